Context: an optimization exercise on an open-source flow, tuned for small area, a short achievable clock period and few clock cycles. The choices shown serve that exercise and are no tape-out recipe.
Only simulation tests tie the RTL to the original design; equivalence was not proved.
Order is by start time. A run may have started before the one above it ended, and the first run may already hold edits.
Some runs may be left out. An edit can pass the tests and still lose a function that they never use.
Power is estimated from default activity; no workload was simulated.

## flow/run.sh

```bash
#!/bin/bash
# synth_recipe.tcl (not shown) runs the flow's synth.tcl, then flattens the netlist and writes it again
# the make line also repeats each setting of config.mk as NAME=value (left out here)
make -C /OpenROAD-flow-scripts/flow DESIGN_CONFIG=/design/flow/config.mk WORK_HOME=/design/flow/orfs CLKGATE_MAP_FILE= SYNTH_SCRIPT=/design/flow/synth_recipe.tcl finish
```

## flow/config.mk

```make
export PLATFORM = sky130hd
export DESIGN_NAME = cache
export DESIGN_NICKNAME = cache
export VERILOG_FILES = /design/flow/design.v
export SDC_FILE = /design/flow/constraint.sdc
export NUM_CORES = 8
export LEC_CHECK = 0
export CAP_MARGIN = 40
export CORE_MARGIN = 2
export CORE_UTILIZATION = 30
export PLACE_DENSITY = 0.5
export SLEW_MARGIN = 40
```

## flow/constraint.sdc

```tcl
create_clock -name core_clock -period 12.0 [get_ports {clk}]
set_input_delay 2.4000 -clock core_clock [delete_from_list [all_inputs] [get_ports {clk}]]
set_output_delay 2.4000 -clock core_clock [all_outputs]
set_load 0.01 [all_outputs]
```

## flow/design.v

```verilog
module cache(
    clk,
    proc_reset,
    proc_read,
    proc_write,
    proc_addr,
    proc_rdata,
    proc_wdata,
    proc_stall,
    mem_read,
    mem_write,
    mem_addr,
    mem_rdata,
    mem_wdata,
    mem_ready
);
    input          clk;
    input          proc_reset;
    input          proc_read, proc_write;
    input   [29:0] proc_addr;
    input   [31:0] proc_wdata;
    output         proc_stall;
    output  [31:0] proc_rdata;
    input  [127:0] mem_rdata;
    input          mem_ready;
    output         mem_read, mem_write;
    output  [27:0] mem_addr;
    output [127:0] mem_wdata;
    localparam IDLE = 2'd0;
    localparam READ_STALL = 2'd1;
    localparam WRITE_STALL_READ = 2'd2;
    localparam WRITE_STALL_WRITE = 2'd3;
    reg [1:0] state_r, state_w;
    reg [311:0] cache_r[0:3] ,cache_w[0:3];  
    reg proc_stall_r, proc_stall_w;
    reg [31:0] proc_rdata; 
    reg mem_read_r, mem_read_w;
    reg mem_write_r, mem_write_w;
    reg [27:0] mem_addr_r, mem_addr_w;
    reg [127:0] mem_wdata_r, mem_wdata_w;
    wire [1:0] index;  
    wire [25:0] tag, tag_in_cache_1, tag_in_cache_2;  
    wire valid_in_cache_1, valid_in_cache_2;
    wire LRU_1, LRU_2;  
    wire hit_1, hit_2;  
    assign index            = proc_addr[3:2];
    assign tag              = proc_addr[29:4];
    assign tag_in_cache_1   = cache_r[index][309:284];
    assign tag_in_cache_2   = cache_r[index][153:128];
    assign valid_in_cache_1 = cache_r[index][311];
    assign valid_in_cache_2 = cache_r[index][155];
    assign LRU_1            = cache_r[index][310];
    assign LRU_2            = cache_r[index][154];
    assign hit_1            = (tag == tag_in_cache_1) && valid_in_cache_1;
    assign hit_2            = (tag == tag_in_cache_2) && valid_in_cache_2;
    assign proc_stall   = proc_stall_w;
    assign mem_read     = mem_read_r;
    assign mem_write    = mem_write_r;
    assign mem_addr     = mem_addr_r;
    assign mem_wdata    = mem_wdata_r;
    integer idx;  
    always@(*) begin 
        state_w         = state_r;
        proc_stall_w    = proc_stall_r;
        mem_read_w      = mem_read_r;
        mem_write_w     = mem_write_r;
        mem_addr_w      = mem_addr_r;
        mem_wdata_w     = mem_wdata_r;
        proc_rdata      = 32'd0;
        for(idx = 0; idx <= 3; idx = idx+1) begin
             cache_w[idx] = cache_r[idx];
        end
        case(state_r)
        IDLE:
        begin
            if(proc_read) begin  
                if(hit_1) begin  
                    case(proc_addr[1:0])
                        2'd3: proc_rdata = cache_r[index][283:252];  
                        2'd2: proc_rdata = cache_r[index][251:220];   
                        2'd1: proc_rdata = cache_r[index][219:188];   
                        2'd0: proc_rdata = cache_r[index][187:156];    
                        default: proc_rdata = 32'd0;
                    endcase
                end
                else if(hit_2) begin  
                    case(proc_addr[1:0])
                        2'd3: proc_rdata = cache_r[index][127:96];  
                        2'd2: proc_rdata = cache_r[index][95:64];   
                        2'd1: proc_rdata = cache_r[index][63:32];   
                        2'd0: proc_rdata = cache_r[index][31:0];    
                        default: proc_rdata = 32'd0;
                    endcase
                end
                else begin  
                    state_w         = READ_STALL;
                    proc_stall_w    = 1'd1;
                    mem_read_w      = 1'd1;
                    mem_addr_w      = proc_addr[29:2];
                end
            end
            if(proc_write) begin  
                if(hit_1) begin  
                    state_w = WRITE_STALL_WRITE;
                    case(proc_addr[1:0])
                        2'd3: cache_w[index][283:252]= proc_wdata;
                        2'd2: cache_w[index][251:220] = proc_wdata; 
                        2'd1: cache_w[index][219:188] = proc_wdata;
                        2'd0: cache_w[index][187:156]  = proc_wdata;
                        default: cache_w[index]     = cache_r[index];
                    endcase
                    proc_stall_w        = 1'd1;
                    mem_write_w         = 1'd1;
                    mem_addr_w          = proc_addr[29:2];
                    mem_wdata_w         = cache_w[index][283:156];
                    cache_w[index][310] = 1'd1;
                    cache_w[index][154] = 1'd0;
                end
                else if (hit_2) begin  
                    state_w = WRITE_STALL_WRITE;
                    case(proc_addr[1:0])
                        2'd3: cache_w[index][127:96]= proc_wdata;
                        2'd2: cache_w[index][95:64] = proc_wdata; 
                        2'd1: cache_w[index][63:32] = proc_wdata;
                        2'd0: cache_w[index][31:0]  = proc_wdata;
                        default: cache_w[index]     = cache_r[index];
                    endcase
                    proc_stall_w    = 1'd1;
                    mem_write_w     = 1'd1;
                    mem_addr_w      = proc_addr[29:2];
                    mem_wdata_w     = cache_w[index][127:0];
                    cache_w[index][310] = 1'd0;
                    cache_w[index][154] = 1'd1;
                end
                else begin  
                    state_w = WRITE_STALL_READ;
                    proc_stall_w    = 1'd1;
                    mem_read_w      = 1'd1;
                    mem_addr_w      = proc_addr[29:2];
                end 
            end
        end
        READ_STALL:
        begin
            if(mem_ready) begin
                state_w                 = IDLE;
                proc_stall_w            = 1'd0;
                mem_read_w              = 1'd0;
                mem_addr_w              = 28'd0;
                if(valid_in_cache_1) begin 
                    if(~(valid_in_cache_2)) begin                
                        cache_w[index][155]     = 1'd1;          
                        cache_w[index][153:128] = tag;           
                        cache_w[index][127:0]   = mem_rdata;     
                        cache_w[index][154]     = 1'd1;          
                        cache_w[index][310]     = 1'd0;          
                    end
                    else begin  
                        if(cache_r[index][310]) begin  
                            cache_w[index][153:128] = tag;
                            cache_w[index][127:0]   = mem_rdata;
                            cache_w[index][154]     = 1'd1;
                            cache_w[index][310]     = 1'd0;
                        end
                        else begin  
                            cache_w[index][309:284] = tag;
                            cache_w[index][283:156] = mem_rdata;
                            cache_w[index][310]     = 1'd1;
                            cache_w[index][154]     = 1'd0;
                        end
                    end
                end
                else begin  
                    cache_w[index][311]     = 1'd1;      
                    cache_w[index][309:284] = tag;
                    cache_w[index][283:156] = mem_rdata;
                    cache_w[index][310]     = 1'd1;      
                    cache_w[index][154]     = 1'd0;      
                end
                case(proc_addr[1:0])
                    2'd3: proc_rdata = mem_rdata[127:96];  
                    2'd2: proc_rdata = mem_rdata[95:64];   
                    2'd1: proc_rdata = mem_rdata[63:32];   
                    2'd0: proc_rdata = mem_rdata[31:0];    
                    default: proc_rdata = 32'd0;
                endcase
            end
        end
        WRITE_STALL_READ:  
        begin
            if(mem_ready) begin
                state_w = WRITE_STALL_WRITE;
                if(valid_in_cache_1) begin
                    if(~(valid_in_cache_2)) begin  
                        cache_w[index][155]     = 1'd1;
                        cache_w[index][153:128] = tag;
                        cache_w[index][127:0]   = mem_rdata;
                        cache_w[index][154]     = 1'd1;
                        cache_w[index][310]     = 1'd0;
                    end
                    else begin  
                        if(cache_r[index][310]) begin  
                            cache_w[index][153:128] = tag;
                            cache_w[index][127:0]   = mem_rdata;
                            cache_w[index][154]     = 1'd1;
                            cache_w[index][310]     = 1'd0;
                        end
                        else begin  
                            cache_w[index][309:284] = tag;
                            cache_w[index][283:156] = mem_rdata;
                            cache_w[index][154]     = 1'd0;
                            cache_w[index][310]     = 1'd1;
                        end 
                    end
                end
                else begin  
                    cache_w[index][311]     = 1'd1;
                    cache_w[index][309:284] = tag;
                    cache_w[index][283:156] = mem_rdata;
                    cache_w[index][154]     = 1'd0;
                    cache_w[index][310]     = 1'd1;
                end
                case(proc_addr[1:0])
                    2'd3: 
                    begin
                        if(valid_in_cache_1) begin
                            if(~(valid_in_cache_2)) begin  
                                cache_w[index][127:96]= proc_wdata;
                                mem_wdata_w = cache_w[index][127:0];     
                            end
                            else begin  
                                if(cache_r[index][310]) begin
                                    cache_w[index][127:96] = proc_wdata;
                                    mem_wdata_w = cache_w[index][127:0];
                                end
                                else begin  
                                    cache_w[index][283:252] = proc_wdata;
                                    mem_wdata_w = cache_w[index][283:156];
                                end               
                            end
                        end 
                        else begin   
                            cache_w[index][283:252] = proc_wdata; 
                            mem_wdata_w = cache_w[index][283:156];  
                        end                      
                    end
                    2'd2: 
                    begin
                        if(valid_in_cache_1) begin
                            if(~(valid_in_cache_2)) begin  
                                cache_w[index][95:64]= proc_wdata;
                                mem_wdata_w = cache_w[index][127:0];          
                            end
                            else begin
                                if(cache_r[index][310]) begin  
                                    cache_w[index][95:64] = proc_wdata;
                                    mem_wdata_w = cache_w[index][127:0];     
                                end
                                else begin  
                                    cache_w[index][251:220] = proc_wdata; 
                                    mem_wdata_w = cache_w[index][283:156];                 
                                end
                            end
                        end 
                        else begin   
                            cache_w[index][251:220] = proc_wdata;
                            mem_wdata_w = cache_w[index][283:156];    
                        end                     
                    end 
                    2'd1: 
                    begin
                        if(valid_in_cache_1) begin  
                            if(~(valid_in_cache_2)) begin 
                                cache_w[index][63:32]= proc_wdata;
                                mem_wdata_w = cache_w[index][127:0];     
                            end
                            else begin
                                if(cache_r[index][310]) begin  
                                    cache_w[index][63:32] = proc_wdata;
                                    mem_wdata_w = cache_w[index][127:0];
                                end
                                else begin  
                                    cache_w[index][219:188] = proc_wdata;
                                    mem_wdata_w = cache_w[index][283:156];                 
                                end
                            end
                        end
                        else begin  
                            cache_w[index][219:188] = proc_wdata;
                            mem_wdata_w = cache_w[index][283:156];
                        end                         
                    end
                    2'd0:
                    begin
                        if(valid_in_cache_1) begin
                            if(~(valid_in_cache_2)) begin  
                                cache_w[index][31:0]= proc_wdata; 
                                mem_wdata_w = cache_w[index][127:0];    
                            end
                            else begin
                                if(cache_r[index][310]) begin  
                                    cache_w[index][31:0] = proc_wdata;
                                    mem_wdata_w = cache_w[index][127:0];
                                end
                                else begin  
                                    cache_w[index][187:156] = proc_wdata; 
                                    mem_wdata_w = cache_w[index][283:156];                 
                                end
                            end
                        end
                        else begin  
                            cache_w[index][187:156] = proc_wdata;
                            mem_wdata_w = cache_w[index][283:156]; 
                        end                         
                    end
                    default: cache_w[index] = cache_r[index];
                endcase
                proc_stall_w = 1'd1;
                mem_read_w = 1'd0;
                mem_write_w = 1'd1;
                mem_addr_w = proc_addr[29:2];
            end
        end
        WRITE_STALL_WRITE: 
        begin
            if(mem_ready) begin
                state_w         = IDLE;
                proc_stall_w    = 1'd0;
                mem_write_w     = 1'd0;
                mem_addr_w      = 28'd0;
            end
        end
        default:
        begin
            state_w         = state_r;
            proc_stall_w    = proc_stall_r;
            mem_read_w      = mem_read_r;
            mem_write_w     = mem_write_r;
            mem_addr_w      = mem_addr_r;
            mem_wdata_w     = mem_wdata_r;
            for(idx = 0; idx <= 3; idx = idx+1) begin
                 cache_w[idx] = cache_r[idx];
            end
        end
        endcase
    end
integer i;
always@( posedge clk ) begin
    if( proc_reset ) begin
        for(i = 0; i<=3; i = i+1) begin
            cache_r[i]  <= 154'd0;
        end
        state_r         <= 2'd0;
        proc_stall_r    <= 1'd0;
        mem_read_r      <= 1'd0;
        mem_write_r     <= 1'd0;
        mem_addr_r      <= 28'd0;
        mem_wdata_r     <= 128'd0;
    end
    else begin
        for(i = 0; i<=3; i = i+1) begin
            cache_r[i]  <= cache_w[i];
        end
        state_r         <= state_w;
        proc_stall_r    <= proc_stall_w;
        mem_read_r      <= mem_read_w;
        mem_write_r     <= mem_write_w;
        mem_addr_r      <= mem_addr_w;
        mem_wdata_r     <= mem_wdata_w;
    end
end
endmodule
```

==> results of run 1 <==
-- per-stage QoR --
step | utilization, % | worst slack (ns)
after floorplan | - | 4.11
after global placement | 32.3 | 2.11
after detailed placement | 32.6 | 2.28
after CTS | 34.2 | 2.28
after global routing | 34.3 | 2.20
final | 34.4 | 1.96
-- where the power goes --
group / internal (uW) / switching, uW / total, uW
clock: 3220 / 2670 / 5890
sequential: 6040 / 2460 / 8510
combinational: 5740 / 14200 / 19900
-- metal layers --
metal  wire length [um]  global-route usage, %
met3             159000                   27.4
met2             312000                   54.9
met1             297000                   50.5
met4              96100                   38.9
met5               3020                   5.48
-- layout make-up --
class                           instances  area (sq um)  share of cell area [%]
Multi-Input combinational cell      11600         75600                    59.6
Sequential cell                      1405         28100                    22.2
Timing Repair Buffer                 1003          9390                    7.40
Tap cell                             4950          6190                    4.88
Clock buffer                          276          5350                    4.21
Inverter                              283          1090                   0.862
Antenna cell                          256           641                   0.505
Clock inverter                         42           517                   0.407
-- cell usage in the layout (no fill, tap or decap), types with 123 or more instances in the layout --
cell,instances
a211oi_1,354
a21oi_1,1709
a221oi_1,229
a31oi_1,334
a32o_1,205
and2_1,210
and3_1,136
buf_4,528
clkbuf_16,182
clkdlybuf4s50_1,337
dfxtp_1,1399
diode_2,256
inv_1,277
mux2i_1,271
mux4_2,361
nand2_1,2012
nand3_1,134
nor2_1,1233
nor3_1,169
o211ai_1,267
o21ai_0,1315
o221a_2,150
o221ai_1,137
o22ai_1,380
o2bb2ai_1,187
o311ai_0,123
o41ai_1,127
-- synth_stat cells (all sizes together) (124+ instances only) --
| master | number | area [sq um] |
|---|---|---|
| o221ai | 137 | 1200 |
| mux4 | 362 | 8150 |
| nand2 | 2040 | 7660 |
| buf | 416 | 2010 |
| o22ai | 382 | 2400 |
| o311ai | 124 | 1090 |
| nand3 | 146 | 741 |
| o221a | 150 | 1690 |
| a211oi | 356 | 2680 |
| and3 | 138 | 863 |
| o2bb2ai | 187 | 1640 |
| dfxtp | 1405 | 28100 |
| a221oi | 325 | 3450 |
| nor2 | 1301 | 4910 |
| clkbuf | 1507 | 5660 |
| inv | 283 | 1060 |
| a32o | 205 | 2050 |
| a31oi | 343 | 2170 |
| o211ai | 267 | 2000 |
| o21ai | 1347 | 6740 |
| mux2i | 280 | 2800 |
| nor3 | 195 | 1040 |
| o41ai | 128 | 1120 |
| a21oi | 1723 | 8630 |
| and2 | 213 | 1330 |
-- worst max-delay path, delay by kind of cell --
family / cells / cell delay, ns
muxes: 1 / 0.46
AOI/OAI and AO/OA: 2 / 1.23
buffers and inverters: 4 / 1.84
and+or+nand+nor: 3 / 1.34
-- state kept, by name, indices dropped and copies added, names as in the netlist --
register,flops
cache_r,1244
mem_wdata_r,128
mem_addr_r,28
state_r,2
mem_read_r,1
mem_write_r,1
proc_stall_r,1
-- worst max-delay path by stage --
stage / startpoint / end / slack (ns) / cells after the start
after CTS: proc_addr[3] / proc_rdata[31] / 2.28 / 11
after detailed placement: proc_addr[3] / proc_rdata[31] / 2.28 / 11
final: proc_addr[3] / proc_rdata[5] / 1.96 / 10
after floorplan: proc_addr[2] / proc_rdata[14] / 4.11 / 13
after global placement: proc_addr[2] / proc_rdata[5] / 2.11 / 11
after global routing: proc_addr[29] / proc_rdata[5] / 2.20 / 11
-- cell families after synthesis --
| group | count (synthesis) |
|---|---|
| and+or+nand+nor | 4318 |
| buffers and inverters | 2206 |
| AOI/OAI and AO/OA | 6538 |
| muxes | 655 |
| adders and majority gates | 4 |
| DFF | 1405 |
| xor gates and xnor gates | 40 |
==> flow_metrics.py, run 1 <==
metrics = {
    "run_status": {
        "status": "complete, no violations",
    },
    "global_routing": {
        "antenna_found_initial": 210,
        "grt_start_max_net_pins": 137,
        "grt_pass1_vias": 126000,
        "grt_pass1_wl_um": 1150000,
        "grt_usage_pct": 44.0,
        "overflow": 0,
    },
    "sta": {
        "drv_slew": 0,
        "skew_ns": 0.0722,
        "tightest_slew_ns": 1.16,
        "fin_hold_ws_ns": 0.451,
        "fmax_mhz": 99.6,
        "min_period_ns": 10.04,
        "setup_violations": 0,
        "totalNegativeSetupSlack_ns": 0,
        "hold_violations": 0,
        "rsz0062_at_grt": "false",
        "period_share_pct": 83.6,
        "timing.slew.headroom_pct": 22.9,
    },
    "power": {
        "total_power_uw": 34300,
        "ir_drop_uv": 248,
        "p_leak_uw": 0.0395,
        "powerDensity_mw_per_mm2": 270,
    },
    "synthesis": {
        "netlist_area_sq_mm": 0.111,
        "synth_compound_area_share_pct": 39.8,
        "yosysUniqueCellTypes": 100,
        "async_flop_share_pct": 0,
        "seq_area_frac_synth_pct": 25.3,
        "yosys.area_share.simple_pct": 16.6,
        "synthCells": 15200,
        "ys.flop_type": "dfxtp_1",
        "ys_warn_count": 3,
        "synth_edf_count": 0,
        "syn_avg_cell_area_sq_um": 7.32,
        "synthXorXnorAreaFrac_pct": 0.315,
        "yosys-mux-area-fraction_pct": 10.0,
        "ys_ff_latch": 1405,
        "syn_nets": 15400,
        "synth_top_family_by_area": "compound AO/OA/AOI/OAI gates",
        "synth-adder-area-share_pct": 0.0451,
    },
    "worst_setup_path": {
        "crit_type": "input pin to output pin",
        "crit_top_cell": "buf_12",
        "arrival_ns": 7.64,
        "path_cells": "buf_8, buf_12, mux2_2, or4_4, or4_1, nor2_4, buf_12, a21oi_1, o21ai_1, clkdlybuf4s50_1",
        "crit_path_top_delay_cell": "o21ai_1",
        "rr_startpoint": "state_r[0]",
        "max_stage_delay_ns": 0.93,
        "reg2reg_slack_ns": 5.52,
        "worstReg2RegEnd": "cache_r[0][207]",
        "endpoint_kind": "output pin",
        "crit_required_ns": 9.60,
        "r2r_cells": 13,
        "start_kind": "input pin",
        "crit_fanout": 82,
    },
    "floorplanning": {
        "core_area_sq_mm": 0.369,
        "row_count": 223,
        "io_pins": 386,
        "die_x_um": 612,
        "die_area_sq_mm": 0.375,
        "start_util_pct": 30.1,
        "die_y_um": 612,
    },
    "cts": {
        "htree_levels": 4,
        "root_buffer": "clkbuf_16",
        "cts.sinks": 1405,
        "cts_setup_buffers": 0,
        "clk_pin_slew_ns": 0.06,
        "hold_buffers": 0,
        "cts_resized": 0,
        "max-clock-path-buffers": 4,
        "clock_latency_ns": 1.00,
        "numCtsBuffers": 181,
        "cts_tree": "built",
    },
    "placed_design": {
        "place.port_buffers": 385,
        "dp_cells": 19200,
        "dp_hpwl_um": 558000,
        "dpl-instance-area_sq_mm": 0.120,
        "gp_congestion": 1.09,
    },
    "min_path": {
        "min_path_type": "flip-flop to flip-flop",
        "whs_endpoint": "mem_addr_r[3]",
        "min_from": "mem_addr_r[3]",
        "hold_depth": 2,
    },
    "routing": {
        "ant_nets": 0,
        "routed_wirelength_um": 868000,
        "wl_per_cell_um": 43.9,
        "drc": 0,
        "vias": 148000,
        "drtPass1Iterations": 13,
        "via_per_inst": 7.48,
        "first_iter_violations": 30100,
    },
    "final_layout": {
        "fillers": 39200,
        "final_design_area_no_fill_sq_mm": 0.127,
        "layout.nets": 14600,
        "syn2layout_area_growth_pct": 14.3,
        "drive_gt1_share_pct": 12.8,
        "fin_cells": 19800,
    },
    "job": {
        "maxCapViolCount": 0,
    },
}
Testbench counts, summed over its fixed seeds: cycles 118,196.
==> inputs of run 2 (changes only) <==
==> flow/design.v (replaced) <==
module cache(
    clk,
    proc_reset,
    proc_read,
    proc_write,
    proc_addr,
    proc_rdata,
    proc_wdata,
    proc_stall,
    mem_read,
    mem_write,
    mem_addr,
    mem_rdata,
    mem_wdata,
    mem_ready
);
    input          clk;
    input          proc_reset;
    input          proc_read, proc_write;
    input   [29:0] proc_addr;
    input   [31:0] proc_wdata;
    output         proc_stall;
    output  [31:0] proc_rdata;
    input  [127:0] mem_rdata;
    input          mem_ready;
    output         mem_read, mem_write;
    output  [27:0] mem_addr;
    output [127:0] mem_wdata;
    localparam IDLE  = 2'd0;    
    localparam RWAIT = 2'd1;    
    localparam WWAIT = 2'd2;    
    localparam DONE  = 2'd3;    
    reg [127:0] data0 [0:3];
    reg [127:0] data1 [0:3];
    reg  [25:0] tag0  [0:3];
    reg  [25:0] tag1  [0:3];
    reg   [3:0] v0, v1;
    reg   [3:0] mru0;           
    reg   [1:0] state;
    reg         done_r;
    reg         mem_read_r, mem_write_r;
    reg  [29:0] addr_r;         
    reg         wr_r;
    reg         way_r;          
    reg  [31:0] rdata_r;
    reg [127:0] wdata_r;
    assign proc_stall = ~done_r;
    assign proc_rdata = rdata_r;
    assign mem_read   = mem_read_r;
    assign mem_write  = mem_write_r;
    assign mem_addr   = addr_r[29:2];
    assign mem_wdata  = wdata_r;
    wire  [1:0] idx = proc_addr[3:2];
    wire  [1:0] off = proc_addr[1:0];
    wire [25:0] tg  = proc_addr[29:4];
    wire [3:0] eq0, eq1;
    genvar s;
    generate
        for (s = 0; s < 4; s = s + 1) begin : g_cmp
            assign eq0[s] = v0[s] & (tag0[s] == tg);
            assign eq1[s] = v1[s] & (tag1[s] == tg);
        end
    endgenerate
    wire h0 = eq0[idx];
    wire h1 = eq1[idx];
    wire hit = h0 | h1;
    wire [127:0] blk0 = data0[idx];
    wire [127:0] blk1 = data1[idx];
    wire  [31:0] w0 = blk0[32*off +: 32];
    wire  [31:0] w1 = blk1[32*off +: 32];
    wire [127:0] hblk = ({128{h0}} & blk0) | ({128{h1}} & blk1);
    wire  [1:0] idx_r = addr_r[3:2];
    wire  [1:0] off_r = addr_r[1:0];
    wire vic = ~v0[idx_r] ? 1'b0 : (~v1[idx_r] ? 1'b1 : mru0[idx_r]);
    reg [127:0] refill;         
    reg [127:0] hmerge;         
    integer k;
    always @(*) begin
        refill = mem_rdata;
        hmerge = hblk;
        for (k = 0; k < 4; k = k + 1) begin
            if (wr_r && off_r == k) refill[32*k +: 32] = proc_wdata;
            if (off == k)           hmerge[32*k +: 32] = proc_wdata;
        end
    end
    wire req = proc_read | proc_write;
    wire refill_en = (state == RWAIT) & mem_ready;
    always @(posedge clk) begin
        addr_r  <= proc_addr;
        wr_r    <= proc_write;
        rdata_r <= (state == IDLE) ? (({32{h0}} & w0) | ({32{h1}} & w1))
                                   : mem_rdata[32*off_r +: 32];
        wdata_r <= (state == RWAIT) ? refill : hmerge;
    end
    always @(posedge clk) begin
        if (proc_reset) begin
            state       <= IDLE;
            done_r      <= 1'b0;
            mem_read_r  <= 1'b0;
            mem_write_r <= 1'b0;
        end else begin
            case (state)
            IDLE: if (req) begin
                if (hit & proc_read) begin
                    state  <= DONE;
                    done_r <= 1'b1;
                end else if (hit) begin
                    state       <= WWAIT;
                    mem_write_r <= 1'b1;
                end else begin
                    state      <= RWAIT;
                    mem_read_r <= 1'b1;
                end
            end
            RWAIT: if (mem_ready) begin
                mem_read_r <= 1'b0;
                if (wr_r) begin
                    state       <= WWAIT;
                    mem_write_r <= 1'b1;
                end else begin
                    state  <= DONE;
                    done_r <= 1'b1;
                end
            end
            WWAIT: if (mem_ready) begin
                mem_write_r <= 1'b0;
                state       <= DONE;
                done_r      <= 1'b1;
            end
            default: begin
                state  <= IDLE;
                done_r <= 1'b0;
            end
            endcase
        end
    end
    always @(posedge clk) begin
        if (state == IDLE) way_r <= h1;
        else if (refill_en) way_r <= vic;
    end
    integer i;
    always @(posedge clk) begin
        if (proc_reset) begin
            v0 <= 4'd0;
            v1 <= 4'd0;
        end else begin
            for (i = 0; i < 4; i = i + 1) begin
                if (refill_en && idx_r == i) begin
                    if (vic) v1[i] <= 1'b1;
                    else     v0[i] <= 1'b1;
                end
            end
        end
    end
    always @(posedge clk) begin
        for (i = 0; i < 4; i = i + 1) begin
            if (refill_en && idx_r == i) begin
                mru0[i] <= ~vic;
                if (vic) begin
                    tag1[i]  <= addr_r[29:4];
                    data1[i] <= refill;
                end else begin
                    tag0[i]  <= addr_r[29:4];
                    data0[i] <= refill;
                end
            end
            if (state == WWAIT && idx_r == i) begin
                mru0[i] <= ~way_r;
                if (way_r) data1[i][32*off_r +: 32] <= proc_wdata;
                else       data0[i][32*off_r +: 32] <= proc_wdata;
            end
        end
    end
endmodule
==> run 2 against run 1 <==
- largest power group is now registers
- non-clock buffer count is 444 lower
- via count shrank 56%
- synthesized area decreased by 40%
==> flow_metrics.py, run 2 <==
metrics = {
    "run_status": {
        "status": "complete, no violations",
    },
    "worst_setup_path": {
        "start_kind": "input pin",
        "rr_startpoint": "addr_r[1]",
        "crit_fanout": 57,
        "arrival_ns": 6.81,
        "startpoint": "proc_addr[24]",
        "crit_type": "input pin to flip-flop",
        "endpoint_kind": "flip-flop",
        "crit_required_ns": 12.77,
    },
    "final_layout": {
        "syn2layout_area_growth_pct": 17.6,
        "layout_common_cells": "1226 x dfxtp_1, 1112 x o22ai_1, 1065 x o21ai_0",
        "layout.nets": 7167,
        "utilization_pct": 35.4,
        "final_common_cell": "dfxtp_1",
        "largestRegisters": "data0: 512 flops, data1: 512 flops, wdata_r: 128 flops",
        "drive_gt1_share_pct": 12.9,
    },
    "power": {
        "ir_drop_uv": 179,
        "total_power_uw": 18500,
        "p_leak_uw": 0.0255,
        "powerDensity_mw_per_mm2": 236,
    },
    "synthesis": {
        "syn_nets": 7250,
        "post-synth-top-area-cell": "dfxtp_1",
        "ys_warn_count": 5,
        "synth-adder-area-share_pct": 0.187,
        "synth_edf_count": 213,
        "ys_ff_latch": 1441,
        "seq_area_frac_synth_pct": 46.4,
        "yosys-mux-area-fraction_pct": 13.9,
        "synthXorXnorAreaFrac_pct": 2.73,
        "async_flop_share_pct": 0,
        "ys_top_cells_by_count": "1228 x dfxtp_1, 1112 x o22ai_1, 1065 x o21ai_0",
        "synth_top_family_by_area": "compound AO/OA/AOI/OAI gates",
        "ys.flop_type": "dfxtp_1",
        "yosysMostFrequentCell": "dfxtp_1",
        "syn_avg_cell_area_sq_um": 9.49,
        "synth_compound_area_share_pct": 21.7,
        "yosys.area_share.simple_pct": 9.82,
        "yosysUniqueCellTypes": 48,
        "synthCells": 7045,
        "netlist_top_cells_area": "dfxtp_1 37%, mux4_2 12%, o22ai_1 10%",
        "yosysTopAreaCellShare_pct": 36.8,
        "netlist_area_sq_mm": 0.0668,
    },
    "cts": {
        "cts_setup_buffers": 0,
        "clock_latency_ns": 0.88,
        "max-clock-path-buffers": 3,
        "clk_pin_slew_ns": 0.06,
        "cts.sinks": 1441,
        "root_buffer": "clkbuf_16",
        "cts_resized": 0,
        "hold_buffers": 0,
        "numCtsBuffers": 164,
        "htree_levels": 4,
        "cts_tree": "built",
    },
    "global_routing": {
        "grt_start_max_net_pins": 161,
        "grt_pass1_vias": 59700,
        "antenna_found_initial": 40,
        "grt_usage_pct": 32.0,
        "grt_pass1_wl_um": 507000,
        "overflow": 0,
    },
    "routing": {
        "via_per_inst": 6.46,
        "routed_wirelength_um": 376000,
        "drtPass1Iterations": 9,
        "drc": 0,
        "vias": 65100,
        "ant_nets": 0,
        "first_iter_violations": 11000,
        "wl_per_cell_um": 37.3,
    },
    "sta": {
        "timing.slew.headroom_pct": 31.6,
        "period_share_pct": 50.3,
        "hold_violations": 0,
        "final.setup.worst_slack_ns": 5.96,
        "totalNegativeSetupSlack_ns": 0,
        "skew_ns": 0.0471,
        "tightest_slew_ns": 1.03,
        "fin_hold_ws_ns": 0.494,
        "setup_violations": 0,
        "min_period_ns": 6.04,
        "drv_slew": 0,
        "rsz0062_at_grt": "false",
        "fmax_mhz": 166,
    },
    "placed_design": {
        "dp_hpwl_um": 231000,
        "gp_congestion": 0.954,
        "place_ws_ns": 5.02,
        "place.port_buffers": 385,
    },
    "floorplanning": {
        "die_x_um": 476,
        "io_pins": 386,
        "start_util_pct": 30.1,
        "row_count": 173,
        "die_y_um": 476,
        "die_area_sq_mm": 0.227,
        "core_area_sq_mm": 0.222,
    },
    "min_path": {
        "min_path_type": "flip-flop to flip-flop",
        "min_from": "v1[1]",
    },
    "job": {
        "maxCapViolCount": 0,
    },
}
[run 2: kinds of logic after synthesis]
kind of cell	Yosys count
AOI/OAI and AO/OA	2488
xor gates and xnor gates	208
adders and majority gates	10
buffers and inverters	822
DFF	1441
muxes	488
and+or+nand+nor	1588
[run 2: cell type report]
| cell class | instances | area (sq um) |
|---|---|---|
| well taps | 2975 | 3720 |
| clock inverters | 52 | 454 |
| diodes | 12 | 30.0 |
| fillers | 22000 | 143000 |
| clock buffers | 245 | 4770 |
| repair buffers | 559 | 5730 |
| flip-flops and latches | 1441 | 31000 |
| multi-input cells | 4782 | 32800 |
| inverters | 14 | 61.3 |
[run 2: metrics by stage]
stage,std cells,cell area (sq um)
after detailed placement,9764,73100
after global routing,10100,78600
after floorplan,7045,66800
final,10100,78600
after CTS,10100,78300
after global placement,9744,72500
[run 2: power by group]
part | leakage, uW | switching [uW] | internal, uW
registers | 0.0121 | 1410 | 6750
clock network | 0.00257 | 2230 | 2780
logic | 0.0108 | 3000 | 2380
[run 2: final timing paths]
path / endpoint / slack [ns] / depth (start not counted)
hold / removal: v1[1] / 0.49 / 2
hold reg to reg: v1[1] / 0.49 / 2
setup / recovery: wdata_r[36] / 5.96 / 10
setup reg to reg: data0[1][0] / 7.37 / 9
[run 2: worst max-delay path, stage by stage]
cell and delay [ns]:
clkdlybuf4s50_1 0.78, xor2_1 0.31, nor4_1 0.65, nand3_1 0.15
o22ai_1 0.21, a311o_2 0.45, buf_6 0.59, buf_4 0.69
a221oi_1 0.22, o22ai_1 0.19
[run 2: per-layer routing]
layer / vias to the layer above / global-route usage, % / share of wire [%]
met5: - / 0 / 0.041
met4: 24 / 27.3 / 10
met3: 1354 / 9.62 / 13
met2: 5610 / 45.7 / 41
met1: 31800 / 39.3 / 36
li1: 26300 / - / -
Testbench counts for the RTL of run 2, summed over its fixed seeds: cycles 142,196.
==> inputs of run 3 (changes only) <==
--- a/flow/design.v
+++ b/flow/design.v
@@ -45,4 +45,5 @@
     reg  [31:0] rdata_r;
     reg [127:0] wdata_r;
+    reg         fill_r;         
     assign proc_stall = ~done_r;
     assign proc_rdata = rdata_r;
@@ -91,5 +92,6 @@
         rdata_r <= (state == IDLE) ? (({32{h0}} & w0) | ({32{h1}} & w1))
                                    : mem_rdata[32*off_r +: 32];
-        wdata_r <= (state == RWAIT) ? refill : hmerge;
+        if (state != WWAIT) wdata_r <= (state == RWAIT) ? refill : hmerge;
+        fill_r  <= refill_en;
     end
     always @(posedge clk) begin
@@ -153,20 +155,16 @@
         end
     end
+    wire store = fill_r | (state == WWAIT);
     always @(posedge clk) begin
         for (i = 0; i < 4; i = i + 1) begin
             if (refill_en && idx_r == i) begin
                 mru0[i] <= ~vic;
-                if (vic) begin
-                    tag1[i]  <= addr_r[29:4];
-                    data1[i] <= refill;
-                end else begin
-                    tag0[i]  <= addr_r[29:4];
-                    data0[i] <= refill;
-                end
+                if (vic) tag1[i] <= addr_r[29:4];
+                else     tag0[i] <= addr_r[29:4];
             end
-            if (state == WWAIT && idx_r == i) begin
-                mru0[i] <= ~way_r;
-                if (way_r) data1[i][32*off_r +: 32] <= proc_wdata;
-                else       data0[i][32*off_r +: 32] <= proc_wdata;
+            if (state == WWAIT && idx_r == i) mru0[i] <= ~way_r;
+            if (store && idx_r == i) begin
+                if (way_r) data1[i] <= wdata_r;
+                else       data0[i] <= wdata_r;
             end
         end
==> flow/flow/run.sh (new file) <==
#!/bin/bash
set -euo pipefail
SETUP_MARGIN=8.2
bash standard.sh synth > synth.log 2>&1
bash standard.sh SETUP_SLACK_MARGIN=$SETUP_MARGIN finish > layout.log 2>&1
==> flow/standard.sh (new file) <==
#!/bin/bash
# synth_recipe.tcl (not shown) runs the flow's synth.tcl, then flattens the netlist and writes it again
# the make line also repeats each setting of config.mk as NAME=value (left out here)
make -C /OpenROAD-flow-scripts/flow DESIGN_CONFIG=/design/flow/config.mk WORK_HOME=/design/flow/orfs CLKGATE_MAP_FILE= SYNTH_SCRIPT=/design/flow/synth_recipe.tcl "${@:-finish}"
removed: flow/run.sh
==> run 3 against run 2 <==
- fmax grew 47%
- clock power shrank 2%
- still clean
- flip-flop and latch count up 1
- design area up 1.3%
- hold slack improved by 0.0035 ns
- via count is 46% lower
- total power is 18% lower
- highest routed layer unchanged
==> flow_metrics.py, run 3 <==
metrics = {
    "run_status": {
        "status": "complete, no violations",
    },
    "cts": {
        "max-clock-path-buffers": 3,
        "hold_buffers": 0,
        "htree_levels": 4,
        "cts_tree": "built",
        "root_buffer": "clkbuf_16",
        "cts.sinks": 1442,
        "numCtsBuffers": 163,
        "clk_pin_slew_ns": 0.06,
        "clock_latency_ns": 0.83,
    },
    "global_routing": {
        "antenna_found_initial": 10,
        "grt_pass1_vias": 35300,
        "grt_pass1_wl_um": 295000,
        "grt_usage_pct": 21.2,
        "grt_start_max_net_pins": 116,
        "overflow": 0,
    },
    "sta": {
        "hold_violations": 0,
        "skew_ns": 0.0451,
        "min_period_ns": 4.10,
        "fmax_mhz": 244,
        "totalNegativeSetupSlack_ns": 0,
        "setup_violations": 0,
        "drv_slew": 0,
        "tightest_slew_ns": 0.888,
        "rsz0062_at_grt": "true",
        "timing.slew.headroom_pct": 40.8,
        "period_share_pct": 34.2,
    },
    "routing": {
        "via_per_inst": 5.31,
        "wl_per_cell_um": 32.5,
        "drtPass1Iterations": 5,
        "first_iter_violations": 3388,
        "routed_wirelength_um": 216000,
        "drc": 0,
        "vias": 35300,
        "ant_nets": 0,
    },
    "floorplanning": {
        "die_area_sq_mm": 0.201,
        "die_y_um": 448,
        "core_area_sq_mm": 0.195,
        "die_x_um": 448,
        "io_pins": 386,
        "row_count": 162,
        "start_util_pct": 30.3,
    },
    "synthesis": {
        "synthCells": 3072,
        "synth_edf_count": 1365,
        "ys.flop_type": "edfxtp_1",
        "yosysMostFrequentCell": "edfxtp_1",
        "ys_top_cells_by_count": "1365 x edfxtp_1, 352 x mux4_2, 160 x a221oi_1",
        "yosysTopAreaCellShare_pct": 69.3,
        "ys_warn_count": 5,
        "syn_nets": 3272,
        "yosysUniqueCellTypes": 44,
        "netlist_top_cells_area": "edfxtp_1 69%, mux4_2 13%, dfxtp_1 2.6%",
        "syn_avg_cell_area_sq_um": 19.3,
        "post-synth-top-area-cell": "edfxtp_1",
        "seq_area_frac_synth_pct": 71.9,
        "async_flop_share_pct": 0,
        "ys_ff_latch": 1442,
        "netlist_area_sq_mm": 0.0591,
    },
    "final_layout": {
        "layout.nets": 4077,
        "layout_common_cells": "1365 x edfxtp_1, 352 x mux4_2, 308 x buf_4",
        "largestRegisters": "data0: 512 flops, data1: 512 flops, wdata_r: 128 flops",
        "syn2layout_area_growth_pct": 34.6,
        "drive_gt1_share_pct": 41.3,
        "final_common_cell": "edfxtp_1",
    },
    "worst_setup_path": {
        "start_kind": "input pin",
        "crit_required_ns": 12.53,
        "crit_fanout": 6,
        "worstReg2RegEnd": "wdata_r[47]",
        "r2r_cells": 7,
        "max_stage_delay_ns": 0.43,
        "path_buf_inv": 7,
        "startpoint": "proc_addr[19]",
        "rr_startpoint": "state[1]",
        "crit_family": "buffers and inverters",
        "crit_path_top_delay_cell": "a311o_2",
        "crit_top_cell": "buf_12",
        "endpoint_kind": "flip-flop",
        "path_depth": 14,
        "reg2reg_slack_ns": 8.50,
        "crit_end": "wdata_r[34]",
        "crit_type": "input pin to flip-flop",
        "arrival_ns": 4.64,
        "path_cells": "buf_8, buf_12, xor2_4, nor4_4, nand4_1, nor4_2, a311o_2, buf_4, buf_6, buf_12, buf_12, buf_16, a221oi_4, o22ai_1",
    },
    "power": {
        "powerDensity_mw_per_mm2": 190,
        "total_power_uw": 15100,
        "p_leak_uw": 0.0270,
        "ir_drop_uv": 164,
    },
    "placed_design": {
        "place.port_buffers": 385,
        "dp_hpwl_um": 116000,
        "gp_congestion": 0.797,
    },
    "min_path": {
        "min_path_type": "flip-flop to flip-flop",
    },
    "job": {
        "maxCapViolCount": 0,
    },
}
## run 3: changes by cell type after synthesis, moves of 138 or more
| cell | previous run | this run |
|---|---|---|
| edfxtp_1 | 213 | 1365 |
| o21ai_0 | 1065 | 139 |
| nor2_1 | 243 | 105 |
| nand2_1 | 1028 | 9 |
| o22ai_1 | 1112 | 129 |
| clkbuf_1 | 508 | 124 |
| dfxtp_1 | 1228 | 77 |
| nand3_1 | 193 | 12 |
## run 3: timing repair
item,4_1_cts,5_1_grt
endpoints found under the setup margin,375,417
resized for setup,1519,79
setup buffers,276,74
pin swaps,80,61
gates cloned,64,9
## run 3: cells by family (layout without fill, tap and decap cells)
logic type	count (synthesis)	in the layout	share of synthesized area [%]
AOI/OAI and AO/OA	452	452	5.21
xor gates and xnor gates	208	208	3.08
adders and majority gates	5	5	0.106
buffers and inverters	261	1204	2.23
DFF	1442	1442	71.9
muxes	486	486	15.7
other	0	3	0
and+or+nand+nor	218	218	1.79
## run 3: layer usage
layer	up-vias	GRT usage (%)	wire length, um
met5	-	0	13
met4	2	7.07	6890
met3	331	3.92	13900
met2	1393	35.8	108000
met1	19100	27.3	87200
li1	14500	-	-
## run 3: final cells by class
type | instances | area, sq um
diodes | 3 | 7.51
clock buffers | 206 | 4350
clock inverters | 97 | 887
fillers | 17600 | 116000
inverters | 11 | 57.6
multi-input cells | 1369 | 18300
flip-flops and latches | 1442 | 42700
well taps | 2624 | 3280
repair buffers | 890 | 10100
## run 3: worst min path at each step
stage	from	end	slack (ns)	cells after the start
5_1_grt	v1[0]	v1[0]	0.52	1
4_1_cts	v1[0]	v1[0]	0.50	1
6_report	v1[0]	v1[0]	0.50	1
3_5_place_dp	v1[0]	v1[0]	0.48	1
3_3_place_gp	v1[0]	v1[0]	0.47	1
2_1_floorplan	v0[0]	v0[0]	0.45	2
## run 3: where the power goes
part / internal [uW] / switching (uW)
sequential: 6630 / 313
clock: 2800 / 2100
combinational: 1310 / 1980
total: 10700 / 4400
## run 3: worst register-to-register path, delay by kind of cell, from the launching register on
family	cells	cell delay, ns
compound gates	2	0.62
fa+ha+maj	1	0.31
buf+inv	4	2.07
flops	1	0.38
## run 3: stage by stage
stage	instances	hold slack [ns]	cell area, sq um	utilization (%)	worst slack [ns]
floorplan	3072	0.448	61200	-	7.14
global route	6642	0.523	79600	40.7	7.89
detailed placement	5912	0.484	67200	34.4	5.03
global placement	5899	0.467	66900	34.2	4.82
CTS	6555	0.498	78200	40.0	7.96
finish	6642	0.497	79600	40.7	7.90
Testbench counts for the RTL of run 3, summed over its fixed seeds: cycles 142,196.
==> inputs of run 4 (changes only) <==
==> flow/flow/run.sh (replaced) <==
#!/bin/bash
# The standard layout with a few knobs changed:
# - ports get buf_2 buffers instead of the delay buffer the resizer picks;
# - the clock tree uses clkbuf_8 with larger sink clusters.
# Clock, constraints and all other steps are the standard ones; synthesis is
# the standard synthesis, unchanged.
set -euo pipefail
KNOBS=(
  SETUP_SLACK_MARGIN=8.0
  "BUFFER_PORTS_ARGS=-buffer_cell sky130_fd_sc_hd__buf_2"
  CTS_BUF_LIST=sky130_fd_sc_hd__clkbuf_8
  CTS_CLUSTER_SIZE=20
  CTS_CLUSTER_DIAMETER=50
)
bash standard.sh synth > synth.log 2>&1
bash standard.sh "${KNOBS[@]}" finish > layout.log 2>&1
==> run 4 against run 3 <==
- still clean on timing, DRC and antenna
- total power shrank 8.3%
- critical endpoint is now wdata_r[31]
- non-clock buffer count shrank 200
- clock power shrank 21%
- worst setup slack gained 0.010 ns
==> flow_metrics.py, run 4 <==
metrics = {
    "cts": {
        "htree_levels": 4,
        "numCtsBuffers": 162,
        "max-clock-path-buffers": 3,
        "cts.sinks": 1442,
        "clk_pin_slew_ns": 0.10,
        "cts_tree": "built",
        "root_buffer": "clkbuf_8",
        "clock_latency_ns": 0.97,
        "hold_buffers": 0,
    },
    "sta": {
        "skew_ns": 0.0758,
        "min_period_ns": 4.09,
        "drv_slew": 0,
        "period_share_pct": 34.1,
        "hold_violations": 0,
        "timing.slew.headroom_pct": 41.2,
        "totalNegativeSetupSlack_ns": 0,
        "fmax_mhz": 244,
        "setup_violations": 0,
        "rsz0062_at_grt": "true",
        "tightest_slew_ns": 0.881,
    },
    "synthesis": {
        "syn_avg_cell_area_sq_um": 19.3,
        "ys_ff_latch": 1442,
        "post-synth-top-area-cell": "edfxtp_1",
        "seq_area_frac_synth_pct": 71.9,
        "yosysUniqueCellTypes": 44,
        "synthCells": 3072,
        "ys.flop_type": "edfxtp_1",
        "ys_top_cells_by_count": "1365 x edfxtp_1, 352 x mux4_2, 160 x a221oi_1",
        "synth_edf_count": 1365,
        "netlist_top_cells_area": "edfxtp_1 69%, mux4_2 13%, dfxtp_1 2.6%",
        "ys_warn_count": 5,
        "syn_nets": 3272,
        "async_flop_share_pct": 0,
        "yosysMostFrequentCell": "edfxtp_1",
        "netlist_area_sq_mm": 0.0591,
        "yosysTopAreaCellShare_pct": 69.3,
    },
    "placed_design": {
        "dp_hpwl_um": 114000,
        "dp_cells": 5908,
        "dpl-instance-area_sq_mm": 0.0653,
        "gp_congestion": 0.773,
        "place.port_buffers": 385,
    },
    "floorplanning": {
        "start_util_pct": 30.3,
        "die_y_um": 448,
        "io_pins": 386,
        "row_count": 162,
        "die_area_sq_mm": 0.201,
        "core_area_sq_mm": 0.195,
        "die_x_um": 448,
    },
    "routing": {
        "via_per_inst": 5.28,
        "drc": 0,
        "drtPass1Iterations": 5,
        "routed_wirelength_um": 205000,
        "ant_nets": 0,
        "wl_per_cell_um": 31.8,
        "first_iter_violations": 3156,
        "vias": 34100,
    },
    "global_routing": {
        "antenna_found_initial": 38,
        "top_usage_layer": "met2",
        "grt_pass1_vias": 34200,
        "grt_usage_pct": 19.9,
        "globalRouteMet3Util_pct": 3.85,
        "grt_start_max_net_pins": 167,
        "grt_util_met1_pct": 25.9,
        "gr-usage-met2_pct": 33.2,
        "overflow": 0,
        "grt_pass1_wl_um": 280000,
    },
    "power": {
        "total_power_uw": 13900,
        "p_switching_uw": 4320,
        "pwr-share-clk_pct": 27.9,
        "p_comb_share_pct": 22.1,
        "p_seq_share_pct": 50.0,
        "internal-power_uw": 9550,
        "p_leak_uw": 0.0246,
        "ir_drop_uv": 107,
        "swShare_pct": 31.2,
        "powerDensity_mw_per_mm2": 191,
    },
    "worst_setup_path": {
        "endpoint_kind": "flip-flop",
        "crit_type": "input pin to flip-flop",
        "crit_required_ns": 12.76,
        "start_kind": "input pin",
        "crit_fanout": 38,
        "arrival_ns": 4.85,
    },
    "final_layout": {
        "drive_gt1_share_pct": 42.3,
        "final_common_cell": "edfxtp_1",
        "utilization_pct": 37.2,
        "largestRegisters": "data0: 512 flops, data1: 512 flops, wdata_r: 128 flops",
        "final_design_area_no_fill_sq_mm": 0.0727,
        "syn2layout_area_growth_pct": 22.9,
        "fillers": 18300,
        "fin_cells": 6458,
        "layout_common_cells": "1365 x edfxtp_1, 352 x mux4_2, 266 x buf_2",
        "layout.nets": 3876,
    },
    "job": {
        "maxCapViolCount": 0,
    },
    "run_status": {
        "status": "complete, no violations",
    },
    "min_path": {
        "min_path_type": "flip-flop to flip-flop",
    },
}
run 4: through the flow:
| stage | setup WS [ns] | hold slack (ns) |
|---|---|---|
| floorplan | 7.14 | 0.448 |
| global placement | 5.62 | 0.469 |
| detailed placement | 5.66 | 0.469 |
| CTS | 7.81 | 0.487 |
| global route | 7.85 | 0.518 |
| finish | 7.91 | 0.485 |
run 4: per-layer routing:
metal	up-vias	part of all wire (%)
li1	14100	-
met4	22	3.6
met2	1318	49
met5	-	0.062
met3	345	6.2
met1	18300	41
run 4: repair_timing:
item / in CTS / in global routing
gates resized for setup: 335 / 31
gates cloned: 16 / 6
pin swaps: 5 / 6
endpoints found under the setup margin: 333 / 216
buffers inserted: 173 / 32
run 4: worst max-delay path, stage by stage:
cell	delay, ns
buf_6	0.46
buf_8	0.51
or2_4	0.48
buf_4	0.51
o21ai_0	0.17
o22ai_1	0.22
run 4: path summary, 6_finish.rpt:
| path | from | to | slack, ns | depth (start not counted) |
|---|---|---|---|---|
| max reg2reg | addr_r[3] | data0[3][56] | 8.67 | 6 |
| min reg2reg | v1[0] | v1[0] | 0.48 | 1 |
| max | proc_addr[1] | wdata_r[31] | 7.91 | 6 |
| min | v1[0] | v1[0] | 0.48 | 1 |
run 4: cell type report:
type                       instances  area, sq um  share of cell area [%]
sequential                      1442        42700                    58.7
inverter                          11         63.8                  0.0878
timing repair buffer             690         5940                    8.18
clock buffer                     169         2330                    3.20
multi-input combinational       1369        16800                    23.2
tap                             2624         3280                    4.52
antenna                           17         42.5                  0.0585
clock inverter                   136         1510                    2.07
run 4: cell families (layout without fill, tap and decap cells):
kind of cell               count (synthesis)  count (layout)  synth area share, %
DFF                                     1442            1442                 71.9
muxes                                    486             486                 15.7
and+or+nand+nor                          218             218                 1.79
xor gates and xnor gates                 208             208                 3.08
AOI/OAI and AO/OA                        452             452                 5.21
adders and majority gates                  5               5                0.106
buffers and inverters                    261            1006                 2.23
other                                      0              17                    0
run 4: power groups by stage:
stage,logic (uW),clock network (uW),registers (uW)
floorplan,1040,0,7230
global placement,2170,0,7320
detailed placement,2200,0,7350
CTS,3030,3970,6940
global route,3260,4160,6980
finish,3070,3870,6930
==> inputs of run 5 (changes only) <==
--- a/flow/flow/run.sh
+++ b/flow/flow/run.sh
@@ -2,5 +2,6 @@
 # The standard layout with a few knobs changed:
 # - ports get buf_2 buffers instead of the delay buffer the resizer picks;
-# - the clock tree uses clkbuf_8 with larger sink clusters.
+# - the clock tree uses clkbuf_8;
+# - the core is smaller (65% utilisation), for shorter wires.
 # Clock, constraints and all other steps are the standard ones; synthesis is
 # the standard synthesis, unchanged.
@@ -12,4 +13,6 @@
   CTS_CLUSTER_SIZE=20
   CTS_CLUSTER_DIAMETER=50
+  CORE_UTILIZATION=65
+  PLACE_DENSITY=0.75
 )
 bash standard.sh synth > synth.log 2>&1
==> run 5 against run 4 <==
- via count up 3.0%
- first-iteration DRC count up 63%
- clock power down 14%
- largest power group unchanged
- highest routed layer unchanged
==> flow_metrics.py, run 5 <==
metrics = {
    "global_routing": {
        "antenna_found_initial": 9,
        "grt_start_max_net_pins": 120,
        "overflow": 0,
        "grt_pass1_wl_um": 245000,
        "grt_pass1_vias": 35100,
        "grt_usage_pct": 37.1,
    },
    "sta": {
        "drv_slew": 0,
        "totalNegativeSetupSlack_ns": 0,
        "timing.slew.headroom_pct": 39.0,
        "tightest_slew_ns": 0.914,
        "fmax_mhz": 250,
        "final.setup.worst_slack_ns": 7.99,
        "rsz0062_at_grt": "true",
        "setup_violations": 0,
        "skew_ns": 0.0482,
        "period_share_pct": 33.4,
        "hold_violations": 0,
        "min_period_ns": 4.01,
    },
    "synthesis": {
        "ys_top_cells_by_count": "1365 x edfxtp_1, 352 x mux4_2, 160 x a221oi_1",
        "synth_edf_count": 1365,
        "ys_ff_latch": 1442,
        "ys.flop_type": "edfxtp_1",
        "syn_avg_cell_area_sq_um": 19.3,
        "seq_area_frac_synth_pct": 71.9,
        "post-synth-top-area-cell": "edfxtp_1",
        "syn_nets": 3272,
        "yosysUniqueCellTypes": 44,
        "yosysMostFrequentCell": "edfxtp_1",
        "netlist_top_cells_area": "edfxtp_1 69%, mux4_2 13%, dfxtp_1 2.6%",
        "synthCells": 3072,
        "netlist_area_sq_mm": 0.0591,
        "ys_warn_count": 5,
        "yosysTopAreaCellShare_pct": 69.3,
        "async_flop_share_pct": 0,
    },
    "final_layout": {
        "syn2layout_area_growth_pct": 17.3,
        "fin_cells": 4888,
        "layout_common_cells": "1365 x edfxtp_1, 354 x buf_2, 352 x mux4_2",
        "final_common_cell": "edfxtp_1",
        "drive_gt1_share_pct": 40.4,
        "utilization_pct": 77.0,
        "layout.nets": 3803,
        "fillers": 4861,
        "largestRegisters": "data0: 512 flops, data1: 512 flops, wdata_r: 128 flops",
    },
    "routing": {
        "wl_per_cell_um": 35.7,
        "drc": 0,
        "vias": 35100,
        "first_iter_violations": 5154,
        "drtPass1Iterations": 7,
        "ant_nets": 0,
        "via_per_inst": 7.19,
        "routed_wirelength_um": 175000,
    },
    "worst_setup_path": {
        "arrival_ns": 4.68,
        "start_kind": "input pin",
        "endpoint_kind": "flip-flop",
        "crit_fanout": 43,
        "crit_required_ns": 12.67,
        "crit_type": "input pin to flip-flop",
    },
    "placed_design": {
        "dp_cells": 4451,
        "gp_congestion": 0.879,
        "dp_hpwl_um": 92400,
        "place.port_buffers": 385,
        "place_ws_ns": 5.86,
    },
    "power": {
        "total_power_uw": 13000,
        "ir_drop_uv": 144,
        "p_leak_uw": 0.0240,
        "powerDensity_mw_per_mm2": 187,
    },
    "cts": {
        "cts_tree": "built",
        "numCtsBuffers": 133,
        "max-clock-path-buffers": 3,
        "htree_levels": 4,
        "root_buffer": "clkbuf_8",
        "clock_latency_ns": 0.87,
        "clk_pin_slew_ns": 0.11,
        "cts.sinks": 1442,
    },
    "floorplanning": {
        "start_util_pct": 65.6,
        "die_y_um": 306,
        "core_area_sq_mm": 0.0901,
        "row_count": 110,
        "io_pins": 386,
        "die_area_sq_mm": 0.0934,
        "die_x_um": 306,
    },
    "min_path": {
        "min_path_type": "flip-flop to flip-flop",
    },
    "job": {
        "maxCapViolCount": 0,
    },
    "run_status": {
        "status": "complete, no violations",
    },
}
run 5: cell types whose count changed in the layout (fill, tap and decap cells not counted), sizes merged:
cell / previous run / this run
buf: 663 / 623
clkinv: 54 / 29
inv: 67 / 51
clkbuf: 187 / 155
diode: 17 / 5
bufbuf: 9 / 10
clkinvlp: 12 / 14
run 5: where the power goes:
| part | total, uW | switching, uW | internal (uW) |
|---|---|---|---|
| registers | 6920 | 309 | 6610 |
| logic | 2730 | 1770 | 961 |
| clock network | 3310 | 1830 | 1480 |
| total | 13000 | 3910 | 9060 |
run 5: worst max-delay path: stages:
cell and delay [ns]:
buf_4 0.30, buf_8 0.37, nor2b_4 0.60, buf_6 0.60
a221oi_2 0.08, o22ai_1 0.24
run 5: final timing paths:
| kind | end | startpoint | slack [ns] | cells past startpoint |
|---|---|---|---|---|
| worst max-delay path | wdata_r[61] | proc_addr[1] | 7.99 | 6 |
| worst min-delay path | v0[0] | v0[0] | 0.51 | 2 |
| worst max register to register | data1[2][108] | addr_r[2] | 8.87 | 6 |
| worst min register to register | v0[0] | v0[0] | 0.51 | 2 |
run 5: logic make-up after synthesis:
logic type | share of synthesized area [%]
AO/OA/AOI/OAI | 5.21
XOR/XNOR | 3.08
adder cells (fa/ha/maj) | 0.106
buffers and inverters | 2.23
flip-flops | 71.9
multiplexers | 15.7
AND/OR/NAND/NOR | 1.79
run 5: layout make-up:
type | count | area [sq um] | share of cell area (%)
Antenna cell | 5 | 12.5 | 0.0180
Clock buffer | 142 | 1950 | 2.82
Clock inverter | 97 | 1090 | 1.58
Inverter | 11 | 58.8 | 0.0848
Multi-Input combinational cell | 1369 | 16900 | 24.4
Sequential cell | 1442 | 42600 | 61.4
Tap cell | 1176 | 1470 | 2.12
Timing Repair Buffer | 646 | 5280 | 7.61
run 5: timing repair:
| item | in CTS | in global routing |
|---|---|---|
| gates resized for setup | 119 | 65 |
| hold buffers | 0 | 0 |
| pin swaps | 3 | 14 |
| buffers inserted | 127 | 37 |
| endpoints found under the setup margin | 308 | 162 |
| gates cloned | 19 | 7 |
run 5: metrics by stage:
| stage | instance area (sq um) | hold WS, ns |
|---|---|---|
| floorplan | 61100 | 0.448 |
| global placement | 63000 | 0.463 |
| detailed placement | 63400 | 0.492 |
| CTS | 68500 | 0.512 |
| global route | 69400 | 0.543 |
| finish | 69400 | 0.512 |
run 5: routing by layer:
| layer | wire length (um) | part of all wire (%) | vias up | GRT usage (%) |
|---|---|---|---|---|
| li1 | - | - | 13900 | - |
| met1 | 60000 | 34 | 17900 | 50.0 |
| met2 | 82400 | 47 | 2873 | 57.6 |
| met3 | 23700 | 14 | 494 | 10.4 |
| met4 | 8270 | 4.7 | 10 | 16.2 |
| met5 | 62 | 0.036 | - | 0 |
==> inputs of run 6 (changes only) <==
--- a/flow/design.v
+++ b/flow/design.v
@@ -27,8 +27,10 @@
     output  [27:0] mem_addr;
     output [127:0] mem_wdata;
-    localparam IDLE  = 2'd0;    
-    localparam RWAIT = 2'd1;    
-    localparam WWAIT = 2'd2;    
-    localparam DONE  = 2'd3;    
+    localparam IDLE  = 3'd0;    
+    localparam RWAIT = 3'd1;    
+    localparam WWAIT = 3'd2;    
+    localparam DONE  = 3'd3;    
+    localparam FIX   = 3'd4;    
+    localparam PK    = 4;       
     reg [127:0] data0 [0:3];
     reg [127:0] data1 [0:3];
@@ -37,5 +39,5 @@
     reg   [3:0] v0, v1;
     reg   [3:0] mru0;           
-    reg   [1:0] state;
+    reg   [2:0] state;
     reg         done_r;
     reg         mem_read_r, mem_write_r;
@@ -44,6 +46,5 @@
     reg         way_r;          
     reg  [31:0] rdata_r;
-    reg [127:0] wdata_r;
-    reg         fill_r;         
+    reg [127:0] wdata_r;        
     assign proc_stall = ~done_r;
     assign proc_rdata = rdata_r;
@@ -66,9 +67,18 @@
     wire h1 = eq1[idx];
     wire hit = h0 | h1;
+    wire [3:0] pm0, pm1;
+    generate
+        for (s = 0; s < 4; s = s + 1) begin : g_pred
+            assign pm0[s] = v0[s] & (tag0[s][PK-1:0] == tg[PK-1:0]);
+            assign pm1[s] = v1[s] & (tag1[s][PK-1:0] == tg[PK-1:0]);
+        end
+    endgenerate
+    wire p1 = pm1[idx] & ~pm0[idx];
+    wire sel = (state == IDLE) ? p1 : way_r;
+    wire right = sel ? h1 : h0;        
     wire [127:0] blk0 = data0[idx];
     wire [127:0] blk1 = data1[idx];
-    wire  [31:0] w0 = blk0[32*off +: 32];
-    wire  [31:0] w1 = blk1[32*off +: 32];
-    wire [127:0] hblk = ({128{h0}} & blk0) | ({128{h1}} & blk1);
+    wire [127:0] hblk = sel ? blk1 : blk0;
+    wire  [31:0] w    = hblk[32*off +: 32];
     wire  [1:0] idx_r = addr_r[3:2];
     wire  [1:0] off_r = addr_r[1:0];
@@ -90,8 +100,6 @@
         addr_r  <= proc_addr;
         wr_r    <= proc_write;
-        rdata_r <= (state == IDLE) ? (({32{h0}} & w0) | ({32{h1}} & w1))
-                                   : mem_rdata[32*off_r +: 32];
-        if (state != WWAIT) wdata_r <= (state == RWAIT) ? refill : hmerge;
-        fill_r  <= refill_en;
+        rdata_r <= (state == RWAIT) ? mem_rdata[32*off_r +: 32] : w;
+        wdata_r <= (state == RWAIT) ? refill : hmerge;
     end
     always @(posedge clk) begin
@@ -104,5 +112,7 @@
             case (state)
             IDLE: if (req) begin
-                if (hit & proc_read) begin
+                if (hit & ~right) begin
+                    state <= FIX;
+                end else if (hit & proc_read) begin
                     state  <= DONE;
                     done_r <= 1'b1;
@@ -129,4 +139,11 @@
                 state       <= DONE;
                 done_r      <= 1'b1;
+            end
+            FIX: if (proc_read) begin
+                state  <= DONE;
+                done_r <= 1'b1;
+            end else begin
+                state       <= WWAIT;
+                mem_write_r <= 1'b1;
             end
             default: begin
@@ -155,16 +172,21 @@
         end
     end
-    wire store = fill_r | (state == WWAIT);
+    wire [127:0] col = (state == RWAIT) ? refill : wdata_r;
     always @(posedge clk) begin
         for (i = 0; i < 4; i = i + 1) begin
             if (refill_en && idx_r == i) begin
                 mru0[i] <= ~vic;
-                if (vic) tag1[i] <= addr_r[29:4];
-                else     tag0[i] <= addr_r[29:4];
+                if (vic) begin
+                    tag1[i]  <= tg;
+                    data1[i] <= col;
+                end else begin
+                    tag0[i]  <= tg;
+                    data0[i] <= col;
+                end
             end
-            if (state == WWAIT && idx_r == i) mru0[i] <= ~way_r;
-            if (store && idx_r == i) begin
-                if (way_r) data1[i] <= wdata_r;
-                else       data0[i] <= wdata_r;
+            if (state == WWAIT && idx_r == i) begin
+                mru0[i] <= ~way_r;
+                if (way_r) data1[i] <= col;
+                else       data0[i] <= col;
             end
         end
==> run 6 against run 5 <==
- count of clock-buffer cells in the layout up 11
- utilization decreased by 3.8 points
- highest routed layer unchanged
- fmax shrank 2.5%
- first-iteration DRC count is 38% higher
- global-route usage increased by 6.5 points
- flip-flop and latch count unchanged
- clock power hardly changed
- sequential power grew 13%
- critical endpoint is now wdata_r[127]
- largest cell class unchanged
- non-clock buffer count down 149
==> flow_metrics.py, run 6 <==
metrics = {
    "run_status": {
        "status": "complete, no violations",
    },
    "sta": {
        "period_share_pct": 34.2,
        "totalNegativeSetupSlack_ns": 0,
        "hold_violations": 0,
        "drv_slew": 0,
        "fmax_mhz": 243,
        "min_period_ns": 4.11,
        "skew_ns": 0.0543,
        "rsz0062_at_grt": "true",
        "setup_violations": 0,
        "timing.slew.headroom_pct": 37.3,
        "tightest_slew_ns": 0.941,
        "final.setup.worst_slack_ns": 7.89,
    },
    "final_layout": {
        "fin_cells": 7226,
        "layout.nets": 6102,
        "syn2layout_area_growth_pct": 11.9,
        "drive_gt1_share_pct": 20.3,
        "final_design_area_no_fill_sq_mm": 0.0658,
        "layout_common_cells": "1187 x dfxtp_1, 1051 x nand2_1, 909 x o21ai_0",
        "largestRegisters": "data0: 512 flops, data1: 512 flops, wdata_r: 128 flops",
        "final_common_cell": "dfxtp_1",
    },
    "worst_setup_path": {
        "path_buf_inv": 3,
        "crit_top_cell": "buf_16",
        "crit_required_ns": 12.78,
        "crit_path_top_delay_cell": "mux2_2",
        "path_cells": "buf_16, buf_16, nand2_1, nor2_1, nand3_2, o2111ai_4, o21a_4, buf_12, mux2_2, nor2b_1, a221o_1",
        "endpoint_kind": "flip-flop",
        "crit_type": "input pin to flip-flop",
        "crit_family": "compound AO/OA/AOI/OAI gates",
        "arrival_ns": 4.89,
        "max_stage_delay_ns": 0.40,
        "crit_fanout": 32,
        "start_kind": "input pin",
    },
    "synthesis": {
        "async_flop_share_pct": 0,
        "yosysUniqueCellTypes": 65,
        "yosysTopAreaCellShare_pct": 41.9,
        "yosys-mux-area-fraction_pct": 15.0,
        "synth_compound_area_share_pct": 14.2,
        "synth-adder-area-share_pct": 0.0170,
        "yosysMostFrequentCell": "dfxtp_1",
        "synth_top_family_by_area": "multiplexers",
        "syn_nets": 5964,
        "post-synth-top-area-cell": "dfxtp_1",
        "netlist_area_sq_mm": 0.0588,
        "netlist_top_cells_area": "dfxtp_1 42%, mux4_2 11%, edfxtp_1 11%",
        "synthCells": 5769,
        "ys_ff_latch": 1442,
        "ys.flop_type": "dfxtp_1",
        "synthXorXnorAreaFrac_pct": 3.10,
        "seq_area_frac_synth_pct": 52.7,
        "syn_avg_cell_area_sq_um": 10.2,
        "yosys.area_share.simple_pct": 11.0,
        "ys_top_cells_by_count": "1229 x dfxtp_1, 1137 x o21ai_0, 1055 x nand2_1",
        "synth_edf_count": 213,
        "ys_warn_count": 5,
    },
    "cts": {
        "root_buffer": "clkbuf_8",
        "htree_levels": 4,
        "hold_buffers": 0,
        "clock_latency_ns": 0.90,
        "clk_pin_slew_ns": 0.10,
        "cts_tree": "built",
        "max-clock-path-buffers": 3,
        "cts.sinks": 1442,
        "numCtsBuffers": 136,
    },
    "routing": {
        "vias": 47500,
        "drtPass1Iterations": 7,
        "ant_nets": 0,
        "routed_wirelength_um": 206000,
        "first_iter_violations": 7111,
        "drc": 0,
        "via_per_inst": 6.57,
        "wl_per_cell_um": 28.6,
    },
    "power": {
        "pwr-share-clk_pct": 19.6,
        "p_leak_uw": 0.0255,
        "powerDensity_mw_per_mm2": 256,
        "swShare_pct": 38.8,
        "total_power_uw": 16900,
        "internal-power_uw": 10300,
        "p_comb_share_pct": 34.1,
        "ir_drop_uv": 154,
        "p_seq_share_pct": 46.3,
        "p_switching_uw": 6540,
    },
    "min_path": {
        "min_path_type": "flip-flop to flip-flop",
    },
    "floorplanning": {
        "io_pins": 386,
        "die_x_um": 305,
        "die_area_sq_mm": 0.0929,
        "start_util_pct": 65.4,
        "die_y_um": 305,
        "row_count": 110,
        "core_area_sq_mm": 0.0899,
    },
    "placed_design": {
        "dp_cells": 6902,
        "gp_congestion": 0.949,
        "dp_hpwl_um": 127000,
        "dpl-instance-area_sq_mm": 0.0612,
        "place_ws_ns": 5.68,
        "place.port_buffers": 385,
    },
    "global_routing": {
        "grt_usage_pct": 43.5,
        "antenna_found_initial": 53,
        "grt_start_max_net_pins": 134,
        "grt_pass1_wl_um": 297000,
        "overflow": 0,
        "grt_pass1_vias": 43800,
    },
    "job": {
        "maxCapViolCount": 0,
    },
}
-- run 6: cell count changes in the layout (fill, tap and decap cells not counted), moves of 159 or more --
cell and delta:
nand2_1 +1043, a221oi_2 -159, dfxtp_1 +1142, o21ai_1 +245, edfxtp_1 -1152, o21ai_0 +773
-- run 6: cell type report --
class | instances | area (sq um)
tap | 1176 | 1470
sequential | 1442 | 31100
multi-input combinational | 3791 | 26200
clock inverter | 97 | 920
clock buffer | 153 | 2110
inverter | 39 | 146
fill | 6542 | 24100
timing repair buffer | 497 | 3820
antenna | 31 | 77.6
-- run 6: power by group through the flow --
stage	Sequential [uW]	Combinational, uW	Clock (uW)
6_report	7800	5750	3310
3_3_place_gp	7740	5010	0
2_1_floorplan	7500	3520	0
5_1_grt	7950	6150	3490
3_5_place_dp	7810	5180	0
4_1_cts	7720	5480	3300
-- run 6: through the flow --
| stage | hold WS [ns] | utilization (%) |
|---|---|---|
| 2_1_floorplan | 0.419 | - |
| 3_3_place_gp | 0.428 | 67.9 |
| 3_5_place_dp | 0.436 | 68.1 |
| 4_1_cts | 0.453 | 72.5 |
| 5_1_grt | 0.475 | 73.2 |
| 6_report | 0.452 | 73.2 |
-- run 6: what timing repair did --
item,in CTS,in global routing
pin swaps,9,14
hold endpoints to repair,0,0
endpoints found under the setup margin,791,509
gates cloned,15,7
buffers inserted,9,11
resized for setup,132,79
-- run 6: metal layers --
layer / track usage, % / share of wire (%)
met1: 56.7 / 36
met2: 60.6 / 41
met3: 17.8 / 16
met4: 26.4 / 7.4
met5: 0.517 / 0.17
-- run 6: cells by family after synthesis --
kind of cell / count (synthesis)
AO/OA/AOI/OAI: 1522
XOR/XNOR: 208
adder cells (fa/ha/maj): 1
buffers and inverters: 539
AND/OR/NAND/NOR: 1544
flip-flops: 1442
multiplexers: 513
-- run 6: worst min-delay path: cells and delay by family, from the launching register on --
kind            cells  cell delay [ns]
flops               1             0.32
compound gates      1             0.05
simple gates        1             0.04
-- run 6: worst paths after layout --
check,slack (ns),end,start,cells after the start
min reg2reg,0.45,data1[3][120],data1[3][120],2
max,7.89,wdata_r[127],proc_addr[2],11
max reg2reg,8.19,data0[1][15],state[1],8
min,0.45,data1[3][120],data1[3][120],2
Testbench counts for the RTL of run 6, summed over its fixed seeds: cycles 143,066.
==> inputs of run 7 (changes only) <==
--- a/flow/design.v
+++ b/flow/design.v
@@ -32,5 +32,6 @@
     localparam DONE  = 3'd3;    
     localparam FIX   = 3'd4;    
-    localparam PK    = 4;       
+    localparam WPREP = 3'd5;    
+    localparam PK    = 6;       
     reg [127:0] data0 [0:3];
     reg [127:0] data1 [0:3];
@@ -79,9 +80,10 @@
     wire [127:0] blk0 = data0[idx];
     wire [127:0] blk1 = data1[idx];
-    wire [127:0] hblk = sel ? blk1 : blk0;
-    wire  [31:0] w    = hblk[32*off +: 32];
-    wire  [1:0] idx_r = addr_r[3:2];
+    wire  [31:0] w0 = blk0[32*off +: 32];
+    wire  [31:0] w1 = blk1[32*off +: 32];
+    wire [127:0] hblk = way_r ? blk1 : blk0;
+    wire wright = way_r ? h1 : h0;
     wire  [1:0] off_r = addr_r[1:0];
-    wire vic = ~v0[idx_r] ? 1'b0 : (~v1[idx_r] ? 1'b1 : mru0[idx_r]);
+    wire vic = ~v0[idx] ? 1'b0 : (~v1[idx] ? 1'b1 : mru0[idx]);
     reg [127:0] refill;         
     reg [127:0] hmerge;         
@@ -100,5 +102,5 @@
         addr_r  <= proc_addr;
         wr_r    <= proc_write;
-        rdata_r <= (state == RWAIT) ? mem_rdata[32*off_r +: 32] : w;
+        rdata_r <= (state == RWAIT) ? mem_rdata[32*off_r +: 32] : (sel ? w1 : w0);
         wdata_r <= (state == RWAIT) ? refill : hmerge;
     end
@@ -112,12 +114,14 @@
             case (state)
             IDLE: if (req) begin
-                if (hit & ~right) begin
+                if (hit & proc_write & wright) begin
+                    state       <= WWAIT;
+                    mem_write_r <= 1'b1;
+                end else if (hit & proc_write) begin
+                    state <= WPREP;
+                end else if (hit & ~right) begin
                     state <= FIX;
-                end else if (hit & proc_read) begin
+                end else if (hit) begin
                     state  <= DONE;
                     done_r <= 1'b1;
-                end else if (hit) begin
-                    state       <= WWAIT;
-                    mem_write_r <= 1'b1;
                 end else begin
                     state      <= RWAIT;
@@ -140,8 +144,9 @@
                 done_r      <= 1'b1;
             end
-            FIX: if (proc_read) begin
+            FIX: begin
                 state  <= DONE;
                 done_r <= 1'b1;
-            end else begin
+            end
+            WPREP: begin
                 state       <= WWAIT;
                 mem_write_r <= 1'b1;
@@ -165,5 +170,5 @@
         end else begin
             for (i = 0; i < 4; i = i + 1) begin
-                if (refill_en && idx_r == i) begin
+                if (refill_en && idx == i) begin
                     if (vic) v1[i] <= 1'b1;
                     else     v0[i] <= 1'b1;
@@ -172,21 +177,19 @@
         end
     end
-    wire [127:0] col = (state == RWAIT) ? refill : wdata_r;
+    wire [127:0] col = (state == RWAIT) ? refill : {4{proc_wdata}};
+    integer j;
     always @(posedge clk) begin
         for (i = 0; i < 4; i = i + 1) begin
-            if (refill_en && idx_r == i) begin
+            if (refill_en && idx == i) begin
                 mru0[i] <= ~vic;
-                if (vic) begin
-                    tag1[i]  <= tg;
-                    data1[i] <= col;
-                end else begin
-                    tag0[i]  <= tg;
-                    data0[i] <= col;
-                end
+                if (vic) tag1[i] <= tg;
+                else     tag0[i] <= tg;
             end
-            if (state == WWAIT && idx_r == i) begin
-                mru0[i] <= ~way_r;
-                if (way_r) data1[i] <= col;
-                else       data0[i] <= col;
+            if (state == WWAIT && idx == i) mru0[i] <= ~way_r;
+            for (j = 0; j < 4; j = j + 1) begin
+                if (idx == i && (refill_en && vic || state == WWAIT && way_r && off == j))
+                    data1[i][32*j +: 32] <= col[32*j +: 32];
+                if (idx == i && (refill_en && !vic || state == WWAIT && !way_r && off == j))
+                    data0[i][32*j +: 32] <= col[32*j +: 32];
             end
         end
==> flow/flow/run.sh (replaced) <==
#!/bin/bash
# The standard layout with a few knobs changed:
# - ports get buf_2 buffers instead of the delay buffer the resizer picks;
# - the clock tree uses clkbuf_8 with smaller sink clusters;
# - the core is smaller (55% utilisation), for shorter wires.
# Clock, constraints and all other steps are the standard ones; synthesis is
# the standard synthesis, unchanged.
set -euo pipefail
KNOBS=(
  SETUP_SLACK_MARGIN=8.2
  "BUFFER_PORTS_ARGS=-buffer_cell sky130_fd_sc_hd__buf_2"
  CTS_BUF_LIST=sky130_fd_sc_hd__clkbuf_8
  CTS_CLUSTER_SIZE=16
  CTS_CLUSTER_DIAMETER=40
  CORE_UTILIZATION=55
  PLACE_DENSITY=0.7
)
bash standard.sh synth > synth.log 2>&1
bash standard.sh "${KNOBS[@]}" finish > layout.log 2>&1
==> run 7 against run 6 <==
- flip-flop and latch count is the same
- worst setup slack gained 0.16 ns
- die area grew 18%
- routed wire length shrank 14%
- non-clock buffer count grew 28
- fmax grew 4.1%
- critical path type unchanged
- critical endpoint is now wdata_r[95]
- highest routed layer unchanged
==> flow_metrics.py, run 7 <==
metrics = {
    "routing": {
        "via_per_inst": 6.59,
        "drc": 0,
        "wl_met2_um": 83300,
        "ant_nets": 0,
        "first_iter_violations": 5302,
        "met3WireLength_um": 23500,
        "vias": 34600,
        "routed_wirelength_um": 178000,
        "met1Wirelength_um": 63000,
        "highest_layer": "met5",
        "wl_per_cell_um": 34.0,
        "drtPass1Iterations": 6,
    },
    "final_layout": {
        "syn2layout_area_growth_pct": 16.4,
        "utilization_pct": 64.6,
        "fin_cells": 5248,
        "final_common_cell": "edfxtp_1",
        "layout.nets": 3910,
        "largestRegisters": "data0: 512 flops, data1: 512 flops, wdata_r: 128 flops",
        "layout_common_cells": "1237 x edfxtp_1, 353 x mux4_2, 296 x buf_2",
        "drive_gt1_share_pct": 36.6,
    },
    "sta": {
        "fin_hold_ws_ns": 0.474,
        "fmax_mhz": 253,
        "setup_violations": 0,
        "hold_violations": 0,
        "min_period_ns": 3.95,
        "drv_slew": 0,
        "skew_ns": 0.0730,
        "timing.slew.headroom_pct": 44.4,
        "rsz0062_at_grt": "true",
        "tightest_slew_ns": 0.834,
        "period_share_pct": 32.9,
        "totalNegativeSetupSlack_ns": 0,
    },
    "synthesis": {
        "yosysTopAreaCellShare_pct": 63.4,
        "async_flop_share_pct": 0,
        "ys.flop_type": "edfxtp_1",
        "syn_nets": 3446,
        "synthCells": 3251,
        "yosysMostFrequentCell": "edfxtp_1",
        "yosysUniqueCellTypes": 52,
        "ys_warn_count": 5,
        "seq_area_frac_synth_pct": 70.4,
        "netlist_area_sq_mm": 0.0586,
        "syn_avg_cell_area_sq_um": 18.0,
        "post-synth-top-area-cell": "edfxtp_1",
        "ys_top_cells_by_count": "1237 x edfxtp_1, 353 x mux4_2, 238 x nand2_1",
        "ys_ff_latch": 1442,
        "netlist_top_cells_area": "edfxtp_1 63%, mux4_2 14%, dfxtp_1 7.0%",
        "synth_edf_count": 1237,
    },
    "min_path": {
        "hold_depth": 2,
        "whs_endpoint": "done_r",
        "min_from": "done_r",
        "min_path_type": "flip-flop to flip-flop",
    },
    "cts": {
        "clock_latency_ns": 0.93,
        "hold_buffers": 0,
        "clk_pin_slew_ns": 0.08,
        "htree_levels": 4,
        "root_buffer": "clkbuf_8",
        "cts_tree": "built",
        "cts.sinks": 1442,
        "max-clock-path-buffers": 3,
        "numCtsBuffers": 163,
    },
    "global_routing": {
        "antenna_found_initial": 5,
        "overflow": 0,
        "grt_start_max_net_pins": 104,
        "grt_pass1_vias": 33900,
        "grt_pass1_wl_um": 246000,
        "grt_usage_pct": 32.6,
    },
    "power": {
        "ir_drop_uv": 140,
        "powerDensity_mw_per_mm2": 198,
        "p_leak_uw": 0.0229,
    },
    "worst_setup_path": {
        "endpoint_kind": "flip-flop",
        "crit_fanout": 36,
        "reg2reg_slack_ns": 8.36,
        "max_stage_delay_ns": 0.56,
        "worstReg2RegEnd": "wdata_r[127]",
        "arrival_ns": 4.67,
        "crit_required_ns": 12.72,
        "rr_startpoint": "state[1]",
        "start_kind": "input pin",
        "crit_type": "input pin to flip-flop",
        "path_cells": "buf_6, nor2b_2, nand2_1, o21a_2, buf_4, o22ai_1, a21oi_2",
        "crit_path_top_delay_cell": "o21a_2",
        "r2r_cells": 8,
    },
    "floorplanning": {
        "start_util_pct": 55.5,
        "die_area_sq_mm": 0.109,
        "row_count": 119,
        "die_y_um": 330,
        "die_x_um": 330,
        "core_area_sq_mm": 0.106,
        "io_pins": 386,
    },
    "placed_design": {
        "dp_cells": 4866,
        "dp_hpwl_um": 104000,
        "place.port_buffers": 385,
        "gp_congestion": 0.863,
    },
    "run_status": {
        "status": "complete, no violations",
    },
    "job": {
        "maxCapViolCount": 0,
    },
}
run 7: cell type report:
| cell class | instances | area (sq um) |
|---|---|---|
| clock buffer | 172 | 2370 |
| antenna | 2 | 5.00 |
| tap | 1391 | 1740 |
| inverter | 9 | 41.3 |
| clock inverter | 133 | 1360 |
| multi-input combinational | 1574 | 16900 |
| sequential | 1442 | 41400 |
| timing repair buffer | 525 | 4390 |
| fill | 7060 | 37400 |
run 7: worst max path at each step:
stage / startpoint / to / slack, ns / cells after the start
floorplan: proc_addr[2] / tag1[0][0] / 7.50 / 5
global placement: proc_addr[3] / rdata_r[22] / 5.84 / 7
detailed placement: proc_addr[2] / data1[2][73] / 6.18 / 7
CTS: proc_addr[2] / tag1[2][17] / 7.97 / 5
global route: rdata_r[0] / proc_rdata[0] / 8.11 / 1
finish: proc_addr[1] / wdata_r[95] / 8.05 / 7
run 7: cells by family (layout without fill, tap and decap cells):
family | Yosys count | count (layout) | synth area share [%]
DFF | 1442 | 1442 | 70.4
xor gates and xnor gates | 208 | 208 | 3.11
AOI/OAI and AO/OA | 349 | 349 | 3.40
buffers and inverters | 239 | 839 | 2.13
and+or+nand+nor | 426 | 429 | 3.25
other | 0 | 2 | 0
muxes | 587 | 588 | 17.7
run 7: critical path: cells and delay by family:
| kind | cells | cell delay [ns] |
|---|---|---|
| and+or+nand+nor | 2 | 0.45 |
| AOI/OAI and AO/OA | 3 | 1.11 |
| buffers and inverters | 2 | 0.61 |
run 7: timing repair:
item	CTS	global route
setup endpoints to repair	1673	812
setup buffers	46	11
hold endpoints to repair	0	0
cloned	11	4
pin swaps	37	9
resized for setup	261	50
run 7: power breakdown:
part           total [uW]  switching (uW)  internal (uW)
Sequential           6490             231           6260
Clock                3700            2000           1700
Combinational        3320            2150           1170
Total               13500            4390           9130
run 7: through the flow:
step | worst slack, ns | power (uW) | instance area, sq um
2_1_floorplan | 7.50 | 8150 | 59300
3_3_place_gp | 5.84 | 9400 | 62100
3_5_place_dp | 6.18 | 9490 | 62300
4_1_cts | 7.97 | 13400 | 67700
5_1_grt | 8.11 | 13900 | 68200
6_report | 8.05 | 13500 | 68200
run 7: layer usage:
layer  GRT usage, %  vias up
li1               -    13900
met1           43.1    17600
met2           50.3     2565
met3           9.85      466
met4           14.8        4
met5              0        -
Testbench counts for the RTL of run 7, summed over its fixed seeds: cycles 143,402.
==> inputs of run 8 (changes only) <==
--- a/flow/design.v
+++ b/flow/design.v
@@ -86,14 +86,10 @@
     wire  [1:0] off_r = addr_r[1:0];
     wire vic = ~v0[idx] ? 1'b0 : (~v1[idx] ? 1'b1 : mru0[idx]);
-    reg [127:0] refill;         
-    reg [127:0] hmerge;         
+    reg [127:0] nblk;
     integer k;
     always @(*) begin
-        refill = mem_rdata;
-        hmerge = hblk;
-        for (k = 0; k < 4; k = k + 1) begin
-            if (wr_r && off_r == k) refill[32*k +: 32] = proc_wdata;
-            if (off == k)           hmerge[32*k +: 32] = proc_wdata;
-        end
+        nblk = (state == RWAIT) ? mem_rdata : hblk;
+        for (k = 0; k < 4; k = k + 1)
+            if (off == k) nblk[32*k +: 32] = proc_wdata;
     end
     wire req = proc_read | proc_write;
@@ -103,5 +99,5 @@
         wr_r    <= proc_write;
         rdata_r <= (state == RWAIT) ? mem_rdata[32*off_r +: 32] : (sel ? w1 : w0);
-        wdata_r <= (state == RWAIT) ? refill : hmerge;
+        wdata_r <= nblk;
     end
     always @(posedge clk) begin
@@ -177,5 +173,5 @@
         end
     end
-    wire [127:0] col = (state == RWAIT) ? refill : {4{proc_wdata}};
+    wire [127:0] col = (state == RWAIT) ? mem_rdata : {4{proc_wdata}};
     integer j;
     always @(posedge clk) begin
--- a/flow/flow/run.sh
+++ b/flow/flow/run.sh
@@ -8,5 +8,5 @@
 set -euo pipefail
 KNOBS=(
-  SETUP_SLACK_MARGIN=8.2
+  SETUP_SLACK_MARGIN=8.3
   "BUFFER_PORTS_ARGS=-buffer_cell sky130_fd_sc_hd__buf_2"
   CTS_BUF_LIST=sky130_fd_sc_hd__clkbuf_8
==> run 8 against run 7 <==
- clock skew down 0.040 ns
- still clean on timing, DRC and antenna
- flip-flop and latch count unchanged
- count of clock-buffer cells in the layout down 3
- worst setup slack better by 0.14 ns
- critical endpoint is now proc_rdata[0]
- global-route usage down 2.5 points
- utilization up 0.75 points
- critical path depth down 6
- largest cell class unchanged
==> flow_metrics.py, run 8 <==
metrics = {
    "run_status": {
        "status": "complete, no violations",
    },
    "global_routing": {
        "grt_pass1_vias": 32700,
        "grt_start_max_net_pins": 113,
        "grt_usage_pct": 30.1,
        "overflow": 0,
        "antenna_found_initial": 4,
        "grt_pass1_wl_um": 231000,
    },
    "power": {
        "powerDensity_mw_per_mm2": 195,
        "p_leak_uw": 0.0233,
        "ir_drop_uv": 155,
    },
    "synthesis": {
        "syn_avg_cell_area_sq_um": 18.1,
        "async_flop_share_pct": 0,
        "synthCells": 3245,
        "ys_top_cells_by_count": "1237 x edfxtp_1, 353 x mux4_2, 336 x nand2_1",
        "netlist_area_sq_mm": 0.0586,
        "netlist_top_cells_area": "edfxtp_1 63%, mux4_2 14%, dfxtp_1 7.0%",
        "seq_area_frac_synth_pct": 70.4,
        "post-synth-top-area-cell": "edfxtp_1",
        "yosysMostFrequentCell": "edfxtp_1",
        "synth_edf_count": 1237,
        "syn_nets": 3440,
        "ys_warn_count": 5,
        "ys_ff_latch": 1442,
        "yosysUniqueCellTypes": 50,
        "yosysTopAreaCellShare_pct": 63.4,
        "ys.flop_type": "edfxtp_1",
    },
    "sta": {
        "totalNegativeSetupSlack_ns": 0,
        "period_share_pct": 31.7,
        "min_period_ns": 3.81,
        "rsz0062_at_grt": "true",
        "hold_violations": 0,
        "drv_slew": 0,
        "tightest_slew_ns": 0.817,
        "fmax_mhz": 263,
        "setup_violations": 0,
        "skew_ns": 0.0326,
        "timing.slew.headroom_pct": 45.6,
    },
    "placed_design": {
        "dp_hpwl_um": 94700,
        "dp_cells": 4860,
        "place.port_buffers": 385,
        "gp_congestion": 0.818,
    },
    "min_path": {
        "min_path_type": "flip-flop to flip-flop",
    },
    "floorplanning": {
        "io_pins": 386,
        "die_area_sq_mm": 0.109,
        "start_util_pct": 55.6,
        "row_count": 119,
        "die_x_um": 330,
        "die_y_um": 330,
        "core_area_sq_mm": 0.105,
    },
    "cts": {
        "root_buffer": "clkbuf_8",
        "clock_latency_ns": 0.87,
        "numCtsBuffers": 158,
        "cts.sinks": 1442,
        "max-clock-path-buffers": 3,
        "clk_pin_slew_ns": 0.08,
        "cts_tree": "built",
        "htree_levels": 4,
    },
    "worst_setup_path": {
        "crit_type": "flip-flop to output pin",
        "reg2reg_slack_ns": 8.54,
        "arrival_ns": 1.41,
        "crit_fanout": 1,
        "crit_path_top_delay_cell": "dfxtp_4",
        "max_stage_delay_ns": 0.42,
        "path_cells": "buf_6",
        "path_buf_inv": 1,
        "crit_family": "flip-flops",
        "start_kind": "flip-flop",
        "endpoint_kind": "output pin",
        "crit_required_ns": 9.60,
    },
    "final_layout": {
        "utilization_pct": 65.4,
        "layout.nets": 3919,
        "drive_gt1_share_pct": 39.0,
        "largestRegisters": "data0: 512 flops, data1: 512 flops, wdata_r: 128 flops",
        "fin_cells": 5252,
        "seqCellArea_sq_mm": 0.0414,
        "multiInputGateArea_sq_mm": 0.0171,
        "fillers": 6910,
        "syn2layout_area_growth_pct": 17.6,
        "layout_common_cells": "1237 x edfxtp_1, 353 x mux4_2, 334 x nand2_1",
        "final_common_cell": "edfxtp_1",
    },
    "routing": {
        "via_per_inst": 6.32,
        "drc": 0,
        "first_iter_violations": 3912,
        "wl_per_cell_um": 31.5,
        "routed_wirelength_um": 165000,
        "vias": 33200,
        "ant_nets": 0,
        "drtPass1Iterations": 6,
    },
    "job": {
        "maxCapViolCount": 0,
    },
}
==> run 8: kinds of logic (layout without fill, tap and decap cells) <==
family	Yosys count	in the layout	synth area share, %
other	0	3	0
buffers and inverters	224	829	1.97
DFF	1442	1442	70.4
AOI/OAI and AO/OA	213	213	1.97
muxes	646	646	18.9
and+or+nand+nor	512	520	3.72
xor gates and xnor gates	208	208	3.11
==> run 8: final cells by class <==
cell class / instances / share of cell area (%)
Sequential cell: 1442 / 60.1
Inverter: 5 / 0.0272
Timing Repair Buffer: 530 / 7.28
Tap cell: 1391 / 2.53
Antenna cell: 3 / 0.0109
Clock inverter: 125 / 1.82
Multi-Input combinational cell: 1587 / 24.8
Clock buffer: 169 / 3.38
==> run 8: through the flow <==
stage	hold WS [ns]	total power, uW	setup slack, ns	cell area (sq um)
final	0.511	13400	8.19	68900
after global routing	0.535	13900	8.16	68900
after CTS	0.498	13300	8.14	68000
after detailed placement	0.498	9470	6.28	62200
after global placement	0.485	9370	5.76	62000
after floorplan	0.456	8380	7.52	59400
==> run 8: repair_timing <==
action	4_1_cts	5_1_grt
hold buffers	0	0
gates resized for setup	308	149
setup buffers	50	16
gates cloned	24	5
pin swaps	47	17
setup endpoints to repair	1589	404
==> run 8: worst paths after layout <==
check / start / endpoint / depth (start not counted)
setup / recovery: rdata_r[0] / proc_rdata[0] / 1
hold / removal: v1[0] / v1[0] / 2
setup reg to reg: state[1] / wdata_r[105] / 6
hold reg to reg: v1[0] / v1[0] / 2
==> run 8: layer usage <==
layer | part of all wire [%] | global-route usage [%]
met3 | 10 | 7.68
met2 | 49 | 49.1
met5 | 0.0097 | 0
met4 | 4.1 | 11.9
met1 | 36 | 39.2
==> run 8: report_power, final <==
part	total, uW	internal (uW)	switching, uW
clock network	3590	1660	1930
logic	3250	1260	1990
registers	6580	6370	217
Testbench counts for the RTL of run 8, summed over its fixed seeds: cycles 143,402.
==> inputs of run 9 (changes only) <==
==> flow/flow/run.sh (replaced) <==
#!/bin/bash
# The standard layout with a few knobs changed:
# - ports get buf_2 buffers instead of the delay buffer the resizer picks;
# - the clock tree uses clkbuf_8 with smaller sink clusters and no dummy loads;
# - the core is smaller (55% utilisation), for shorter wires.
# Clock, constraints and all other steps are the standard ones; synthesis is
# the standard synthesis, unchanged.
set -euo pipefail
KNOBS=(
  SETUP_SLACK_MARGIN=8.3
  "BUFFER_PORTS_ARGS=-buffer_cell sky130_fd_sc_hd__buf_2"
  "CTS_ARGS=-sink_clustering_enable -repair_clock_nets -buf_list sky130_fd_sc_hd__clkbuf_8 -sink_clustering_size 16 -sink_clustering_max_diameter 40 -dont_use_dummy_load"
  CORE_UTILIZATION=55
  PLACE_DENSITY=0.7
)
bash standard.sh synth > synth.log 2>&1
bash standard.sh "${KNOBS[@]}" finish > layout.log 2>&1
==> run 9 against run 8 <==
- final cell count fell by 2.2%
- global-route usage rose by 0.19 points
- via count is 0.48% lower
- utilization decreased by 0.79 points
- hold slack better by 0.0088 ns
- synthesized area unchanged
- first-iteration DRC count is 5.1% higher
- sequential power is essentially flat
- critical path type is now input pin to flip-flop
- clock skew is 0.038 ns higher
==> flow_metrics.py, run 9 <==
metrics = {
    "global_routing": {
        "grt_start_max_net_pins": 113,
        "grt_pass1_vias": 32700,
        "grt_usage_pct": 30.3,
        "overflow": 0,
        "antenna_found_initial": 4,
        "grt_pass1_wl_um": 232000,
    },
    "min_path": {
        "whs_endpoint": "v1[3]",
        "min_from": "v1[3]",
        "hold_depth": 2,
        "min_path_type": "flip-flop to flip-flop",
    },
    "cts": {
        "numCtsBuffers": 158,
        "root_buffer": "clkbuf_8",
        "clk_pin_slew_ns": 0.09,
        "cts.sinks": 1442,
        "htree_levels": 4,
        "cts_tree": "built",
        "hold_buffers": 0,
        "clock_latency_ns": 0.86,
        "max-clock-path-buffers": 3,
    },
    "worst_setup_path": {
        "r2r_cells": 6,
        "endpoint_kind": "flip-flop",
        "crit_required_ns": 12.71,
        "arrival_ns": 4.49,
        "crit_fanout": 8,
        "reg2reg_slack_ns": 8.50,
        "start_kind": "input pin",
        "crit_type": "input pin to flip-flop",
        "worstReg2RegEnd": "wdata_r[105]",
        "rr_startpoint": "state[1]",
    },
    "power": {
        "p_leak_uw": 0.0228,
        "ir_drop_uv": 124,
        "powerDensity_mw_per_mm2": 185,
    },
    "placed_design": {
        "gp_congestion": 0.818,
        "dp_hpwl_um": 94700,
        "place.port_buffers": 385,
        "dp_cells": 4860,
    },
    "synthesis": {
        "ys_warn_count": 5,
        "syn_nets": 3440,
        "yosysMostFrequentCell": "edfxtp_1",
        "ys_ff_latch": 1442,
        "ys.flop_type": "edfxtp_1",
        "netlist_top_cells_area": "edfxtp_1 63%, mux4_2 14%, dfxtp_1 7.0%",
        "post-synth-top-area-cell": "edfxtp_1",
        "synth_edf_count": 1237,
        "async_flop_share_pct": 0,
        "syn_avg_cell_area_sq_um": 18.1,
        "netlist_area_sq_mm": 0.0586,
        "ys_top_cells_by_count": "1237 x edfxtp_1, 353 x mux4_2, 336 x nand2_1",
        "yosysUniqueCellTypes": 50,
        "synthCells": 3245,
        "seq_area_frac_synth_pct": 70.4,
        "yosysTopAreaCellShare_pct": 63.4,
    },
    "routing": {
        "routed_wirelength_um": 167000,
        "wl_per_cell_um": 32.5,
        "drtPass1Iterations": 6,
        "first_iter_violations": 4113,
        "vias": 33100,
        "drc": 0,
        "via_per_inst": 6.43,
        "ant_nets": 0,
    },
    "sta": {
        "skew_ns": 0.0703,
        "fmax_mhz": 264,
        "totalNegativeSetupSlack_ns": 0,
        "drv_slew": 0,
        "rsz0062_at_grt": "true",
        "period_share_pct": 31.5,
        "hold_violations": 0,
        "min_period_ns": 3.78,
        "setup_violations": 0,
        "tightest_slew_ns": 0.838,
        "timing.slew.headroom_pct": 44.1,
    },
    "job": {
        "maxCapViolCount": 0,
    },
    "final_layout": {
        "syn2layout_area_growth_pct": 16.1,
        "largestRegisters": "data0: 512 flops, data1: 512 flops, wdata_r: 128 flops",
        "drive_gt1_share_pct": 37.8,
        "fin_cells": 5139,
        "final_common_cell": "edfxtp_1",
        "layout.nets": 3942,
        "layout_common_cells": "1237 x edfxtp_1, 353 x mux4_2, 334 x nand2_1",
    },
    "floorplanning": {
        "die_area_sq_mm": 0.109,
        "start_util_pct": 55.6,
        "row_count": 119,
        "io_pins": 386,
        "core_area_sq_mm": 0.105,
        "die_y_um": 330,
        "die_x_um": 330,
    },
    "run_status": {
        "status": "complete, no violations",
    },
}
[run 9: through the flow]
stage | util [%] | setup WS [ns] | total power (uW) | instance area (sq um) | hold WS (ns)
floorplan | - | 7.52 | 8380 | 59400 | 0.456
detailed placement | 59.0 | 6.28 | 9470 | 62200 | 0.498
finish | 64.6 | 8.22 | 12600 | 68100 | 0.519
global route | 64.6 | 8.18 | 13000 | 68100 | 0.533
CTS | 63.5 | 8.17 | 12400 | 66900 | 0.495
global placement | 58.8 | 5.76 | 9370 | 62000 | 0.485
[run 9: timing repair]
item / CTS / global route
gates resized for setup: 328 / 159
setup endpoints to repair: 1577 / 430
gates cloned: 29 / 7
pin swaps: 54 / 28
setup buffers: 59 / 22
[run 9: cell families (layout without fill, tap and decap cells)]
logic type	Yosys count	count (layout)	synth area share, %
AOI/OAI and AO/OA	213	213	1.97
xor gates and xnor gates	208	208	3.11
buffers and inverters	224	716	1.97
DFF	1442	1442	70.4
muxes	646	646	18.9
other	0	3	0
and+or+nand+nor	512	520	3.72
[run 9: worst max path at each step]
stage,from,slack (ns),depth (start not counted),endpoint
2_1_floorplan,proc_addr[2],7.52,7,data1[0][0]
3_3_place_gp,proc_addr[2],5.76,5,data1[2][120]
3_5_place_dp,proc_addr[2],6.28,7,data0[0][49]
4_1_cts,rdata_r[0],8.17,1,proc_rdata[0]
5_1_grt,rdata_r[0],8.18,1,proc_rdata[0]
6_report,proc_addr[5],8.22,11,rdata_r[2]
[run 9: per-layer routing]
| layer | routed length (um) | up-vias | track usage, % | share of wire, % |
|---|---|---|---|---|
| li1 | - | 13600 | - | - |
| met1 | 60400 | 17100 | 39.9 | 36 |
| met2 | 82000 | 1937 | 49.5 | 49 |
| met3 | 17500 | 387 | 6.89 | 10 |
| met4 | 6950 | 2 | 12.0 | 4.2 |
| met5 | 15 | - | 0 | 0.0090 |
[run 9: final cells by class]
type | count | area, sq um
diodes | 3 | 7.51
clock buffers | 158 | 2170
fillers | 6961 | 37400
inverters | 5 | 18.8
multi-input cells | 1587 | 17200
flip-flops and latches | 1442 | 41400
well taps | 1391 | 1740
repair buffers | 553 | 5490
[run 9: where the power goes]
group	internal [uW]	leakage [uW]	switching (uW)	total, uW
logic	1270	0.00876	2020	3290
clock network	1170	0.00114	1550	2710
registers	6370	0.0129	212	6580
total	8810	0.0228	3780	12600
[run 9: critical path, cell delays in order]
cell and delay, ns:
buf_16 0.13, buf_4 0.14, xnor2_1 0.14, nand4_1 0.16, o31ai_1 0.41, a21oi_2 0.12, or2_4 0.30, buf_12 0.16
buf_16 0.19, mux2i_2 0.23, o21ai_2 0.10

[what the ideal ports hide]
The flow's constraints put no driver on any port. The routed layouts listed below were extracted and timed again, unchanged, in two steps. Step 1: set_driving_cell puts a clkbuf_16 on clk and a buf_2 on each other input, an assumption about the parent block. Step 2, shift: input delay + t, output delay - t, t = (earliest + latest rising clock arrival at the registers) / 2. This alone moves slack from input paths to output paths. Slacks: no drivers / after step 1 / after step 2; pairs: no drivers / after step 1.
run | t, ns | slack for setup (ns) | hold slack, ns | worst setup path at the end | slew at the worst register clock pin (ns)
run 1 | 1.087 | 1.964 / 1.912 / 1.912 | 0.451 / 0.451 / 0.451 | input to output | 0.08 / 0.08
run 2 | 0.938 | 5.958 / 6.020 / 5.082 | 0.494 / 0.494 / 0.494 | input to register | 0.07 / 0.07
run 3 | 0.895 | 7.895 / 7.694 / 6.799 | 0.497 / 0.497 / 0.497 | input to register | 0.06 / 0.06
run 4 | 1.014 | 7.906 / 7.853 / 6.840 | 0.485 / 0.485 / 0.485 | input to register | 0.11 / 0.11
run 5 | 0.921 | 7.992 / 7.870 / 6.949 | 0.512 / 0.512 / 0.512 | input to register | 0.12 / 0.12
run 6 | 0.947 | 7.892 / 7.784 / 6.837 | 0.452 / 0.452 / 0.452 | input to register | 0.12 / 0.12
run 7 | 0.962 | 8.053 / 8.043 / 7.081 | 0.474 / 0.474 / 0.474 | input to register | 0.10 / 0.10
run 8 | 0.928 | 8.194 / 8.093 / 7.165 | 0.511 / 0.511 / 0.511 | input to register | 0.10 / 0.10
run 9 | 0.906 | 8.219 / 8.098 / 7.192 | 0.519 / 0.519 / 0.519 | input to register | 0.10 / 0.10
After both steps every run listed still meets setup and hold. The setup slack of run 3, which loses most, moves by -0.201 ns with the drivers and by -1.096 ns with both steps.
